This design comes from an exercise in tuning for small area, a short achievable clock period and few clock cycles on the open sky130 flow, not from production work. Where RTL was checked, it was by simulation tests only, not by an equivalence proof against the original. The runs stand in the order in which they began. Some may have run side by side, so a run need not build on the results above it, and the first need not be the original design. The series may have gaps, and a smaller design here may also do less where the tests do not look. The RTL of runs 2 and 3 was laid out without a check of its function.

### run.sh
#!/bin/bash
# synth_recipe.tcl (not shown) runs the flow's synth.tcl, then flattens the netlist and writes it again
# the make line also repeats each setting of config.mk as NAME=value (left out here)
make -C /OpenROAD-flow-scripts/flow DESIGN_CONFIG=/design/flow/config.mk WORK_HOME=/design/flow/orfs CLKGATE_MAP_FILE= SYNTH_SCRIPT=/design/flow/synth_recipe.tcl finish
### config.mk
export PLATFORM = sky130hd
export DESIGN_NAME = processor
export DESIGN_NICKNAME = processor
export VERILOG_FILES = /design/flow/design.v
export SDC_FILE = /design/flow/constraint.sdc
export NUM_CORES = 8
export LEC_CHECK = 0
export CAP_MARGIN = 20
export CORE_MARGIN = 2
export CORE_UTILIZATION = 40
export SETUP_SLACK_MARGIN = 2.0
export SLEW_MARGIN = 20
### constraint.sdc
create_clock -name core_clock -period 28.0 [get_ports {clk}]
set_input_delay 5.6000 -clock core_clock [delete_from_list [all_inputs] [get_ports {clk}]]
set_output_delay 5.6000 -clock core_clock [all_outputs]
set_load 0.01 [all_outputs]
### design.v
`timescale 1ns / 1ps
`default_nettype none
/*verilator lint_off UNUSEDPARAM*/
module lif #(
    parameter integer INPUT_WIDTH   = 16,            
    parameter integer VMEM_WIDTH    = 16,            
    parameter integer THRESH_WIDTH  = 16,            
    parameter integer LEAK_WIDTH    = 16,            
    parameter integer REFRAC_WIDTH  = 4              
) (
    input  wire clk,
    input  wire rst_n,
    input  wire [THRESH_WIDTH-1:0]  cfg_threshold,        
    input  wire [LEAK_WIDTH-1:0]    cfg_leak,             
    input  wire [VMEM_WIDTH-1:0]    cfg_reset_potential,  
    input  wire [REFRAC_WIDTH-1:0]  cfg_refractory,       
    input  wire [INPUT_WIDTH-1:0]        synaptic_input,
    input  wire                          input_valid,      
    input  wire                          update_en,        
    output reg                           spike_out,        
    output reg  [VMEM_WIDTH-1:0]         vmem_out,         
    output wire                          in_refractory     
);
    localparam [15:0] FP16_ZERO     = 16'h0000;   
    localparam [15:0] FP16_NEG_ZERO = 16'h8000;   
    reg [VMEM_WIDTH-1:0] vmem;               
    reg [REFRAC_WIDTH-1:0] refrac_cnt;       
    assign in_refractory = (refrac_cnt != 0);
    function [15:0] fp16_add;
        input [15:0] a;
        input [15:0] b;
        reg        sign_a, sign_b;
        reg [4:0]  exp_a, exp_b;
        reg [9:0]  mant_a, mant_b;
        reg        a_is_zero, b_is_zero;
        reg [4:0]  exp_diff;
        reg        a_larger;
        reg [11:0] full_mant_a, full_mant_b;
        reg [11:0] mant_large, mant_small;
        reg        sign_large, sign_small;
        reg [4:0]  result_exp;
        reg        effective_sub;
        reg [12:0] mant_sum;
        reg        result_sign;
        reg [12:0] mant_abs;
        reg [11:0] mant_norm;
        reg [5:0]  exp_adj;
        reg [9:0]  final_mant;
        reg [4:0]  final_exp;
        begin
            sign_a = a[15];
            sign_b = b[15];
            exp_a  = a[14:10];
            exp_b  = b[14:10];
            mant_a = a[9:0];
            mant_b = b[9:0];
            a_is_zero = (exp_a == 5'd0) && (mant_a == 10'd0);
            b_is_zero = (exp_b == 5'd0) && (mant_b == 10'd0);
            if (a_is_zero && b_is_zero) begin
                fp16_add = FP16_ZERO;
            end else if (a_is_zero) begin
                fp16_add = b;
            end else if (b_is_zero) begin
                fp16_add = a;
            end else begin
                if (exp_a == 5'd0) begin
                    full_mant_a = {1'b0, mant_a, 1'b0};   
                end else begin
                    full_mant_a = {1'b1, mant_a, 1'b0};   
                end
                if (exp_b == 5'd0) begin
                    full_mant_b = {1'b0, mant_b, 1'b0};   
                end else begin
                    full_mant_b = {1'b1, mant_b, 1'b0};   
                end
                if (exp_a > exp_b) begin
                    a_larger = 1'b1;
                end else if (exp_a < exp_b) begin
                    a_larger = 1'b0;
                end else begin
                    a_larger = (full_mant_a >= full_mant_b);
                end
                if (a_larger) begin
                    exp_diff   = (exp_a == 5'd0 ? 5'd1 : exp_a) - (exp_b == 5'd0 ? 5'd1 : exp_b);
                    mant_large = full_mant_a;
                    mant_small = (exp_diff > 5'd11) ? 12'd0 : (full_mant_b >> exp_diff);
                    sign_large = sign_a;
                    sign_small = sign_b;
                    result_exp = exp_a;
                end else begin
                    exp_diff   = (exp_b == 5'd0 ? 5'd1 : exp_b) - (exp_a == 5'd0 ? 5'd1 : exp_a);
                    mant_large = full_mant_b;
                    mant_small = (exp_diff > 5'd11) ? 12'd0 : (full_mant_a >> exp_diff);
                    sign_large = sign_b;
                    sign_small = sign_a;
                    result_exp = exp_b;
                end
                effective_sub = sign_large ^ sign_small;
                if (effective_sub) begin
                    mant_sum = {1'b0, mant_large} - {1'b0, mant_small};
                    result_sign = sign_large;
                end else begin
                    mant_sum = {1'b0, mant_large} + {1'b0, mant_small};
                    result_sign = sign_large;
                end
                mant_abs = mant_sum;
                if (mant_abs == 13'd0) begin
                    fp16_add = FP16_ZERO;
                end else begin
                    if (mant_abs[12]) begin
                        mant_norm = mant_abs[12:1];
                        exp_adj = {1'b0, result_exp} + 6'd1;
                    end else if (mant_abs[11]) begin
                        mant_norm = mant_abs[11:0];
                        exp_adj = {1'b0, result_exp};
                    end else if (mant_abs[10]) begin
                        mant_norm = {mant_abs[10:0], 1'b0};
                        exp_adj = {1'b0, result_exp} - 6'd1;
                    end else if (mant_abs[9]) begin
                        mant_norm = {mant_abs[9:0], 2'b0};
                        exp_adj = {1'b0, result_exp} - 6'd2;
                    end else if (mant_abs[8]) begin
                        mant_norm = {mant_abs[8:0], 3'b0};
                        exp_adj = {1'b0, result_exp} - 6'd3;
                    end else if (mant_abs[7]) begin
                        mant_norm = {mant_abs[7:0], 4'b0};
                        exp_adj = {1'b0, result_exp} - 6'd4;
                    end else if (mant_abs[6]) begin
                        mant_norm = {mant_abs[6:0], 5'b0};
                        exp_adj = {1'b0, result_exp} - 6'd5;
                    end else if (mant_abs[5]) begin
                        mant_norm = {mant_abs[5:0], 6'b0};
                        exp_adj = {1'b0, result_exp} - 6'd6;
                    end else if (mant_abs[4]) begin
                        mant_norm = {mant_abs[4:0], 7'b0};
                        exp_adj = {1'b0, result_exp} - 6'd7;
                    end else if (mant_abs[3]) begin
                        mant_norm = {mant_abs[3:0], 8'b0};
                        exp_adj = {1'b0, result_exp} - 6'd8;
                    end else if (mant_abs[2]) begin
                        mant_norm = {mant_abs[2:0], 9'b0};
                        exp_adj = {1'b0, result_exp} - 6'd9;
                    end else if (mant_abs[1]) begin
                        mant_norm = {mant_abs[1:0], 10'b0};
                        exp_adj = {1'b0, result_exp} - 6'd10;
                    end else begin
                        mant_norm = {mant_abs[0], 11'b0};
                        exp_adj = {1'b0, result_exp} - 6'd11;
                    end
                    final_mant = mant_norm[10:1];
                    if (exp_adj[5]) begin
                        fp16_add = FP16_ZERO;
                    end else if (exp_adj == 6'd0) begin
                        fp16_add = {result_sign, 5'd0, final_mant};
                    end else if (exp_adj >= 6'd31) begin
                        fp16_add = {result_sign, 5'b11111, 10'd0};
                    end else begin
                        final_exp = exp_adj[4:0];
                        fp16_add = {result_sign, final_exp, final_mant};
                    end
                end
            end
        end
    endfunction
    function [15:0] fp16_sub;
        input [15:0] a;
        input [15:0] b;
        reg [15:0] neg_b;
        begin
            neg_b = {~b[15], b[14:0]};
            fp16_sub = fp16_add(a, neg_b);
        end
    endfunction
    function fp16_gte;
        input [15:0] a;
        input [15:0] b;
        reg sign_a, sign_b;
        reg [4:0] exp_a, exp_b;
        reg [9:0] mant_a, mant_b;
        reg a_is_zero, b_is_zero;
        reg a_is_neg, b_is_neg;
        begin
            sign_a = a[15];
            sign_b = b[15];
            exp_a  = a[14:10];
            exp_b  = b[14:10];
            mant_a = a[9:0];
            mant_b = b[9:0];
            a_is_zero = (exp_a == 5'd0) && (mant_a == 10'd0);
            b_is_zero = (exp_b == 5'd0) && (mant_b == 10'd0);
            a_is_neg = sign_a && !a_is_zero;
            b_is_neg = sign_b && !b_is_zero;
            if (a_is_zero && b_is_zero) begin
                fp16_gte = 1'b1;
            end
            else if (!a_is_neg && b_is_neg) begin
                fp16_gte = 1'b1;
            end
            else if (a_is_neg && !b_is_neg) begin
                fp16_gte = 1'b0;
            end
            else if (!a_is_neg && !b_is_neg) begin
                if (exp_a > exp_b) begin
                    fp16_gte = 1'b1;
                end else if (exp_a < exp_b) begin
                    fp16_gte = 1'b0;
                end else begin
                    fp16_gte = (mant_a >= mant_b);
                end
            end
            else begin
                if (exp_a > exp_b) begin
                    fp16_gte = 1'b0;
                end else if (exp_a < exp_b) begin
                    fp16_gte = 1'b1;
                end else begin
                    fp16_gte = (mant_a <= mant_b);
                end
            end
        end
    endfunction
    function fp16_is_negative;
        input [15:0] a;
        reg [4:0] exp_a;
        reg [9:0] mant_a;
        begin
            exp_a = a[14:10];
            mant_a = a[9:0];
            fp16_is_negative = a[15] && !((exp_a == 5'd0) && (mant_a == 10'd0));
        end
    endfunction
    reg [15:0] vmem_after_leak;
    reg [15:0] vmem_after_input;
    always @(posedge clk) begin
        if (!rst_n) begin
            vmem <= FP16_ZERO;
            refrac_cnt <= {REFRAC_WIDTH{1'b0}};
            spike_out <= 1'b0;
        end else if (update_en) begin
            spike_out <= 1'b0;
            if (refrac_cnt != 0) begin
                refrac_cnt <= refrac_cnt - 1'b1;
            end else begin
                vmem_after_leak = fp16_sub(vmem, cfg_leak);
                if (fp16_is_negative(vmem_after_leak)) begin
                    vmem_after_leak = FP16_ZERO;
                end
                if (input_valid) begin
                    vmem_after_input = fp16_add(vmem_after_leak, synaptic_input);
                end else begin
                    vmem_after_input = vmem_after_leak;
                end
                if (fp16_is_negative(vmem_after_input)) begin
                    vmem_after_input = FP16_ZERO;
                end
                if (fp16_gte(vmem_after_input, cfg_threshold)) begin
                    spike_out <= 1'b1;
                    vmem <= cfg_reset_potential;
                    refrac_cnt <= cfg_refractory;
                end else begin
                    vmem <= vmem_after_input;
                end
            end
        end
    end
    always @(*) begin
        vmem_out = vmem;
    end
endmodule
`default_nettype wire
`timescale 1ns / 1ps
/*verilator lint_off WIDTHEXPAND*/
/*verilator lint_off UNUSEDPARAM*/
/*verilator lint_off UNUSEDSIGNAL*/
module processor #(
    parameter ROWS        = 256,       
    parameter SPIKES      = 16,        
    parameter PE_COUNT    = 16,        
    parameter WEIGHT_WIDTH = 16,       
    parameter ACC_WIDTH   = 16,        
    parameter NO_WIDTH    = 8,         
    parameter VMEM_WIDTH    = 16,      
    parameter THRESH_WIDTH  = 16,      
    parameter LEAK_WIDTH    = 16,      
    parameter REFRAC_WIDTH  = 4        
) (
    input  wire clk,
    input  wire rst_n,
    input  wire                        task_valid,
    output wire                        task_ready,
    input  wire [$clog2(ROWS)-1:0]     task_row_id,
    input  wire [$clog2(ROWS)-1:0]     task_prefix_id, 
    input  wire [SPIKES-1:0]           task_pattern,     
    output wire [$clog2(SPIKES*PE_COUNT)-1:0] weight_addr,     
    input  wire [WEIGHT_WIDTH-1:0] weight_data,               
    output wire                    weight_rd_en,
    output wire [$clog2(ROWS)-1:0]     output_rd_addr,
    output wire [$clog2(ROWS)-1:0]     output_wr_addr,
    input  wire [PE_COUNT*ACC_WIDTH-1:0] output_rd_data,
    output wire [PE_COUNT*ACC_WIDTH-1:0] output_wr_data,
    output wire                        output_wr_en,
    input  wire [THRESH_WIDTH-1:0]     cfg_threshold,         
    input  wire [LEAK_WIDTH-1:0]       cfg_leak,              
    input  wire [VMEM_WIDTH-1:0]       cfg_reset_potential,   
    input  wire [REFRAC_WIDTH-1:0]     cfg_refractory,        
    input  wire                        lif_enable,            
    input  wire                        timestep_end,          
    output wire [PE_COUNT-1:0]         spike_out,             
    output reg                         spike_valid,           
    input  wire [$clog2(PE_COUNT)-1:0] vmem_rd_idx,
    output wire [VMEM_WIDTH-1:0]       vmem_rd_data,
    output wire                        proc_busy,
    output wire                        proc_done
);
    localparam ST_IDLE       = 4'd0;
    localparam ST_LOAD_WEIGHTS = 4'd1;
    localparam ST_LOAD_PFX   = 4'd2;
    localparam ST_DECODE     = 4'd3;
    localparam ST_ACCUMULATE = 4'd4;
    localparam ST_CLEAR_BIT  = 4'd5;
    localparam ST_LIF_UPDATE = 4'd6;    
    localparam ST_WRITEBACK  = 4'd7;
    reg [3:0] state, next_state;
    reg [$clog2(ROWS)-1:0] current_row_id;
    reg [$clog2(ROWS)-1:0] current_prefix_id;
    reg [SPIKES-1:0] current_pattern;
    reg [SPIKES-1:0] pattern_working;   
    wire is_null_prefix;
    assign is_null_prefix = (current_prefix_id == current_row_id);
    reg [ACC_WIDTH-1:0] pe_partial_sum [0:PE_COUNT-1];
    reg [WEIGHT_WIDTH-1:0] pe_weight [0:PE_COUNT-1];   
    reg [WEIGHT_WIDTH-1:0] weight_buffer [0:PE_COUNT-1][0:SPIKES-1];  
    reg pe_accumulate_en;
    reg [$clog2(PE_COUNT)-1:0] weight_load_pe_idx;
    reg [$clog2(SPIKES)-1:0] weight_load_spike_idx;
    reg weight_loading;
    reg weights_loaded;
    reg [$clog2(PE_COUNT)-1:0] weight_store_pe_idx;
    reg [$clog2(SPIKES)-1:0] weight_store_spike_idx;
    reg weight_store_valid;
    reg [$clog2(SPIKES)-1:0] current_spike_idx;
    reg spike_valid_decode;
    wire pattern_empty;
    reg mac_accumulate;
    wire [PE_COUNT-1:0] lif_spike_out;
    wire [VMEM_WIDTH-1:0] lif_vmem_out [0:PE_COUNT-1];
    wire [PE_COUNT-1:0] lif_in_refractory;
    reg lif_update_en;
    reg lif_input_valid;
    reg [PE_COUNT*ACC_WIDTH-1:0] prefix_result;
    reg prefix_loaded;
    reg writeback_en;
    function [15:0] fp16_add;
        input [15:0] a;
        input [15:0] b;
        reg        sign_a, sign_b;
        reg [4:0]  exp_a, exp_b;
        reg [9:0]  mant_a, mant_b;
        reg        a_is_zero, b_is_zero;
        reg [4:0]  exp_diff;
        reg        a_larger;
        reg [11:0] full_mant_a, full_mant_b;   
        reg [11:0] mant_large, mant_small;
        reg        sign_large, sign_small;
        reg [4:0]  result_exp;
        reg        effective_sub;
        reg [12:0] mant_sum;       
        reg        result_sign;
        reg [12:0] mant_abs;
        reg [3:0]  lz;             
        reg [11:0] mant_norm;
        reg [5:0]  exp_adj;
        reg [9:0]  final_mant;
        reg [4:0]  final_exp;
        begin
            sign_a = a[15];
            sign_b = b[15];
            exp_a  = a[14:10];
            exp_b  = b[14:10];
            mant_a = a[9:0];
            mant_b = b[9:0];
            a_is_zero = (exp_a == 5'd0) && (mant_a == 10'd0);
            b_is_zero = (exp_b == 5'd0) && (mant_b == 10'd0);
            if (a_is_zero && b_is_zero) begin
                fp16_add = 16'h0000;
            end else if (a_is_zero) begin
                fp16_add = b;
            end else if (b_is_zero) begin
                fp16_add = a;
            end else begin
                if (exp_a == 5'd0) begin
                    full_mant_a = {1'b0, mant_a, 1'b0};   
                end else begin
                    full_mant_a = {1'b1, mant_a, 1'b0};   
                end
                if (exp_b == 5'd0) begin
                    full_mant_b = {1'b0, mant_b, 1'b0};   
                end else begin
                    full_mant_b = {1'b1, mant_b, 1'b0};   
                end
                if (exp_a > exp_b) begin
                    a_larger = 1'b1;
                end else if (exp_a < exp_b) begin
                    a_larger = 1'b0;
                end else begin
                    a_larger = (full_mant_a >= full_mant_b);
                end
                if (a_larger) begin
                    exp_diff   = (exp_a == 5'd0 ? 5'd1 : exp_a) - (exp_b == 5'd0 ? 5'd1 : exp_b);
                    mant_large = full_mant_a;
                    mant_small = (exp_diff > 5'd11) ? 12'd0 : (full_mant_b >> exp_diff);
                    sign_large = sign_a;
                    sign_small = sign_b;
                    result_exp = exp_a;
                end else begin
                    exp_diff   = (exp_b == 5'd0 ? 5'd1 : exp_b) - (exp_a == 5'd0 ? 5'd1 : exp_a);
                    mant_large = full_mant_b;
                    mant_small = (exp_diff > 5'd11) ? 12'd0 : (full_mant_a >> exp_diff);
                    sign_large = sign_b;
                    sign_small = sign_a;
                    result_exp = exp_b;
                end
                effective_sub = sign_large ^ sign_small;
                if (effective_sub) begin
                    mant_sum = {1'b0, mant_large} - {1'b0, mant_small};
                    result_sign = sign_large;
                end else begin
                    mant_sum = {1'b0, mant_large} + {1'b0, mant_small};
                    result_sign = sign_large;
                end
                mant_abs = mant_sum;
                if (mant_abs == 13'd0) begin
                    fp16_add = 16'h0000;
                end else begin
                    if (mant_abs[12]) begin
                        mant_norm = mant_abs[12:1];
                        exp_adj = {1'b0, result_exp} + 6'd1;
                    end else if (mant_abs[11]) begin
                        mant_norm = mant_abs[11:0];
                        exp_adj = {1'b0, result_exp};
                    end else if (mant_abs[10]) begin
                        mant_norm = {mant_abs[10:0], 1'b0};
                        exp_adj = {1'b0, result_exp} - 6'd1;
                    end else if (mant_abs[9]) begin
                        mant_norm = {mant_abs[9:0], 2'b0};
                        exp_adj = {1'b0, result_exp} - 6'd2;
                    end else if (mant_abs[8]) begin
                        mant_norm = {mant_abs[8:0], 3'b0};
                        exp_adj = {1'b0, result_exp} - 6'd3;
                    end else if (mant_abs[7]) begin
                        mant_norm = {mant_abs[7:0], 4'b0};
                        exp_adj = {1'b0, result_exp} - 6'd4;
                    end else if (mant_abs[6]) begin
                        mant_norm = {mant_abs[6:0], 5'b0};
                        exp_adj = {1'b0, result_exp} - 6'd5;
                    end else if (mant_abs[5]) begin
                        mant_norm = {mant_abs[5:0], 6'b0};
                        exp_adj = {1'b0, result_exp} - 6'd6;
                    end else if (mant_abs[4]) begin
                        mant_norm = {mant_abs[4:0], 7'b0};
                        exp_adj = {1'b0, result_exp} - 6'd7;
                    end else if (mant_abs[3]) begin
                        mant_norm = {mant_abs[3:0], 8'b0};
                        exp_adj = {1'b0, result_exp} - 6'd8;
                    end else if (mant_abs[2]) begin
                        mant_norm = {mant_abs[2:0], 9'b0};
                        exp_adj = {1'b0, result_exp} - 6'd9;
                    end else if (mant_abs[1]) begin
                        mant_norm = {mant_abs[1:0], 10'b0};
                        exp_adj = {1'b0, result_exp} - 6'd10;
                    end else begin
                        mant_norm = {mant_abs[0], 11'b0};
                        exp_adj = {1'b0, result_exp} - 6'd11;
                    end
                    final_mant = mant_norm[10:1];
                    if (exp_adj[5]) begin
                        fp16_add = 16'h0000;
                    end else if (exp_adj == 6'd0) begin
                        fp16_add = {result_sign, 5'd0, final_mant};
                    end else if (exp_adj >= 6'd31) begin
                        fp16_add = {result_sign, 5'b11111, 10'd0};
                    end else begin
                        final_exp = exp_adj[4:0];
                        fp16_add = {result_sign, final_exp, final_mant};
                    end
                end
            end
        end
    endfunction
    assign weight_addr = weight_loading ? (($clog2(SPIKES*PE_COUNT))'(weight_load_pe_idx) * SPIKES + ($clog2(SPIKES*PE_COUNT))'(weight_load_spike_idx)) : 
                                         {($clog2(SPIKES*PE_COUNT)){1'b0}};  
    assign weight_rd_en = weight_loading;  
    reg [$clog2(PE_COUNT)-1:0] weight_pipe_pe_idx;
    reg [$clog2(SPIKES)-1:0] weight_pipe_spike_idx;
    reg weight_pipe_valid;
    reg [WEIGHT_WIDTH-1:0] weight_data_reg;
    reg [WEIGHT_WIDTH-1:0] weight_data_reg2;
    always @(posedge clk) begin
        if (!rst_n) begin
            weight_data_reg <= {WEIGHT_WIDTH{1'b0}};
            weight_data_reg2 <= {WEIGHT_WIDTH{1'b0}};
            weight_pipe_pe_idx <= 0;
            weight_pipe_spike_idx <= 0;
            weight_pipe_valid <= 1'b0;
        end else begin
            weight_data_reg <= weight_data;
            weight_pipe_pe_idx <= weight_load_pe_idx;
            weight_pipe_spike_idx <= weight_load_spike_idx;
            weight_pipe_valid <= weight_loading;
            weight_data_reg2 <= weight_data_reg;
        end
    end
    always @(posedge clk) begin
        if (!rst_n) begin
            weight_loading <= 1'b0;
            weights_loaded <= 1'b0;
            weight_load_pe_idx <= 0;
            weight_load_spike_idx <= 0;
            weight_store_pe_idx <= 0;
            weight_store_spike_idx <= 0;
            weight_store_valid <= 1'b0;
        end else begin
            weight_store_pe_idx <= weight_pipe_pe_idx;
            weight_store_spike_idx <= weight_pipe_spike_idx;
            weight_store_valid <= weight_pipe_valid;
            if (weight_store_valid) begin
                weight_buffer[weight_store_pe_idx][weight_store_spike_idx] <= weight_data_reg;
            end
            if (state == ST_LOAD_WEIGHTS && !weights_loaded) begin
                if (weight_loading) begin
                    if (weight_load_spike_idx == ($clog2(SPIKES))'(SPIKES-1)) begin
                        weight_load_spike_idx <= 0;
                        if (weight_load_pe_idx == ($clog2(PE_COUNT))'(PE_COUNT-1)) begin
                            weight_load_pe_idx <= 0;
                            weight_loading <= 1'b0;
                            weights_loaded <= 1'b1;
                        end else begin
                            weight_load_pe_idx <= weight_load_pe_idx + 1;
                        end
                    end else begin
                        weight_load_spike_idx <= weight_load_spike_idx + 1;
                    end
                end else begin
                    weight_loading <= 1'b1;
                end
            end
        end
    end
    genvar i;
    generate
        for (i = 0; i < PE_COUNT; i = i + 1) begin : pe_array
            always @(*) begin
                if (spike_valid_decode)
                    pe_weight[i] = weight_buffer[i][current_spike_idx];
                else
                    pe_weight[i] = 16'h0000;   
            end
            wire [15:0] fp16_sum;
            assign fp16_sum = fp16_add(pe_partial_sum[i], pe_weight[i]);
            always @(posedge clk) begin
                if (!rst_n) begin
                    pe_partial_sum[i] <= 16'h0000;   
                end else if (state == ST_LOAD_PFX) begin
                    if (is_null_prefix) begin
                        pe_partial_sum[i] <= 16'h0000;   
                    end else begin
                        pe_partial_sum[i] <= output_rd_data[(i+1)*ACC_WIDTH-1:i*ACC_WIDTH];
                    end
                end else if (mac_accumulate && state != ST_CLEAR_BIT) begin
                    pe_partial_sum[i] <= fp16_sum;
                end
            end
            lif #(
                .INPUT_WIDTH  (ACC_WIDTH),
                .VMEM_WIDTH   (VMEM_WIDTH),
                .THRESH_WIDTH (THRESH_WIDTH),
                .LEAK_WIDTH   (LEAK_WIDTH),
                .REFRAC_WIDTH (REFRAC_WIDTH)
            ) u_lif (
                .clk                (clk),
                .rst_n              (rst_n),
                .cfg_threshold      (cfg_threshold),
                .cfg_leak           (cfg_leak),
                .cfg_reset_potential(cfg_reset_potential),
                .cfg_refractory     (cfg_refractory),
                .synaptic_input     (pe_partial_sum[i]),
                .input_valid        (lif_input_valid),
                .update_en          (lif_update_en),
                .spike_out          (lif_spike_out[i]),
                .vmem_out           (lif_vmem_out[i]),
                .in_refractory      (lif_in_refractory[i])
            );
        end
    endgenerate
    assign spike_out = lif_spike_out;
    assign vmem_rd_data = lif_vmem_out[vmem_rd_idx];
    integer bit_idx;
    always @(*) begin
        current_spike_idx = {$clog2(SPIKES){1'b0}};
        spike_valid_decode = 1'b0;
        for (bit_idx = 0; bit_idx < SPIKES; bit_idx = bit_idx + 1) begin
            if (pattern_working[bit_idx] && !spike_valid_decode) begin
                current_spike_idx = bit_idx[$clog2(SPIKES)-1:0];
                spike_valid_decode = 1'b1;
            end
        end
    end
    assign pattern_empty = (pattern_working == 0);
    assign output_rd_addr = current_prefix_id;   
    assign output_wr_addr = current_row_id;      
    genvar j;
    generate
        for (j = 0; j < PE_COUNT; j = j + 1) begin : output_pack
            assign output_wr_data[(j+1)*ACC_WIDTH-1:j*ACC_WIDTH] = pe_partial_sum[j];
        end
    endgenerate
    assign output_wr_en = writeback_en;
    always @(posedge clk) begin
        if (!rst_n) begin
            state <= ST_IDLE;
        end else begin
            state <= next_state;
        end
    end
    always @(*) begin
        next_state = state;
        case (state)
            ST_IDLE: begin
                if (task_valid) begin
                    next_state = weights_loaded ? ST_LOAD_PFX : ST_LOAD_WEIGHTS;
                end
            end
            ST_LOAD_WEIGHTS: begin
                if (weights_loaded) begin
                    next_state = ST_LOAD_PFX;
                end
            end
            ST_LOAD_PFX: begin
                next_state = ST_DECODE;
            end
            ST_DECODE: begin
                if (pattern_empty) begin
                    next_state = lif_enable ? ST_LIF_UPDATE : ST_WRITEBACK;
                end else if (spike_valid_decode) begin
                    next_state = ST_ACCUMULATE;
                end
            end
            ST_ACCUMULATE: begin
                next_state = ST_CLEAR_BIT;
            end
            ST_CLEAR_BIT: begin
                next_state = ST_DECODE;
            end
            ST_LIF_UPDATE: begin
                next_state = ST_WRITEBACK;
            end
            ST_WRITEBACK: begin
                next_state = ST_IDLE;
            end
            default: next_state = ST_IDLE;
        endcase
    end
    always @(posedge clk) begin
        if (!rst_n) begin
            current_row_id <= 0;
            current_prefix_id <= 0;
            current_pattern <= 0;
            pattern_working <= 0;
            prefix_result <= 0;
            prefix_loaded <= 1'b0;
            pe_accumulate_en <= 1'b0;
            writeback_en <= 1'b0;
            lif_update_en <= 1'b0;
            lif_input_valid <= 1'b0;
            spike_valid <= 1'b0;
            mac_accumulate <= 1'b0;
        end else begin
            lif_update_en <= 1'b0;
            lif_input_valid <= 1'b0;
            spike_valid <= 1'b0;
            case (state)
                ST_IDLE: begin
                    if (task_valid) begin
                        current_row_id <= task_row_id;
                        current_prefix_id <= task_prefix_id;
                        current_pattern <= task_pattern;
                        pattern_working <= task_pattern;
                        prefix_loaded <= 1'b0;
                    end
                    pe_accumulate_en <= 1'b0;
                    writeback_en <= 1'b0;
                end
                ST_LOAD_WEIGHTS: begin
                    pe_accumulate_en <= 1'b0;
                    writeback_en <= 1'b0;
                end
                ST_LOAD_PFX: begin
                    if (!prefix_loaded) begin
                        prefix_result <= output_rd_data;
                        prefix_loaded <= 1'b1;
                    end
                end
                ST_DECODE: begin
                    pe_accumulate_en <= 1'b0;
                    mac_accumulate <= 1'b0;   
                    if (spike_valid_decode && !pattern_empty) begin
                        mac_accumulate <= 1'b1;
                    end
                end
                ST_ACCUMULATE: begin
                    pe_accumulate_en <= 1'b1;
                end
                ST_CLEAR_BIT: begin
                    pe_accumulate_en <= 1'b0;
                    mac_accumulate <= 1'b0;   
                    if (current_spike_idx < SPIKES && pattern_working[current_spike_idx]) begin
                        pattern_working[current_spike_idx] <= 1'b0;
                    end
                end
                ST_LIF_UPDATE: begin
                    lif_update_en <= 1'b1;
                    lif_input_valid <= 1'b1;
                    spike_valid <= 1'b0;   
                end
                ST_WRITEBACK: begin
                    writeback_en <= 1'b1;
                    pe_accumulate_en <= 1'b0;
                    lif_update_en <= 1'b0;   
                    lif_input_valid <= 1'b0;
                    spike_valid <= lif_enable;   
                end
                default: begin
                    pe_accumulate_en <= 1'b0;
                    writeback_en <= 1'b0;
                end
            endcase
            if (timestep_end && lif_enable && state != ST_LIF_UPDATE) begin
                lif_update_en <= 1'b1;
                lif_input_valid <= 1'b0;   
            end
        end
    end
    assign task_ready = (state == ST_IDLE);
    assign proc_busy = (state != ST_IDLE);
    assign proc_done = (state == ST_WRITEBACK);
endmodule
==> impl_metrics.tcl, run 1 <==
set metrics [dict create \
    grt_usage 0.392 \
    wl_per_cell_um 34.9 \
    nets 55200 \
    syn_area_per_cell_um2 8.69 \
    dr.pass1.iters 11 \
    hold_viol 0 \
    slowest_delay_ns 0.61 \
    period_share 0.903 \
    ys_seq_area_frac 0.304 \
    maxSlewHeadroom 0.0748 \
    largest_registers "weight_buffer: 4096 flops, pe_array.u_lif.vmem: 256 flops, pe_partial_sum: 256 flops" \
    grt_max_degree 134 \
    htreeDepth 6 \
    largest_reg_flops 4096 \
    arrival_ns 26.37 \
    yosys_warnings 6 \
    critical_path_required_ns 29.09 \
    cp_max_fo 25 \
    dpl_cell_area_um2 481000 \
    postLayoutCoreUtil 0.449 \
    critical_path_class "in -> reg" \
    die_w_mm 1.06 \
    io_pins 683 \
    synth_cells 51600 \
    top_register "weight_buffer" \
    die_y_mm 1.06 \
    numCtsBuffers 539 \
    synth-edff-count 4096 \
    tightest_slew_ns 1.38 \
    viasPerCell 6.83 \
    setup_viol 0 \
    cap_violations 0 \
    syn_to_final_growth_pct 12.1 \
    dr_total_vias 461000 \
    drive_above_1_share 0.120 \
    core_um2 1120000 \
    timing.fmax_mhz 39.6 \
    numPortBuffers 682 \
    seqCellArea_um2 137000 \
    synth.net_count 55000 \
    drt-total-wl_mm 2350 \
    initialDrtViolationCount 69200 \
    maxSlewViolCount 0 \
    status "timing/DRC/antenna clean" \
    core.rowCount 389 \
    nFillCells 110000 \
    path_clk_slew_ns 0.06 \
    critPathLaunchType "primary input" \
    rr_worst_depth 82 \
    synth_top_flop_cell "edfxtp_1" \
    rsz0062_at_grt "no" \
    min_path_cells 1 \
    ys_ff_latch 4772 \
    route.antenna.remaining_nets 0 \
    gp_congestion 1.07 \
    min_path_type "reg -> reg" \
    drc 0 \
    slowest_stage "or4_1" \
    overflow 0 \
    period_needed_ns 25.28 \
    numClockSinks 4772 \
    cts_tree "yes" \
    holdBufCountCts 0 \
    design_area_um2 503000 \
    synth_area_um2 449000 \
    dp_hpwl_mm 1750 \
    initial_core_util 0.401 \
    insertion_delay_ns 1.18 \
    grt_pass1_wl_mm 3250 \
    clock-root-buffer "clkbuf_16" \
    grt_pass1_vias 414000 \
    clock_skew_ns 0.125 \
    multiInputGateArea_um2 293000 \
    clock_path_buffers 5 \
    synth_cell_types 151 \
    critPathCaptureType "flip-flop" \
    dieArea_um2 1130000 \
    async_flop_share 0 \
    antenna_found_initial 307 \
]
==> through the flow <==
stage / TNS (ns) / hold slack (ns) / worst slack (ns) / cells
finish: 0 / 0.428 / 2.72 / 67400
global route: 0 / 0.455 / 1.92 / 67300
CTS: 0 / 0.430 / 1.96 / 67000
detailed placement: 0 / 0.422 / 0.169 / 66100
global placement: -0.176 / 0.421 / -0.151 / 66100
floorplan: 0 / 0.412 / 2.01 / 51600
==> final cells by class <==
cell class | instances | area share
antenna | 265 | 0.00132
inverter | 1944 | 0.0147
multi-input combinational | 41000 | 0.582
clock inverter | 316 | 0.00689
clock buffer | 650 | 0.0281
timing repair buffer | 3611 | 0.0584
sequential | 4772 | 0.272
timing repair inverter | 1 | 0.00000995
tap | 14900 | 0.0370
==> kinds of logic (layout without fill, tap and decap cells) <==
kind of cell / Yosys count / count (layout) / synth area share
AOI/OAI and AO/OA: 17800 / 17800 / 0.267
and+or+nand+nor: 15200 / 15200 / 0.159
buffers and inverters: 5857 / 6522 / 0.0521
DFF: 4772 / 4772 / 0.304
adders and majority gates: 2965 / 2965 / 0.0851
muxes: 2844 / 2844 / 0.0892
xor gates and xnor gates: 2205 / 2207 / 0.0433
other: 0 / 265 / 0
==> worst max-delay path, delay by kind of cell <==
family / cells / cell delay, ns
multiplexers: 3 / 1.09
adder cells (fa/ha/maj): 9 / 3.19
buffers and inverters: 15 / 2.25
AND/OR/NAND/NOR: 21 / 5.70
AO/OA/AOI/OAI: 34 / 7.83
XOR/XNOR: 3 / 0.60
==> Yosys cell counts, types with 1165 or more instances <==
| library cell | number | area (µm²) |
|---|---|---|
| nand2_1 | 4704 | 17700 |
| edfxtp_1 | 4096 | 123000 |
| nor2_1 | 4024 | 15100 |
| a21oi_1 | 3808 | 19100 |
| o21ai_0 | 3662 | 18300 |
| clkbuf_1 | 3093 | 11600 |
| ha_1 | 2821 | 35300 |
| inv_1 | 1815 | 6810 |
| mux2i_1 | 1636 | 16400 |
| nand3_1 | 1406 | 7040 |
| xnor2_1 | 1392 | 12200 |
| a211oi_1 | 1278 | 9590 |
| nor3_1 | 1165 | 5830 |
==> layout by cell type, fill, tap and decap left out, drive strengths merged, types with 459 or more instances in the layout <==
master	synthesis	layout
a2111oi	560	560
a211o	498	498
a211oi	1294	1294
a21o	913	913
a21oi	3816	3817
a22oi	572	572
a31oi	917	917
and3	703	703
buf	795	2964
clkbuf	3109	652
clkdlybuf4s50	0	645
dfxtp	676	676
edfxtp	4096	4096
ha	2821	2821
inv	1861	1892
mux2i	1636	1636
mux4	892	892
nand2	4708	4708
nand2b	477	477
nand3	1406	1406
nand4	473	473
nor2	4030	4030
nor3	1184	1184
o211ai	687	687
o21ai	3851	3851
o31ai	459	459
xnor2	1399	1401
xor2	806	806
==> path summary, 6_finish.rpt <==
kind | to | slack, ns | start
max | pe_array[3].u_lif.vmem[14]$_SDFFE_PN0P_ | 2.72 | cfg_leak[11]
min | weight_store_pe_idx[0]$_SDFF_PN0_ | 0.43 | weight_pipe_pe_idx[0]$_SDFF_PN0_
max reg2reg | pe_array[3].u_lif.vmem[14]$_SDFFE_PN0P_ | 6.30 | pe_array[3].u_lif.vmem[13]$_SDFFE_PN0P_
min reg2reg | weight_store_pe_idx[0]$_SDFF_PN0_ | 0.43 | weight_pipe_pe_idx[0]$_SDFF_PN0_
==> routing by layer <==
| metal | vias up | global-route usage | share of wire |
|---|---|---|---|
| met4 | 162 | 0.234 | 0.070 |
| met1 | 225000 | 0.526 | 0.40 |
| met5 | - | 0.00331 | 0.00065 |
| met3 | 5801 | 0.124 | 0.13 |
| li1 | 199000 | - | - |
| met2 | 30600 | 0.550 | 0.40 |
==> repair_timing <==
item | 4_1_cts | 5_1_grt
buffers inserted | 4 | 111
pin swaps | 2 | 50
hold endpoints to repair | 0 | 0
endpoints found under the setup margin | 169 | 336
resized for setup | 55 | 495
cloned | 0 | 9
Testbench counts, summed over its fixed seeds: cycles 44,698.
Power of run 1 is not shown: default switching activity piles up to over one toggle a cycle in this logic, so the estimate is an artifact.
==> run 2: changes to the inputs <==
==> design.v (replaced) <==
`timescale 1ns / 1ps
`default_nettype none
module fpadd (
    input  wire [15:0] a,
    input  wire [15:0] b,
    input  wire        byp,
    output wire [15:0] y
);
    wire za = ~|a[14:0];
    wire zb = ~|b[14:0];
    wire swap = a[14:0] < b[14:0];
    wire [14:0] L = swap ? b[14:0] : a[14:0];
    wire [14:0] S = swap ? a[14:0] : b[14:0];
    wire sL = swap ? b[15] : a[15];
    wire sub = a[15] ^ b[15];
    wire [4:0] eL = L[14:10];
    wire [4:0] eS = S[14:10];
    wire hL = |eL;
    wire hS = |eS;
    wire [4:0] d = {eL[4:1], eL[0] | ~hL} - {eS[4:1], eS[0] | ~hS};
    wire [11:0] mS0 = {hS, S[9:0], 1'b0};
    wire [11:0] mS = d[4] ? 12'd0 : (mS0 >> d[3:0]);
    wire [12:0] mL = {1'b0, hL, L[9:0], 1'b0};
    wire [12:0] sum = sub ? (mL - {1'b0, mS}) : (mL + {1'b0, mS});
    wire z8 = ~|sum[12:5];
    wire [12:0] s1 = z8 ? {sum[4:0], 8'b0} : sum;
    wire z4 = ~|s1[12:9];
    wire [12:0] s2 = z4 ? {s1[8:0], 4'b0} : s1;
    wire z2 = ~|s2[12:11];
    wire [12:0] s3 = z2 ? {s2[10:0], 2'b0} : s2;
    wire z1 = ~s3[12];
    wire [12:0] s4 = z1 ? {s3[11:0], 1'b0} : s3;
    wire [5:0] ea = {1'b0, eL} + 6'd1 - {2'b0, z8, z4, z2, z1};
    wire flush = (~|sum) | ea[5];
    wire ovf = &ea[4:0];
    wire [15:0] r = flush ? 16'h0000 : ovf ? {sL, 5'b11111, 10'd0} : {sL, ea[4:0], s4[11:2]};
    assign y = zb ? ((za & ~byp) ? 16'h0000 : a) : za ? b : r;
endmodule
module fpgte (
    input  wire [15:0] a,
    input  wire [15:0] b,
    output reg         ge
);
    wire a_is_zero = ~|a[14:0];
    wire b_is_zero = ~|b[14:0];
    wire a_is_neg = a[15] & ~a_is_zero;
    wire b_is_neg = b[15] & ~b_is_zero;
    always @(*) begin
        if (a_is_zero && b_is_zero) ge = 1'b1;
        else if (!a_is_neg && b_is_neg) ge = 1'b1;
        else if (a_is_neg && !b_is_neg) ge = 1'b0;
        else if (!a_is_neg) ge = (a[14:0] >= b[14:0]);
        else ge = (a[14:0] <= b[14:0]);
    end
endmodule
module lif (
    input  wire        clk,
    input  wire        rst_n,
    input  wire [15:0] cfg_threshold,
    input  wire [15:0] cfg_nleak,           
    input  wire [15:0] cfg_reset_potential,
    input  wire [15:0] cfg_rp_leak,
    input  wire [3:0]  cfg_refractory,
    input  wire [15:0] synaptic_input,
    input  wire        op_leak1,
    input  wire        op_input,
    input  wire        op_check,
    output wire        spike_out,
    output wire [15:0] vmem_out
);
    reg [15:0] vmem;
    reg [3:0]  refrac_cnt;
    reg        pend;
    wire ge;
    fpgte u_gte (.a(vmem), .b(cfg_threshold), .ge(ge));
    wire fire = pend & ge;
    assign spike_out = fire;
    assign vmem_out  = fire ? cfg_reset_potential : vmem;
    wire [3:0] refrac_eff = fire ? cfg_refractory : refrac_cnt;
    wire active_eff = (refrac_eff == 4'd0);
    wire active_raw = (refrac_cnt == 4'd0);
    wire [15:0] sum;
    fpadd u_add (.a(vmem), .b(op_input ? synaptic_input : cfg_nleak), .byp(1'b0), .y(sum));
    wire [15:0] v = (sum[15] && (|sum[14:0])) ? 16'h0000 : sum;
    wire [15:0] v_leak = fire ? cfg_rp_leak : v;
    always @(posedge clk) begin
        if (!rst_n) begin
            vmem       <= 16'h0000;
            refrac_cnt <= 4'd0;
            pend       <= 1'b0;
        end else if (op_input) begin
            if (active_raw) begin
                vmem <= v;
                pend <= 1'b1;
            end else begin
                refrac_cnt <= refrac_cnt - 4'd1;
            end
        end else if (op_leak1 || op_check) begin
            if (active_eff) begin
                vmem       <= v_leak;
                refrac_cnt <= 4'd0;
                pend       <= op_check;
            end else begin
                vmem       <= vmem_out;
                refrac_cnt <= refrac_eff - (op_check ? 4'd1 : 4'd0);
                pend       <= 1'b0;
            end
        end else if (pend) begin
            vmem       <= vmem_out;
            refrac_cnt <= refrac_eff;
            pend       <= 1'b0;
        end
    end
endmodule
`default_nettype wire
`timescale 1ns / 1ps
`default_nettype none
module processor #(
    parameter ROWS        = 256,
    parameter SPIKES      = 16,
    parameter PE_COUNT    = 16,
    parameter WEIGHT_WIDTH = 16,
    parameter ACC_WIDTH   = 16,
    parameter NO_WIDTH    = 8,
    parameter VMEM_WIDTH    = 16,
    parameter THRESH_WIDTH  = 16,
    parameter LEAK_WIDTH    = 16,
    parameter REFRAC_WIDTH  = 4
) (
    input  wire clk,
    input  wire rst_n,
    input  wire                        task_valid,
    output wire                        task_ready,
    input  wire [$clog2(ROWS)-1:0]     task_row_id,
    input  wire [$clog2(ROWS)-1:0]     task_prefix_id,
    input  wire [SPIKES-1:0]           task_pattern,
    output wire [$clog2(SPIKES*PE_COUNT)-1:0] weight_addr,
    input  wire [WEIGHT_WIDTH-1:0] weight_data,
    output wire                    weight_rd_en,
    output wire [$clog2(ROWS)-1:0]     output_rd_addr,
    output wire [$clog2(ROWS)-1:0]     output_wr_addr,
    input  wire [PE_COUNT*ACC_WIDTH-1:0] output_rd_data,
    output wire [PE_COUNT*ACC_WIDTH-1:0] output_wr_data,
    output wire                        output_wr_en,
    input  wire [THRESH_WIDTH-1:0]     cfg_threshold,
    input  wire [LEAK_WIDTH-1:0]       cfg_leak,
    input  wire [VMEM_WIDTH-1:0]       cfg_reset_potential,
    input  wire [REFRAC_WIDTH-1:0]     cfg_refractory,
    input  wire                        lif_enable,
    input  wire                        timestep_end,
    output wire [PE_COUNT-1:0]         spike_out,
    output reg                         spike_valid,
    input  wire [$clog2(PE_COUNT)-1:0] vmem_rd_idx,
    output wire [VMEM_WIDTH-1:0]       vmem_rd_data,
    output wire                        proc_busy,
    output wire                        proc_done
);
    reg [15:0] th_r, nleak_r, rp_r;
    reg [3:0]  ref_r;
    reg        le_r;
    always @(posedge clk) begin
        th_r    <= cfg_threshold;
        nleak_r <= {~cfg_leak[15], cfg_leak[14:0]};
        rp_r    <= cfg_reset_potential;
        ref_r   <= cfg_refractory;
        le_r    <= lif_enable;
    end
    reg  [15:0] rpl_r;
    reg [3:0] ph;
    reg [8:0] ld_cnt;
    reg       ld_dv;
    reg [3:0] ld_dn;
    always @(posedge clk) begin
        if (!rst_n) begin
            ph     <= 4'd0;
            ld_cnt <= 9'd0;
            ld_dv  <= 1'b0;
            ld_dn  <= 4'd0;
        end else begin
            ph     <= ph + 4'd1;
            ld_dv  <= ~ld_cnt[8];
            ld_dn  <= ld_cnt[7:4];
            if (!ld_cnt[8]) ld_cnt <= ld_cnt + 9'd1;
        end
    end
    wire wready = ld_cnt[8] & ~ld_dv;
    wire rpl_cap = (ld_cnt == 9'd32);    
    reg  rpl_add, rpl_st;
    always @(posedge clk) begin
        rpl_add <= rst_n & rpl_cap;
        rpl_st  <= rst_n & rpl_add;
    end
    assign weight_addr  = {ld_cnt[7:4], ph + 4'd1};
    assign weight_rd_en = ~ld_cnt[8];
    genvar gn;
    reg        q_v;
    reg [7:0]  q_row, q_pid;
    reg [15:0] q_pat;
    reg        q_null;
    reg        a_v;
    reg [15:0] a_pat;           
    reg        a_patz;          
    reg [7:0]  a_row;           
    reg        a_rowv;
    reg        use_acc, use_pfx, byp;
    reg        h_v;
    reg [7:0]  h_row;
    reg        r_v;
    reg [7:0]  sl_row;
    reg        l1_done;
    reg        do_l2;           
    reg        op_l1, op_in, op_lk, op_chk;
    reg  [255:0] acc, slot, pfx;
    wire a_last  = a_v & a_patz;
    wire       h_nx       = (h_v & ~do_l2) | a_last;
    wire       l1_done_nx = op_l1 | (l1_done & ~do_l2);
    wire       do_l2_nx   = h_nx & (l1_done_nx | (~le_r & ~do_l2));
    wire       q_go       = q_v & wready & (~a_v | a_last) & (~h_nx | do_l2_nx);
    wire       a_v_nx     = q_go | (a_v & ~a_last);
    assign task_ready = ~q_v | q_go;
    wire   accept     = task_valid & task_ready;
    wire   q_v_nx     = accept | (q_v & ~q_go);
    wire lk_nx      = timestep_end & le_r;
    wire do_l1_nx   = ~l1_done_nx & le_r & ~lk_nx & (q_v_nx | a_v_nx | h_nx);
    wire [15:0] a_pat_rest = a_pat & (a_pat - 16'd1);
    wire [15:0] np_src = q_go ? q_pat : (a_v ? a_pat : 16'd0);
    wire [15:0] np_low = np_src & (~np_src + 16'd1);
    wire [31:0] np_dbl = {np_low, np_low} >> ph;
    wire [15:0] sel_rd = np_dbl[15:0];
    wire [15:0] np_rest = np_src & (np_src - 16'd1);
    wire        fwd_nx = a_rowv & (a_row == q_pid) & ~q_null;
    always @(posedge clk) begin
        if (!rst_n) begin
            q_v     <= 1'b0;
            a_v     <= 1'b0;
            a_rowv  <= 1'b0;
            use_acc <= 1'b1;
            use_pfx <= 1'b0;
            byp     <= 1'b1;
            h_v     <= 1'b0;
            r_v     <= 1'b0;
            l1_done <= 1'b0;
            do_l2   <= 1'b0;
            op_l1   <= 1'b0;
            op_in   <= 1'b0;
            op_lk   <= 1'b0;
            op_chk  <= 1'b0;
        end else begin
            q_v <= q_v_nx;
            if (accept) begin
                q_row  <= task_row_id;
                q_pid  <= task_prefix_id;
                q_pat  <= task_pattern;
                q_null <= (task_prefix_id == task_row_id);
            end
            a_v     <= a_v_nx;
            byp     <= ~|np_src & ~rpl_cap;
            use_acc <= (~q_go | fwd_nx) & ~rpl_cap;
            use_pfx <= (q_go & ~fwd_nx & ~q_null) | rpl_cap;
            if (q_go) begin
                a_row  <= q_row;
                a_rowv <= 1'b1;
                a_pat  <= np_rest;
                a_patz <= ~|np_rest;
            end else begin
                a_pat  <= a_pat_rest;
                a_patz <= ~|a_pat_rest;
            end
            h_v <= h_nx;
            if (a_last) h_row <= a_row;
            r_v <= do_l2;
            if (do_l2) sl_row <= h_row;
            l1_done <= l1_done_nx;
            do_l2   <= do_l2_nx;
            op_l1   <= do_l1_nx;
            op_in   <= do_l2_nx & le_r;
            op_lk   <= lk_nx;
            op_chk  <= (do_l2_nx & le_r) | lk_nx;
        end
    end
    wire fwd_slot = r_v & (sl_row == q_pid);
    always @(posedge clk) begin
        pfx <= fwd_slot ? slot : output_rd_data;
        if (rpl_cap) pfx[15:0] <= rp_r;
        if (rpl_st) rpl_r <= (acc[15] && (|acc[14:0])) ? 16'h0000 : acc[15:0];
        if (do_l2) slot <= acc;
    end
    wire [PE_COUNT-1:0] spk;
    wire [15:0] vm [0:PE_COUNT-1];
    generate
        for (gn = 0; gn < PE_COUNT; gn = gn + 1) begin : pe
            reg [255:0] ring;
            always @(posedge clk)
                ring <= {(ld_dv && ld_dn == gn) ? weight_data : ring[15:0], ring[255:16]};
            wire [15:0] src = ({16{use_acc}} & acc[16*gn +: 16]) | ({16{use_pfx}} & pfx[16*gn +: 16]);
            reg  [15:0] w_rd, w;
            integer j;
            always @(*) begin
                w_rd = 16'd0;
                for (j = 0; j < 16; j = j + 1)
                    w_rd = w_rd | ({16{sel_rd[j]}} & ring[16*j +: 16]);
                if (gn == 0) w_rd = w_rd | ({16{rpl_cap}} & nleak_r);
            end
            always @(posedge clk) w <= w_rd;
            wire [15:0] sum;
            fpadd u_acc (.a(src), .b(w), .byp(byp), .y(sum));
            always @(posedge clk) acc[16*gn +: 16] <= sum;
            lif u_lif (
                .clk                (clk),
                .rst_n              (rst_n),
                .cfg_threshold      (th_r),
                .cfg_nleak          (nleak_r),
                .cfg_reset_potential(rp_r),
                .cfg_rp_leak        (rpl_r),
                .cfg_refractory     (ref_r),
                .synaptic_input     (acc[16*gn +: 16]),
                .op_leak1           (op_l1),
                .op_input           (op_in),
                .op_check           (op_chk),
                .spike_out          (spk[gn]),
                .vmem_out           (vm[gn])
            );
        end
    endgenerate
    assign output_rd_addr = q_pid;
    assign output_wr_addr = sl_row;
    assign output_wr_data = slot;
    assign output_wr_en   = r_v;
    always @(*) spike_valid = r_v & le_r;
    assign spike_out    = spk;
    assign vmem_rd_data = vm[vmem_rd_idx];
    assign proc_done    = do_l2;
    assign proc_busy    = q_v | a_v | h_v;
endmodule
`default_nettype wire
==> flow/run.sh (new file) <==
#!/bin/bash
# Own flow: the standard ORFS flow (standard.sh, unchanged synthesis),
# with repair_timing asked for extra setup slack so that it shortens the
# critical paths below the clock period that the constraints give.
set -euo pipefail
MARGIN=$(cat flow/margin.txt)
bash standard.sh SETUP_SLACK_MARGIN=$MARGIN finish > standard_flow.log 2>&1
==> flow/margin.txt (new file) <==
15
==> standard.sh (new file) <==
#!/bin/bash
# synth_recipe.tcl (not shown) runs the flow's synth.tcl, then flattens the netlist and writes it again
# the make line also repeats each setting of config.mk as NAME=value (left out here)
make -C /OpenROAD-flow-scripts/flow DESIGN_CONFIG=/design/flow/config.mk WORK_HOME=/design/flow/orfs CLKGATE_MAP_FILE= SYNTH_SCRIPT=/design/flow/synth_recipe.tcl "${@:-finish}"
--- a/config.mk
+++ b/config.mk
@@ -5,8 +5,10 @@
 export SDC_FILE = /design/flow/constraint.sdc
 export NUM_CORES = 8
 export LEC_CHECK = 0
+export ABC_AREA = 1
 export CAP_MARGIN = 20
 export CORE_MARGIN = 2
-export CORE_UTILIZATION = 40
+export CORE_UTILIZATION = 55
+export PLACE_DENSITY = 0.65
 export SETUP_SLACK_MARGIN = 2.0
 export SLEW_MARGIN = 20
removed: run.sh
==> impl_metrics.tcl, run 2 <==
set metrics [dict create \
    wl_met1_mm 490 \
    nFillCells 48600 \
    final_cell_mix "10700 x nand2_1, 5254 x dfxtp_1, 4223 x inv_1" \
    ys_seq_area_frac 0.387 \
    wl_met2_mm 521 \
    cap_violations 1 \
    period_needed_ns 13.10 \
    critPathLaunchType "flip-flop" \
    synth.net_count 43000 \
    drt-total-wl_mm 1280 \
    drive_above_1_share 0.0809 \
    numPortBuffers 682 \
    critPathCaptureType "primary output" \
    dr.pass1.iters 18 \
    clock-root-buffer "clkbuf_16" \
    die_y_um 742 \
    die_w_um 742 \
    initialDrtViolationCount 40600 \
    synthTopCellsByCount "10800 x nand2_1, 5286 x dfxtp_1, 4282 x inv_1" \
    postLayoutCoreUtil 0.618 \
    synth_area_um2 300000 \
    path_clk_slew_ns 0.07 \
    grt_pass1_vias 272000 \
    grt_pass1_wl_mm 1810 \
    placed_cells 47400 \
    critical_path_required_ns 22.40 \
    synth_top_flop_cell "dfxtp_1" \
    setup_viol 0 \
    yosysMostFrequentCell "nand2_1" \
    clock_skew_ns 0.123 \
    async_flop_share 0 \
    dr_total_vias 301000 \
    maxSlewHeadroom 0.00407 \
    status "failed layout checks" \
    largest_reg_flops 4096 \
    tightest_slew_ns 1.49 \
    synth_top_area_share 0.353 \
    synthTopCellsByArea "dfxtp_1 35%, nand2_1 14%, ha_1 7.3%" \
    yosys_warnings 3 \
    nets 43100 \
    drc 0 \
    holdBufCountCts 0 \
    met3_length_mm 167 \
    antenna_found_initial 191 \
    gp_congestion 1.07 \
    cp_max_fo 32 \
    route.antenna.remaining_nets 1 \
    min_path_type "reg -> reg" \
    top_register "pe.ring" \
    highest_layer "met5" \
    hold_viol 0 \
    setup_tns_ns 0 \
    core_um2 544000 \
    insertion_delay_ns 1.16 \
    grt_usage 0.439 \
    cts_tree "yes" \
    synth_cells 40800 \
    dp_hpwl_mm 918 \
    wl_per_cell_um 26.3 \
    core.rowCount 271 \
    synth-edff-count 345 \
    final_common_cell "nand2_1" \
    hold_ws_ns 0.269 \
    maxSlewViolCount 0 \
    numClockSinks 5631 \
    arrival_ns 7.50 \
    timing.fmax_mhz 76.3 \
    clock_path_buffers 4 \
    dieArea_um2 551000 \
    fin_cells 48900 \
    initial_core_util 0.551 \
    violations "antenna rules" \
    synth_cell_types 97 \
    syn_to_final_growth_pct 12.1 \
    critical_path_class "reg -> out" \
    viasPerCell 6.15 \
    synth_top_area_cell "dfxtp_1" \
    rsz0062_at_grt "yes" \
    period_share 0.468 \
    htreeDepth 6 \
    overflow 0 \
    numCtsBuffers 556 \
    syn_area_per_cell_um2 7.34 \
    io_pins 683 \
    grt_max_degree 131 \
    ys_ff_latch 5631 \
]
[run 2: cell types whose count changed in the layout (fill, tap and decap cells not counted), moves of 1572 or more]
cell,change
nand2_1,+6015
dfxtp_1,+4597
edfxtp_1,-3751
inv_1,+2447
buf_4,-2381
nor2_1,-1878
nand3_1,+1617
a21oi_1,-1577
mux2i_1,-1572
[run 2: what timing repair did]
| item | 4_1_cts | 5_1_grt |
|---|---|---|
| buffers inserted | 37 | 158 |
| pin swaps | 33 | 76 |
| setup endpoints to repair | 452 | 524 |
| resized for setup | 340 | 603 |
| cloned | 3 | 33 |
[run 2: critical path, cell delays in order (launching register included)]
cell	delay, ns
dfxtp_2	0.31
buf_4	0.37
nor3_1	0.10
nand4_1	0.12
buf_4	0.46
inv_1	0.50
nor2_2	0.47
buf_4	0.59
nand2_1	0.14
o211ai_1	0.12
nand2_1	0.60
buf_4	0.49
o21ai_0	0.78
o22ai_1	0.23
nor4_4	0.48
o2111ai_4	0.30
buf_6	0.21
[run 2: final timing paths]
check	from	endpoint	slack, ns	cells after the start
worst max-delay path	th_r[0]$_DFF_P_	vmem_rd_data[1]	14.90	16
worst min-delay path	pe[8].ring[203]$_DFF_P_	pe[8].ring[187]$_DFF_P_	0.27	0
worst max register to register	op_in$_SDFF_PN0_	pe[5].u_lif.vmem[11]$_SDFFE_PN0P_	15.58	72
worst min register to register	pe[8].ring[203]$_DFF_P_	pe[8].ring[187]$_DFF_P_	0.27	0
[run 2: metrics by stage]
| stage | instance area (µm²) | setup slack [ns] |
|---|---|---|
| after global placement | 310000 | 12.63 |
| after detailed placement | 310000 | 12.53 |
| final | 336000 | 14.90 |
| after CTS | 331000 | 14.98 |
| after global routing | 336000 | 14.81 |
| after floorplan | 300000 | 15.55 |
[run 2: cell families (layout without fill, tap and decap cells)]
kind of cell               Yosys count  in the layout  synth area share
and+or+nand+nor                  18300          18400             0.265
AOI/OAI and AO/OA                 8111           8111             0.161
buffers and inverters             6201           6719            0.0847
DFF                               5631           5631             0.387
adders and majority gates         1843           1843            0.0793
xor gates and xnor gates           410            410            0.0120
muxes                              295            295            0.0108
other                                0            249                 0
[run 2: metal layers]
metal  GRT usage  vias to the layer above
met1       0.554                   141000
met4       0.310                      107
met5           0                        -
met3       0.145                     4173
li1            -                   137000
met2       0.629                    18500
[run 2: cell type report]
class | instances | area (µm²) | area share
Timing Repair Buffer | 1281 | 12500 | 0.0371
Antenna cell | 249 | 623 | 0.00185
Clock inverter | 240 | 3480 | 0.0103
Multi-Input combinational cell | 29000 | 162000 | 0.480
Tap cell | 7234 | 9050 | 0.0269
Clock buffer | 762 | 15700 | 0.0467
Timing Repair inverter | 2 | 23.8 | 0.0000707
Sequential cell | 5631 | 116000 | 0.346
Inverter | 4434 | 17000 | 0.0507
Power of run 2 is not shown: the default activity estimate is doubtful for this run.
==> run 3: changes to the inputs <==
--- a/design.v
+++ b/design.v
@@ -6,22 +6,56 @@
     input  wire        byp,
     output wire [15:0] y
 );
+    function lt_r;
+        input [9:0] x, z;
+        integer i;
+        reg c;
+        begin
+            c = 1'b0;
+            for (i = 0; i < 10; i = i + 1) c = (~x[i] & z[i]) | (~(x[i] ^ z[i]) & c);
+            lt_r = c;
+        end
+    endfunction
+    function [12:0] addsub13;
+        input [12:0] x, z;
+        input s;
+        integer i;
+        reg c, zz;
+        begin
+            c = s;
+            for (i = 0; i < 13; i = i + 1) begin
+                zz = z[i] ^ s;
+                addsub13[i] = x[i] ^ zz ^ c;
+                c = (x[i] & zz) | ((x[i] ^ zz) & c);
+            end
+        end
+    endfunction
     wire za = ~|a[14:0];
     wire zb = ~|b[14:0];
-    wire swap = a[14:0] < b[14:0];
+    wire elt = lt_r({5'd0, a[14:10]}, {5'd0, b[14:10]});
+    wire eeq = (a[14:10] == b[14:10]);
+    wire mlt = lt_r(a[9:0], b[9:0]);
+    wire swap = elt | (eeq & mlt);
     wire [14:0] L = swap ? b[14:0] : a[14:0];
     wire [14:0] S = swap ? a[14:0] : b[14:0];
     wire sL = swap ? b[15] : a[15];
     wire sub = a[15] ^ b[15];
     wire [4:0] eL = L[14:10];
-    wire [4:0] eS = S[14:10];
     wire hL = |eL;
-    wire hS = |eS;
-    wire [4:0] d = {eL[4:1], eL[0] | ~hL} - {eS[4:1], eS[0] | ~hS};
+    wire hS = |S[14:10];
+    wire [4:0] ea1 = {a[14:11], a[10] | ~|a[14:10]};
+    wire [4:0] eb1 = {b[14:11], b[10] | ~|b[14:10]};
+    wire [4:0] dab = ea1 - eb1;
+    wire [4:0] dba = eb1 - ea1;
+    wire [4:0] d = swap ? dba : dab;
     wire [11:0] mS0 = {hS, S[9:0], 1'b0};
-    wire [11:0] mS = d[4] ? 12'd0 : (mS0 >> d[3:0]);
+    wire [11:0] t1 = d[0] ? {1'b0, mS0[11:1]} : mS0;
+    wire [11:0] t2 = d[1] ? {2'b0, t1[11:2]} : t1;
+    wire [11:0] t3 = d[2] ? {4'b0, t2[11:4]} : t2;
+    wire [11:0] t4 = d[3] ? {8'b0, t3[11:8]} : t3;
+    wire [11:0] mS = d[4] ? 12'd0 : t4;
     wire [12:0] mL = {1'b0, hL, L[9:0], 1'b0};
-    wire [12:0] sum = sub ? (mL - {1'b0, mS}) : (mL + {1'b0, mS});
+    wire [12:0] sum = addsub13(mL, {1'b0, mS}, sub);
     wire z8 = ~|sum[12:5];
     wire [12:0] s1 = z8 ? {sum[4:0], 8'b0} : sum;
     wire z4 = ~|s1[12:9];
==> impl_metrics.tcl, run 3 <==
set metrics [dict create \
    yosys_warnings 4 \
    overflow 0 \
    dr.pass1.iters 13 \
    tightest_slew_ns 1.58 \
    violations "capacitance limit, slew limit" \
    grt_usage 0.470 \
    critical_path_class "in -> out" \
    dp_hpwl_mm 913 \
    slowest_delay_ns 0.46 \
    final_common_cell "nand2_1" \
    die_y_um 725 \
    top_register "pe.ring" \
    hold_viol 0 \
    cts_tree "yes" \
    synthTopCellsByArea "dfxtp_1 37%, nand2_1 15%, nand3_1 8.5%" \
    die_w_um 725 \
    slowest_stage "o21ai_4" \
    initial_core_util 0.553 \
    arrival_ns 7.82 \
    syn_to_final_growth_pct 17.4 \
    synth_area_um2 286000 \
    numCtsBuffers 560 \
    clock_skew_ns 0.123 \
    critPathCaptureType "primary output" \
    synthTopCellsByCount "11400 x nand2_1, 5286 x dfxtp_1, 4829 x nand3_1" \
    dieArea_um2 525000 \
    core_um2 517000 \
    period_share 0.479 \
    core.rowCount 264 \
    status "failed layout checks" \
    drt-total-wl_mm 1320 \
    dr_total_vias 297000 \
    largest_reg_flops 4096 \
    maxSlewViolCount 6 \
    route.antenna.remaining_nets 0 \
    numPortBuffers 682 \
    crit_family "buffers and inverters" \
    gp_congestion 1.10 \
    cp_max_fo 5 \
    setup_viol 0 \
    critical_path_required_ns 22.40 \
    setup_tns_ns 0 \
    yosysMostFrequentCell "nand2_1" \
    path_clk_slew_ns 0.06 \
    wl_per_cell_um 27.8 \
    critPathLaunchType "primary input" \
    grt_pass1_vias 265000 \
    synth_top_area_cell "dfxtp_1" \
    clock-root-buffer "clkbuf_16" \
    rsz0062_at_grt "yes" \
    io_pins 683 \
    maxSlewHeadroom -0.0649 \
    period_needed_ns 13.42 \
    final_cell_mix "11100 x nand2_1, 5272 x dfxtp_1, 4749 x nand3_1" \
    synth-edff-count 345 \
    synth_top_area_share 0.370 \
    synth.net_count 41300 \
    path_buf_inv 8 \
    cp_cell_sequence "buf_12, nor2_4, inv_2, buf_12, buf_12, nor2_4, clkinvlp_4, buf_12, buf_16, o21ai_4, nor4_2, nand4_1, buf_2" \
    synth_top_flop_cell "dfxtp_1" \
    async_flop_share 0 \
    antenna_found_initial 214 \
    viasPerCell 6.24 \
    ys_seq_area_frac 0.407 \
    synth_cells 39200 \
    initialDrtViolationCount 44100 \
    nets 42100 \
    drive_above_1_share 0.109 \
    htreeDepth 6 \
    grt_max_degree 122 \
    cap_violations 2 \
    min_path_type "reg -> reg" \
    ys_ff_latch 5631 \
    insertion_delay_ns 1.13 \
    path_common_cell "buf_12" \
    clock_path_buffers 4 \
    grt_pass1_wl_mm 1830 \
    syn_area_per_cell_um2 7.28 \
    numClockSinks 5631 \
    synth_cell_types 89 \
    drc 0 \
    timing.fmax_mhz 74.5 \
    holdBufCountCts 0 \
]
-- run 3: changes by cell type after synthesis, moves of 398 or more --
cell / change
ha_1: -496
a21oi_1: -957
a221oi_1: -589
a22o_1: -398
nand3_1: +1820
inv_1: -436
o21ai_0: -821
nand4_1: +420
nand2_1: +630
-- run 3: area by class of cell --
| class | instances | area [µm²] |
|---|---|---|
| timing repair buffer | 2030 | 20000 |
| fill | 44800 | 181000 |
| clock buffer | 789 | 16100 |
| sequential | 5631 | 116000 |
| antenna | 296 | 741 |
| timing repair inverter | 19 | 175 |
| clock inverter | 226 | 3510 |
| multi-input combinational | 27800 | 155000 |
| tap | 6916 | 8650 |
| inverter | 4000 | 15400 |
-- run 3: logic make-up (layout without fill, tap and decap cells) --
group                    count (synthesis)  after routing  share of synthesized area
multiplexers                           263            263                     0.0103
AND/OR/NAND/NOR                      20400          20400                      0.306
adder cells (fa/ha/maj)               1699           1699                     0.0862
buffers and inverters                 5865           7064                     0.0810
flip-flops                            5631           5631                      0.407
XOR/XNOR                               528            528                     0.0162
other                                    0            296                          0
AO/OA/AOI/OAI                         4833           4839                     0.0936
-- run 3: path summary, 6_finish.rpt --
check | to | startpoint | slack, ns | cells after the start
setup / recovery | vmem_rd_data[13] | vmem_rd_idx[3] | 14.58 | 13
hold / removal | pe[14].ring[79]$_DFF_P_ | pe[14].ring[95]$_DFF_P_ | 0.27 | 0
setup reg to reg | pe[1].u_lif.vmem[7]$_SDFFE_PN0P_ | op_in$_SDFF_PN0_ | 15.27 | 72
hold reg to reg | pe[14].ring[79]$_DFF_P_ | pe[14].ring[95]$_DFF_P_ | 0.27 | 0
-- run 3: repair_timing --
| action | CTS | global route |
|---|---|---|
| gates cloned | 42 | 99 |
| resized for setup | 1083 | 1399 |
| setup endpoints to repair | 528 | 527 |
| hold endpoints to repair | 0 | 0 |
| pin swaps | 119 | 419 |
| buffers inserted | 161 | 646 |
-- run 3: per-stage QoR --
step	cell area, µm²	setup slack (ns)	hold slack [ns]	util	cells
global placement	297000	12.10	0.331	0.574	45400
global route	335000	14.59	0.286	0.648	47400
CTS	323000	14.84	0.279	0.624	46600
detailed placement	297000	11.86	0.335	0.574	45400
floorplan	286000	15.40	0.331	-	39200
finish	335000	14.58	0.266	0.649	47700
-- run 3: worst register-to-register path: cells and delay by family (launching register included) --
family	cells	cell delay (ns)
AOI/OAI and AO/OA	9	1.68
and+or+nand+nor	29	3.52
DFF	1	0.39
adders and majority gates	17	4.97
xor gates and xnor gates	2	0.43
buffers and inverters	15	1.59
-- run 3: per-layer routing --
layer  global-route usage  wire length, µm  up-vias
met5              0.00435              959        -
met4                0.350           117000       96
met3                0.176           196000     5230
met2                0.655           526000    21700
met1                0.590           484000   140000
li1                     -                -   131000
Power of run 3 is not shown: the default activity estimate is doubtful for this run.
==> run 4: changes to the inputs <==
--- a/design.v
+++ b/design.v
@@ -6,56 +6,22 @@
     input  wire        byp,
     output wire [15:0] y
 );
-    function lt_r;
-        input [9:0] x, z;
-        integer i;
-        reg c;
-        begin
-            c = 1'b0;
-            for (i = 0; i < 10; i = i + 1) c = (~x[i] & z[i]) | (~(x[i] ^ z[i]) & c);
-            lt_r = c;
-        end
-    endfunction
-    function [12:0] addsub13;
-        input [12:0] x, z;
-        input s;
-        integer i;
-        reg c, zz;
-        begin
-            c = s;
-            for (i = 0; i < 13; i = i + 1) begin
-                zz = z[i] ^ s;
-                addsub13[i] = x[i] ^ zz ^ c;
-                c = (x[i] & zz) | ((x[i] ^ zz) & c);
-            end
-        end
-    endfunction
     wire za = ~|a[14:0];
     wire zb = ~|b[14:0];
-    wire elt = lt_r({5'd0, a[14:10]}, {5'd0, b[14:10]});
-    wire eeq = (a[14:10] == b[14:10]);
-    wire mlt = lt_r(a[9:0], b[9:0]);
-    wire swap = elt | (eeq & mlt);
+    wire swap = a[14:0] < b[14:0];
     wire [14:0] L = swap ? b[14:0] : a[14:0];
     wire [14:0] S = swap ? a[14:0] : b[14:0];
     wire sL = swap ? b[15] : a[15];
     wire sub = a[15] ^ b[15];
     wire [4:0] eL = L[14:10];
+    wire [4:0] eS = S[14:10];
     wire hL = |eL;
-    wire hS = |S[14:10];
-    wire [4:0] ea1 = {a[14:11], a[10] | ~|a[14:10]};
-    wire [4:0] eb1 = {b[14:11], b[10] | ~|b[14:10]};
-    wire [4:0] dab = ea1 - eb1;
-    wire [4:0] dba = eb1 - ea1;
-    wire [4:0] d = swap ? dba : dab;
+    wire hS = |eS;
+    wire [4:0] d = {eL[4:1], eL[0] | ~hL} - {eS[4:1], eS[0] | ~hS};
     wire [11:0] mS0 = {hS, S[9:0], 1'b0};
-    wire [11:0] t1 = d[0] ? {1'b0, mS0[11:1]} : mS0;
-    wire [11:0] t2 = d[1] ? {2'b0, t1[11:2]} : t1;
-    wire [11:0] t3 = d[2] ? {4'b0, t2[11:4]} : t2;
-    wire [11:0] t4 = d[3] ? {8'b0, t3[11:8]} : t3;
-    wire [11:0] mS = d[4] ? 12'd0 : t4;
+    wire [11:0] mS = d[4] ? 12'd0 : (mS0 >> d[3:0]);
     wire [12:0] mL = {1'b0, hL, L[9:0], 1'b0};
-    wire [12:0] sum = addsub13(mL, {1'b0, mS}, sub);
+    wire [12:0] sum = sub ? (mL - {1'b0, mS}) : (mL + {1'b0, mS});
     wire z8 = ~|sum[12:5];
     wire [12:0] s1 = z8 ? {sum[4:0], 8'b0} : sum;
     wire z4 = ~|s1[12:9];
@@ -200,32 +166,21 @@
         le_r    <= lif_enable;
     end
     reg  [15:0] rpl_r;
+    wire [15:0] rpl_acc;
+    wire [15:0] rpl_now;
     reg [3:0] ph;
-    reg [8:0] ld_cnt;
-    reg       ld_dv;
-    reg [3:0] ld_dn;
+    reg       first;            
     always @(posedge clk) begin
-        if (!rst_n) begin
-            ph     <= 4'd0;
-            ld_cnt <= 9'd0;
-            ld_dv  <= 1'b0;
-            ld_dn  <= 4'd0;
-        end else begin
-            ph     <= ph + 4'd1;
-            ld_dv  <= ~ld_cnt[8];
-            ld_dn  <= ld_cnt[7:4];
-            if (!ld_cnt[8]) ld_cnt <= ld_cnt + 9'd1;
-        end
+        first <= ~rst_n;
+        if (!rst_n) ph <= 4'd0;
+        else        ph <= ph + 4'd1;
     end
-    wire wready = ld_cnt[8] & ~ld_dv;
-    wire rpl_cap = (ld_cnt == 9'd32);    
+    wire rpl_cap = first;
     reg  rpl_add, rpl_st;
     always @(posedge clk) begin
         rpl_add <= rst_n & rpl_cap;
         rpl_st  <= rst_n & rpl_add;
     end
-    assign weight_addr  = {ld_cnt[7:4], ph + 4'd1};
-    assign weight_rd_en = ~ld_cnt[8];
     genvar gn;
     reg        q_v;
     reg [7:0]  q_row, q_pid;
@@ -244,6 +199,54 @@
     reg        l1_done;
     reg        do_l2;           
     reg        op_l1, op_in, op_lk, op_chk;
+    reg        l_act;           
+    reg [3:0]  l_col, l_cnt;
+    reg [15:0] l_req;           
+    reg [15:0] l_done;          
+    reg        ld_dv;           
+    reg [3:0]  ld_dn;           
+    reg        d_last;          
+    reg [3:0]  d_col;
+    wire [3:0]  l_n     = l_col - ph - 4'd1;
+    wire        l_end   = ~l_act | (l_cnt == 4'd15);
+    wire [15:0] l_want  = q_v ? (q_pat & ~l_req) : 16'd0;
+    wire [15:0] l_want2 = task_valid ? (task_pattern & ~l_req) : 16'd0;
+    wire [15:0] l_cand  = (|l_want) ? l_want : (|l_want2) ? l_want2 : ~l_req;
+    reg  [3:0]  l_next;
+    integer li;
+    always @(*) begin
+        l_next = 4'd0;
+        for (li = 15; li >= 0; li = li - 1)
+            if (l_cand[li]) l_next = li[3:0];
+    end
+    wire l_start = l_end & ~&l_req;
+    always @(posedge clk) begin
+        if (!rst_n) begin
+            l_act  <= 1'b0;
+            l_req  <= 16'd0;
+            l_done <= 16'd0;
+            ld_dv  <= 1'b0;
+            d_last <= 1'b0;
+        end else begin
+            ld_dv  <= l_act;
+            ld_dn  <= l_n;
+            d_last <= l_act & (l_cnt == 4'd15);
+            d_col  <= l_col;
+            if (d_last) l_done[d_col] <= 1'b1;
+            if (l_start) begin
+                l_act <= 1'b1;
+                l_col <= l_next;
+                l_cnt <= 4'd0;
+                l_req[l_next] <= 1'b1;
+            end else begin
+                if (l_end) l_act <= 1'b0;
+                l_cnt <= l_cnt + 4'd1;
+            end
+        end
+    end
+    assign weight_addr  = {l_n, l_col};
+    assign weight_rd_en = l_act;
+    wire wready = ~|(q_pat & ~l_done);
     reg  [255:0] acc, slot, pfx;
     wire a_last  = a_v & a_patz;
     wire       h_nx       = (h_v & ~do_l2) | a_last;
@@ -312,11 +315,13 @@
             op_chk  <= (do_l2_nx & le_r) | lk_nx;
         end
     end
+    assign rpl_acc = (acc[15] && (|acc[14:0])) ? 16'h0000 : acc[15:0];
+    assign rpl_now = rpl_st ? rpl_acc : rpl_r;
     wire fwd_slot = r_v & (sl_row == q_pid);
     always @(posedge clk) begin
         pfx <= fwd_slot ? slot : output_rd_data;
-        if (rpl_cap) pfx[15:0] <= rp_r;
-        if (rpl_st) rpl_r <= (acc[15] && (|acc[14:0])) ? 16'h0000 : acc[15:0];
+        if (rpl_cap) pfx[15:0] <= cfg_reset_potential;
+        if (rpl_st) rpl_r <= rpl_acc;
         if (do_l2) slot <= acc;
     end
     wire [PE_COUNT-1:0] spk;
@@ -332,8 +337,8 @@
             always @(*) begin
                 w_rd = 16'd0;
                 for (j = 0; j < 16; j = j + 1)
-                    w_rd = w_rd | ({16{sel_rd[j]}} & ring[16*j +: 16]);
-                if (gn == 0) w_rd = w_rd | ({16{rpl_cap}} & nleak_r);
+                    w_rd = w_rd | ({16{sel_rd[(j + gn) % 16]}} & ring[16*j +: 16]);
+                if (gn == 0) w_rd = w_rd | ({16{rpl_cap}} & {~cfg_leak[15], cfg_leak[14:0]});
             end
             always @(posedge clk) w <= w_rd;
             wire [15:0] sum;
@@ -345,7 +350,7 @@
                 .cfg_threshold      (th_r),
                 .cfg_nleak          (nleak_r),
                 .cfg_reset_potential(rp_r),
-                .cfg_rp_leak        (rpl_r),
+                .cfg_rp_leak        (rpl_now),
                 .cfg_refractory     (ref_r),
                 .synaptic_input     (acc[16*gn +: 16]),
                 .op_leak1           (op_l1),
==> flow/run.sh (replaced) <==
#!/bin/bash
set -euo pipefail
bash standard.sh SETUP_SLACK_MARGIN=15 MAX_REPAIR_ANTENNAS_ITER_DRT=10 finish > standard_flow.log 2>&1
--- a/config.mk
+++ b/config.mk
@@ -6,9 +6,9 @@
 export NUM_CORES = 8
 export LEC_CHECK = 0
 export ABC_AREA = 1
-export CAP_MARGIN = 20
+export CAP_MARGIN = 40
 export CORE_MARGIN = 2
 export CORE_UTILIZATION = 55
 export PLACE_DENSITY = 0.65
 export SETUP_SLACK_MARGIN = 2.0
-export SLEW_MARGIN = 20
+export SLEW_MARGIN = 40
removed: flow/margin.txt
==> impl_metrics.tcl, run 4 <==
set metrics [dict create \
    cap_violations 0 \
    grt_pass1_wl_mm 1790 \
    startpoint "th_r[3]$_DFF_P_" \
    async_flop_share 0 \
    timing.rr.end "pe[0].u_lif.vmem[13]$_SDFFE_PN0P_" \
    overflow 0 \
    status "timing/DRC/antenna clean" \
    critical_path_required_ns 22.40 \
    endpoint "vmem_rd_data[10]" \
    worst_slack_ns 14.57 \
    nets 43500 \
    r2r_setup_slack_ns 15.70 \
    wl_per_cell_um 25.8 \
    reg2reg_from "op_in$_SDFF_PN0_" \
    synth_cell_types 90 \
    final_common_cell "nand2_1" \
    die_w_um 744 \
    numCtsBuffers 566 \
    core_um2 545000 \
    yosys_warnings 3 \
    dp_hpwl_mm 909 \
    arrival_ns 7.83 \
    synth_top_flop_cell "dfxtp_1" \
    period_needed_ns 13.43 \
    synth-edff-count 345 \
    setup_viol 0 \
    numPortBuffers 682 \
    cp_cell_sequence "inv_2, buf_4, nand3_1, nor4_2, buf_4, clkinv_1, buf_4, o211ai_1, nand2_1, buf_4, o21ai_0, or2_2, o221ai_1, nor3_2, o2111ai_4, dlygate4sd2_1" \
    drive_above_1_share 0.0785 \
    viasPerCell 6.12 \
    maxSlewHeadroom 0.308 \
    core.rowCount 271 \
    clock_path_buffers 4 \
    synthTopCellsByArea "dfxtp_1 35%, nand2_1 13%, ha_1 7.3%" \
    clock-root-buffer "clkbuf_16" \
    rsz0062_at_grt "yes" \
    min_path_type "reg -> reg" \
    path_common_cell "buf_4" \
    grt_pass1_vias 270000 \
    maxSlewViolCount 0 \
    final_cell_mix "10700 x nand2_1, 5298 x dfxtp_1, 4276 x inv_1" \
    rr_worst_depth 71 \
    drt-total-wl_mm 1270 \
    dieArea_um2 554000 \
    insertion_delay_ns 1.14 \
    hold_viol 0 \
    dr.pass1.iters 12 \
    synthTopCellsByCount "10800 x nand2_1, 5324 x dfxtp_1, 4373 x inv_1" \
    cp_max_fo 52 \
    synth_top_area_share 0.354 \
    ys_seq_area_frac 0.388 \
    synth.net_count 43400 \
    syn_area_per_cell_um2 7.32 \
    slowest_delay_ns 0.80 \
    grt_usage 0.432 \
    setup_tns_ns 0 \
    drc 0 \
    antenna_found_initial 174 \
    top_register "pe.ring" \
    gp_congestion 1.07 \
    htreeDepth 6 \
    period_share 0.480 \
    critical_path_class "reg -> out" \
    ys_ff_latch 5669 \
    numClockSinks 5669 \
    tightest_slew_ns 1.03 \
    die_y_um 744 \
    cts_tree "yes" \
    syn_to_final_growth_pct 12.1 \
    critPathCaptureType "primary output" \
    postLayoutCoreUtil 0.620 \
    path_clk_slew_ns 0.07 \
    io_pins 683 \
    pre_cts_slack_ns 13.08 \
    initialDrtViolationCount 40400 \
    initial_core_util 0.553 \
    nFillCells 49100 \
    dr_total_vias 300000 \
    largest_reg_flops 4096 \
    yosysMostFrequentCell "nand2_1" \
    clock_skew_ns 0.119 \
    route.antenna.remaining_nets 0 \
    slowest_stage "o21ai_0" \
    timing.fmax_mhz 74.5 \
    critPathLaunchType "flip-flop" \
    grt_max_degree 157 \
    synth_top_area_cell "dfxtp_1" \
    synth_cells 41200 \
    synth_area_um2 301000 \
]
==> run 4: cell types whose count changed in the layout (fill, tap and decap cells not counted), sizes merged, moves of 164 or more <==
cell | before | now
nand3b | 70 | 234
nand2 | 11557 | 11175
nand4 | 1126 | 684
a221oi | 72 | 656
nand3 | 4836 | 3142
o21ai | 2419 | 3371
inv | 3941 | 4454
buf | 1288 | 582
a22o | 14 | 490
fa | 448 | 97
a21oi | 1325 | 2392
ha | 1251 | 1757
==> run 4: area by class of cell <==
cell class | count | area, µm² | area share
antenna | 166 | 415 | 0.00123
clock buffer | 789 | 16200 | 0.0480
clock inverter | 224 | 2840 | 0.00841
inverter | 4522 | 17400 | 0.0515
multi-input combinational | 29200 | 163000 | 0.481
sequential | 5669 | 117000 | 0.346
tap | 7234 | 9050 | 0.0268
timing repair buffer | 1264 | 12300 | 0.0365
timing repair inverter | 4 | 37.5 | 0.000111
==> run 4: routing by layer <==
metal	vias up	wire length, µm	GRT usage
met5	-	831	0
li1	138000	-	-
met2	17300	520000	0.625
met4	76	102000	0.304
met3	3753	156000	0.122
met1	141000	490000	0.554
==> run 4: through the flow <==
| step | area (µm²) | hold WS (ns) | std cells |
|---|---|---|---|
| after floorplan | 301000 | 0.327 | 41200 |
| after global placement | 312000 | 0.328 | 47700 |
| after detailed placement | 313000 | 0.335 | 47700 |
| after CTS | 333000 | 0.265 | 48700 |
| after global routing | 338000 | 0.278 | 49000 |
| final | 338000 | 0.267 | 49100 |
==> run 4: logic make-up after synthesis <==
family          Yosys count  synth area share
compound gates         8227             0.163
xor+xnor                425            0.0124
fa+ha+maj              1854            0.0794
buf+inv                6298            0.0838
flops                  5669             0.388
mux                     286            0.0105
simple gates          18400             0.263
==> run 4: how the worst min path moves through the flow <==
stage / slack, ns / cells past startpoint / startpoint / endpoint
final: 0.27 / 0 / pe[13].ring[16]$_DFF_P_ / pe[13].ring[0]$_DFF_P_
after global routing: 0.28 / 0 / pe[5].ring[45]$_DFF_P_ / pe[5].ring[29]$_DFF_P_
after CTS: 0.27 / 0 / pe[5].ring[45]$_DFF_P_ / pe[5].ring[29]$_DFF_P_
after detailed placement: 0.33 / 0 / pe[13].ring[22]$_DFF_P_ / pe[13].ring[6]$_DFF_P_
after global placement: 0.33 / 0 / pe[14].ring[93]$_DFF_P_ / pe[14].ring[77]$_DFF_P_
after floorplan: 0.33 / 0 / pe[0].ring[247]$_DFF_P_ / pe[0].ring[231]$_DFF_P_
==> run 4: repair_timing <==
item | CTS | global route
hold buffers | 0 | 0
gates resized for setup | 279 | 575
setup buffers | 41 | 151
endpoints found under the setup margin | 392 | 521
gates cloned | 3 | 25
pin swaps | 29 | 61
==> run 4: critical path, delay by kind of cell, from the launching register on <==
kind | cells | cell delay (ns)
buf+inv | 7 | 3.18
compound gates | 4 | 1.71
simple gates | 5 | 1.48
flops | 1 | 0.31
Testbench counts for the RTL of run 4, summed over its fixed seeds: cycles 12,290.
Power of run 4 is not shown: the default activity estimate is doubtful for this run.
==> run 5: changes to the inputs <==
==> flow/run.sh (replaced) <==
#!/bin/bash
set -euo pipefail
bash standard.sh SETUP_SLACK_MARGIN=15.5 MAX_REPAIR_ANTENNAS_ITER_DRT=10 finish > standard_flow.log 2>&1
--- a/config.mk
+++ b/config.mk
@@ -8,7 +8,9 @@
 export ABC_AREA = 1
 export CAP_MARGIN = 40
 export CORE_MARGIN = 2
-export CORE_UTILIZATION = 55
-export PLACE_DENSITY = 0.65
+export CORE_UTILIZATION = 65
+export CTS_CLUSTER_DIAMETER = 100
+export CTS_CLUSTER_SIZE = 30
+export PLACE_DENSITY = 0.72
 export SETUP_SLACK_MARGIN = 2.0
 export SLEW_MARGIN = 40
==> impl_metrics.tcl, run 5 <==
set metrics [dict create \
    status "did not finish" \
    failing_step "global routing (5_1_grt)" \
    error_line "[ERROR GRT-0232] Routing congestion too high. Check the congestion heatmap in the GUI." \
    io_pins 683 \
    yosys_warnings 3 \
    synth_top_area_cell "dfxtp_1" \
    synthXorXnorAreaFrac 0.0124 \
    die_y_um 685 \
    numCtsBuffers 266 \
    synth_top_flop_cell "dfxtp_1" \
    htreeDepth 5 \
    grt_max_degree 121 \
    ys_seq_area_frac 0.388 \
    synthTopCellsByCount "10800 x nand2_1, 5324 x dfxtp_1, 4373 x inv_1" \
    grt-worst-endpoint "vmem_rd_data[13]" \
    synth-simple-area-share 0.263 \
    clock_path_buffers 4 \
    ys_ff_latch 5669 \
    overflow 561 \
    initial_core_util 0.651 \
    worstEpCategory "output port" \
    synth_cell_types 90 \
    synth-edff-count 345 \
    dp_hpwl_mm 934 \
    pre_cts_slack_ns 13.62 \
    core.rowCount 250 \
    synth_area_um2 301000 \
    yosysMostFrequentCell "nand2_1" \
    synthTopCellsByArea "dfxtp_1 35%, nand2_1 13%, ha_1 7.3%" \
    synth_top_family_by_area "simple AND/OR/NAND/NOR gates" \
    grt_usage 0.715 \
    synthAdderAreaFrac 0.0794 \
    die_w_um 685 \
    synth_top_area_share 0.354 \
    dpl_cell_area_um2 311000 \
    gp_congestion 1.11 \
    async_flop_share 0 \
    synth.area.mux_share 0.0105 \
    synth-compound-area-share 0.163 \
    numPortBuffers 682 \
    clock-root-buffer "clkbuf_16" \
    synth.net_count 43400 \
    syn_area_per_cell_um2 7.32 \
    synth_cells 41200 \
    antenna_found_initial 317 \
    numClockSinks 5669 \
    placed_cells 46600 \
]
-- run 5: cell counts after synthesis --
Identical to the previous run, type by type.
-- run 5: worst max path at each step --
| stage | startpoint | end | cells past startpoint |
|---|---|---|---|
| CTS | vmem_rd_idx[2] | vmem_rd_data[13] | 13 |
| detailed placement | vmem_rd_idx[0] | vmem_rd_data[4] | 12 |
| floorplan | vmem_rd_idx[0] | vmem_rd_data[12] | 9 |
| global placement | vmem_rd_idx[0] | vmem_rd_data[6] | 9 |
-- run 5: cell families after synthesis --
kind of cell	after synthesis
simple gates	18400
xor+xnor	425
mux	286
buf+inv	6298
fa+ha+maj	1854
flops	5669
compound gates	8227
-- run 5: metrics by stage --
stage / hold slack [ns] / util
floorplan: 0.327 / -
global placement: 0.329 / 0.671
detailed placement: 0.333 / 0.673
CTS: 0.303 / 0.696
-- run 5: timing repair --
item | 4_1_cts
resized for setup | 442
hold buffers | 0
setup endpoints to repair | 503
setup buffers | 77
gates cloned | 8
pin swaps | 53
-- run 5: metal layers --
metal	global-route usage	overflow
met1	0.751	32
met2	0.864	221
met3	0.559	69
met4	0.631	230
met5	0.387	9
==> run 6: changes to the inputs <==
==> flow/run.sh (replaced) <==
#!/bin/bash
set -euo pipefail
bash standard.sh SETUP_SLACK_MARGIN=15.5 MAX_REPAIR_ANTENNAS_ITER_DRT=10 \
  "BUFFER_PORTS_ARGS=-buffer_cell sky130_fd_sc_hd__buf_2" finish > standard_flow.log 2>&1
--- a/config.mk
+++ b/config.mk
@@ -8,9 +8,9 @@
 export ABC_AREA = 1
 export CAP_MARGIN = 40
 export CORE_MARGIN = 2
-export CORE_UTILIZATION = 65
+export CORE_UTILIZATION = 55
 export CTS_CLUSTER_DIAMETER = 100
 export CTS_CLUSTER_SIZE = 30
-export PLACE_DENSITY = 0.72
+export PLACE_DENSITY = 0.65
 export SETUP_SLACK_MARGIN = 2.0
 export SLEW_MARGIN = 40
==> impl_metrics.tcl, run 6 <==
set metrics [dict create \
    numPortBuffers 682 \
    status "timing/DRC/antenna clean" \
    min_path_type "reg -> reg" \
    die_y_um 744 \
    drive_above_1_share 0.0940 \
    maxSlewHeadroom 0.252 \
    ys_seq_area_frac 0.388 \
    synth_top_flop_cell "dfxtp_1" \
    critPathCaptureType "primary output" \
    dp_hpwl_mm 921 \
    postLayoutCoreUtil 0.601 \
    path_clk_slew_ns 0.11 \
    setup_viol 0 \
    maxSlewViolCount 0 \
    worst_slack_ns 14.83 \
    core.rowCount 271 \
    dieArea_um2 554000 \
    initialDrtViolationCount 41000 \
    hold_viol 0 \
    ys_ff_latch 5669 \
    synth_top_area_share 0.354 \
    synth_top_area_cell "dfxtp_1" \
    async_flop_share 0 \
    critical_path_class "reg -> out" \
    core_um2 545000 \
    htreeDepth 4 \
    insertion_delay_ns 1.09 \
    arrival_ns 7.57 \
    clock_skew_ns 0.0965 \
    synthTopCellsByCount "10800 x nand2_1, 5324 x dfxtp_1, 4373 x inv_1" \
    syn_area_per_cell_um2 7.32 \
    grt_pass1_vias 267000 \
    holdBufCountCts 0 \
    grt_most_used_layer "met2" \
    cap_violations 0 \
    syn_to_final_growth_pct 8.77 \
    fin_cells 48700 \
    period_share 0.470 \
    pre_cts_slack_ns 13.21 \
    gp_congestion 1.07 \
    setup_tns_ns 0 \
    overflow 0 \
    synthTopCellsByArea "dfxtp_1 35%, nand2_1 13%, ha_1 7.3%" \
    critical_path_required_ns 22.40 \
    nets 43400 \
    placed_cells 47700 \
    met2_usage 0.622 \
    dr.pass1.iters 13 \
    clock-root-buffer "clkbuf_16" \
    grt_usage 0.431 \
    final_cell_mix "10700 x nand2_1, 5297 x dfxtp_1, 4251 x inv_1" \
    viasPerCell 6.17 \
    top_register "pe.ring" \
    grt_max_degree 121 \
    initial_core_util 0.553 \
    route.antenna.remaining_nets 0 \
    numClockSinks 5669 \
    nFillCells 50300 \
    drt-total-wl_mm 1270 \
    tightest_slew_ns 1.11 \
    grt.met1_usage 0.561 \
    numCtsBuffers 245 \
    largest_reg_flops 4096 \
    die_w_um 744 \
    synth_area_um2 301000 \
    grt_pass1_wl_mm 1790 \
    io_pins 683 \
    drc 0 \
    synth-edff-count 345 \
    cts_tree "yes" \
    antenna_found_initial 141 \
    yosysMostFrequentCell "nand2_1" \
    critPathLaunchType "flip-flop" \
    final_common_cell "nand2_1" \
    rsz0062_at_grt "yes" \
    clock_path_buffers 4 \
    period_needed_ns 13.17 \
    cp_max_fo 34 \
    use_met3 0.119 \
    synth_cells 41200 \
    wl_per_cell_um 26.1 \
    timing.fmax_mhz 75.9 \
    synth.net_count 43400 \
    yosys_warnings 3 \
    synth_cell_types 90 \
    dr_total_vias 300000 \
]
[run 6: cell counts after synthesis]
No cell type changed its count.
[run 6: repair_timing]
item | CTS | global route
pin swaps | 48 | 121
gates resized for setup | 496 | 845
gates cloned | 9 | 48
setup endpoints to repair | 503 | 528
hold endpoints to repair | 0 | 0
setup buffers | 71 | 307
[run 6: metal layers]
layer,share of wire,vias to the layer above
met5,0.00061,-
met4,0.079,60
met3,0.12,3746
met2,0.41,17700
met1,0.39,141000
li1,-,138000
[run 6: worst max-delay path, stage by stage (launching register included)]
cell	delay [ns]
dfxtp_1	0.32
inv_2	0.64
buf_4	0.57
nand4_1	0.19
nor4_2	0.20
buf_4	0.51
clkinv_1	0.59
buf_4	0.45
o211ai_1	0.38
nand2_2	0.44
buf_4	0.39
o21ai_0	0.72
o22ai_1	0.26
nor3_2	0.29
o2111ai_2	0.29
buf_2	0.25
[run 6: cell families after synthesis]
kind of cell | Yosys count | share of synthesized area
compound gates | 8227 | 0.163
xor+xnor | 425 | 0.0124
fa+ha+maj | 1854 | 0.0794
buf+inv | 6298 | 0.0838
flops | 5669 | 0.388
mux | 286 | 0.0105
simple gates | 18400 | 0.263
[run 6: layout make-up]
type	instances	area (µm²)	share of cell area
clock inverters	68	1370	0.00417
flip-flops and latches	5669	117000	0.357
repair buffers	1490	11100	0.0340
multi-input cells	29200	165000	0.503
clock buffers	265	6300	0.0192
diodes	201	503	0.00153
inverters	4522	17500	0.0535
repair inverters	14	106	0.000325
well taps	7234	9050	0.0276
[run 6: final timing paths]
path	from	end	slack (ns)	cells past startpoint
setup / recovery	th_r[12]$_DFF_P_	vmem_rd_data[10]	14.83	15
hold / removal	pe[14].ring[180]$_DFF_P_	pe[14].ring[164]$_DFF_P_	0.27	0
setup reg to reg	op_in$_SDFF_PN0_	pe[0].u_lif.vmem[3]$_SDFFE_PN0P_	16.10	72
hold reg to reg	pe[14].ring[180]$_DFF_P_	pe[14].ring[164]$_DFF_P_	0.27	0
[run 6: through the flow]
step	area (µm²)	hold WS, ns
6_report	328000	0.274
3_3_place_gp	309000	0.331
4_1_cts	320000	0.286
3_5_place_dp	310000	0.333
5_1_grt	327000	0.293
2_1_floorplan	301000	0.327
Power of run 6 is not shown: the default activity estimate is doubtful for this run.
==> run 7: changes to the inputs <==
--- a/design.v
+++ b/design.v
@@ -36,32 +36,21 @@
     wire [15:0] r = flush ? 16'h0000 : ovf ? {sL, 5'b11111, 10'd0} : {sL, ea[4:0], s4[11:2]};
     assign y = zb ? ((za & ~byp) ? 16'h0000 : a) : za ? b : r;
 endmodule
-module fpgte (
-    input  wire [15:0] a,
-    input  wire [15:0] b,
-    output reg         ge
-);
-    wire a_is_zero = ~|a[14:0];
-    wire b_is_zero = ~|b[14:0];
-    wire a_is_neg = a[15] & ~a_is_zero;
-    wire b_is_neg = b[15] & ~b_is_zero;
-    always @(*) begin
-        if (a_is_zero && b_is_zero) ge = 1'b1;
-        else if (!a_is_neg && b_is_neg) ge = 1'b1;
-        else if (a_is_neg && !b_is_neg) ge = 1'b0;
-        else if (!a_is_neg) ge = (a[14:0] >= b[14:0]);
-        else ge = (a[14:0] <= b[14:0]);
-    end
-endmodule
 module lif (
     input  wire        clk,
     input  wire        rst_n,
     input  wire [15:0] cfg_threshold,
+    input  wire        cfg_th_neg,
     input  wire [15:0] cfg_nleak,           
     input  wire [15:0] cfg_reset_potential,
     input  wire [15:0] cfg_rp_leak,
     input  wire [3:0]  cfg_refractory,
-    input  wire [15:0] synaptic_input,
+    input  wire [15:0] synaptic_input,      
+    input  wire [15:0] synaptic_alt,        
+    input  wire        sel_syn,             
+    input  wire        sel_alt,             
+    input  wire        sel_leak,            
+    output wire [15:0] operand,             
     input  wire        op_leak1,
     input  wire        op_input,
     input  wire        op_check,
@@ -71,8 +60,7 @@
     reg [15:0] vmem;
     reg [3:0]  refrac_cnt;
     reg        pend;
-    wire ge;
-    fpgte u_gte (.a(vmem), .b(cfg_threshold), .ge(ge));
+    wire ge = cfg_th_neg | (vmem[14:0] >= cfg_threshold[14:0]);
     wire fire = pend & ge;
     assign spike_out = fire;
     assign vmem_out  = fire ? cfg_reset_potential : vmem;
@@ -80,7 +68,9 @@
     wire active_eff = (refrac_eff == 4'd0);
     wire active_raw = (refrac_cnt == 4'd0);
     wire [15:0] sum;
-    fpadd u_add (.a(vmem), .b(op_input ? synaptic_input : cfg_nleak), .byp(1'b0), .y(sum));
+    assign operand = ({16{sel_syn}} & synaptic_input) | ({16{sel_alt}} & synaptic_alt) |
+                     ({16{sel_leak}} & cfg_nleak);
+    fpadd u_add (.a(vmem), .b(operand), .byp(1'b0), .y(sum));
     wire [15:0] v = (sum[15] && (|sum[14:0])) ? 16'h0000 : sum;
     wire [15:0] v_leak = fire ? cfg_rp_leak : v;
     always @(posedge clk) begin
@@ -156,10 +146,12 @@
     output wire                        proc_done
 );
     reg [15:0] th_r, nleak_r, rp_r;
+    reg        thn_r;
     reg [3:0]  ref_r;
     reg        le_r;
     always @(posedge clk) begin
         th_r    <= cfg_threshold;
+        thn_r   <= cfg_threshold[15] & (|cfg_threshold[14:0]);
         nleak_r <= {~cfg_leak[15], cfg_leak[14:0]};
         rp_r    <= cfg_reset_potential;
         ref_r   <= cfg_refractory;
@@ -194,6 +186,10 @@
     reg        use_acc, use_pfx, byp;
     reg        h_v;
     reg [7:0]  h_row;
+    reg        p_v;
+    reg [7:0]  p_row;
+    reg        a_st;            
+    reg        bs_a, bs_p, bs_l;  
     reg        r_v;
     reg [7:0]  sl_row;
     reg        l1_done;
@@ -249,16 +245,21 @@
     wire wready = ~|(q_pat & ~l_done);
     reg  [255:0] acc, slot, pfx;
     wire a_last  = a_v & a_patz;
-    wire       h_nx       = (h_v & ~do_l2) | a_last;
+    wire       cons_p     = do_l2 & p_v;       
+    wire       cons_h     = do_l2 & ~p_v;      
+    wire       move       = a_st & h_v & ~cons_h;    
+    wire       p_nx       = (p_v & ~cons_p) | move;
+    wire       h_nx       = (h_v & ~cons_h & ~move) | a_last;
     wire       l1_done_nx = op_l1 | (l1_done & ~do_l2);
-    wire       do_l2_nx   = h_nx & (l1_done_nx | (~le_r & ~do_l2));
-    wire       q_go       = q_v & wready & (~a_v | a_last) & (~h_nx | do_l2_nx);
+    wire       do_l2_nx   = (p_nx | h_nx) & (l1_done_nx | (~le_r & ~do_l2));
+    wire       cap_ok     = (~p_v | cons_p) & ~move;
+    wire       q_go       = q_v & wready & (~a_v | a_last) & cap_ok;
     wire       a_v_nx     = q_go | (a_v & ~a_last);
     assign task_ready = ~q_v | q_go;
     wire   accept     = task_valid & task_ready;
     wire   q_v_nx     = accept | (q_v & ~q_go);
     wire lk_nx      = timestep_end & le_r;
-    wire do_l1_nx   = ~l1_done_nx & le_r & ~lk_nx & (q_v_nx | a_v_nx | h_nx);
+    wire do_l1_nx   = ~l1_done_nx & le_r & ~lk_nx & (q_v_nx | a_v_nx | h_nx | p_nx);
     wire [15:0] a_pat_rest = a_pat & (a_pat - 16'd1);
     wire [15:0] np_src = q_go ? q_pat : (a_v ? a_pat : 16'd0);
     wire [15:0] np_low = np_src & (~np_src + 16'd1);
@@ -275,6 +276,11 @@
             use_pfx <= 1'b0;
             byp     <= 1'b1;
             h_v     <= 1'b0;
+            p_v     <= 1'b0;
+            a_st    <= 1'b0;
+            bs_a    <= 1'b0;
+            bs_p    <= 1'b0;
+            bs_l    <= 1'b1;
             r_v     <= 1'b0;
             l1_done <= 1'b0;
             do_l2   <= 1'b0;
@@ -303,10 +309,16 @@
                 a_pat  <= a_pat_rest;
                 a_patz <= ~|a_pat_rest;
             end
+            a_st    <= q_go;
             h_v <= h_nx;
             if (a_last) h_row <= a_row;
+            p_v <= p_nx;
+            if (move) p_row <= h_row;
+            bs_a <= do_l2_nx & ~p_nx;
+            bs_p <= do_l2_nx & p_nx;
+            bs_l <= ~do_l2_nx;
             r_v <= do_l2;
-            if (do_l2) sl_row <= h_row;
+            if (do_l2) sl_row <= p_v ? p_row : h_row;
             l1_done <= l1_done_nx;
             do_l2   <= do_l2_nx;
             op_l1   <= do_l1_nx;
@@ -317,12 +329,21 @@
     end
     assign rpl_acc = (acc[15] && (|acc[14:0])) ? 16'h0000 : acc[15:0];
     assign rpl_now = rpl_st ? rpl_acc : rpl_r;
+    wire fwd_h    = h_v & (h_row == q_pid);
+    wire fwd_p    = p_v & (p_row == q_pid);
     wire fwd_slot = r_v & (sl_row == q_pid);
+    wire hold_p   = p_v & ~cons_p;
+    wire pf_acc   = move | (~hold_p & fwd_h);
+    wire pf_pfx   = ~move & (hold_p | (~fwd_h & fwd_p));
+    wire pf_slot  = ~move & ~hold_p & ~fwd_h & ~fwd_p & fwd_slot;
+    wire pf_ob    = ~move & ~hold_p & ~fwd_h & ~fwd_p & ~fwd_slot;
+    wire [255:0] operand;
     always @(posedge clk) begin
-        pfx <= fwd_slot ? slot : output_rd_data;
+        pfx <= ({256{pf_acc}} & acc) | ({256{pf_pfx}} & pfx) |
+               ({256{pf_slot}} & slot) | ({256{pf_ob}} & output_rd_data);
         if (rpl_cap) pfx[15:0] <= cfg_reset_potential;
         if (rpl_st) rpl_r <= rpl_acc;
-        if (do_l2) slot <= acc;
+        if (do_l2) slot <= operand;
     end
     wire [PE_COUNT-1:0] spk;
     wire [15:0] vm [0:PE_COUNT-1];
@@ -348,11 +369,17 @@
                 .clk                (clk),
                 .rst_n              (rst_n),
                 .cfg_threshold      (th_r),
+                .cfg_th_neg         (thn_r),
                 .cfg_nleak          (nleak_r),
                 .cfg_reset_potential(rp_r),
                 .cfg_rp_leak        (rpl_now),
                 .cfg_refractory     (ref_r),
                 .synaptic_input     (acc[16*gn +: 16]),
+                .synaptic_alt       (pfx[16*gn +: 16]),
+                .sel_syn            (bs_a),
+                .sel_alt            (bs_p),
+                .sel_leak           (bs_l),
+                .operand            (operand[16*gn +: 16]),
                 .op_leak1           (op_l1),
                 .op_input           (op_in),
                 .op_check           (op_chk),
@@ -369,6 +396,6 @@
     assign spike_out    = spk;
     assign vmem_rd_data = vm[vmem_rd_idx];
     assign proc_done    = do_l2;
-    assign proc_busy    = q_v | a_v | h_v;
+    assign proc_busy    = q_v | a_v | h_v | p_v;
 endmodule
 `default_nettype wire
--- a/config.mk
+++ b/config.mk
@@ -10,7 +10,7 @@
 export CORE_MARGIN = 2
 export CORE_UTILIZATION = 55
 export CTS_CLUSTER_DIAMETER = 100
-export CTS_CLUSTER_SIZE = 30
+export CTS_CLUSTER_SIZE = 26
 export PLACE_DENSITY = 0.65
 export SETUP_SLACK_MARGIN = 2.0
 export SLEW_MARGIN = 40
==> impl_metrics.tcl, run 7 <==
set metrics [dict create \
    status "timing/DRC/antenna clean" \
    synth-simple-area-share 0.254 \
    numPortBuffers 682 \
    core.rowCount 272 \
    dieArea_um2 558000 \
    synth.area.mux_share 0.00178 \
    nFillCells 50200 \
    synth-edff-count 353 \
    htreeDepth 5 \
    tightest_slew_ns 1.12 \
    route.antenna.remaining_nets 0 \
    numCtsBuffers 288 \
    grt_max_degree 105 \
    nets 44200 \
    dr.pass1.iters 8 \
    grt_pass1_wl_mm 1890 \
    synth.net_count 43900 \
    dr_total_vias 309000 \
    slowest_delay_ns 0.45 \
    path_clk_slew_ns 0.09 \
    antenna_found_initial 186 \
    synthXorXnorAreaFrac 0.0147 \
    min_path_type "reg -> reg" \
    synthAdderAreaFrac 0.0805 \
    largest_reg_flops 4096 \
    path_buf_inv 4 \
    io_pins 683 \
    core_um2 549000 \
    numClockSinks 5682 \
    synth-compound-area-share 0.171 \
    gp_congestion 1.12 \
    ys_ff_latch 5682 \
    initial_core_util 0.553 \
    cap_violations 0 \
    ys_seq_area_frac 0.386 \
    timing.fmax_mhz 76.9 \
    clock_path_buffers 4 \
    wl_per_cell_um 27.4 \
    cp_cell_sequence "buf_12, nor2_4, inv_2, nor2_2, buf_6, nand2_4, nand4_1, a2111oi_4, o211ai_1, buf_2" \
    hold_viol 0 \
    drc 0 \
    synth_area_um2 304000 \
    cts_tree "yes" \
    critical_path_required_ns 22.40 \
    die_w_um 747 \
    arrival_ns 7.41 \
    period_share 0.465 \
    synthTopCellsByCount "11500 x nand2_1, 5329 x dfxtp_1, 4817 x inv_1" \
    insertion_delay_ns 1.08 \
    initialDrtViolationCount 43500 \
    yosysMostFrequentCell "nand2_1" \
    yosys_warnings 2 \
    syn_to_final_growth_pct 10.0 \
    clock_skew_ns 0.121 \
    setup_tns_ns 0 \
    slowest_stage "a2111oi_4" \
    final_common_cell "nand2_1" \
    clock-root-buffer "clkbuf_16" \
    synth_top_area_cell "dfxtp_1" \
    synth_top_area_share 0.351 \
    synth_top_family_by_area "simple AND/OR/NAND/NOR gates" \
    critical_path_class "in -> out" \
    die_y_um 747 \
    maxSlewViolCount 0 \
    final_cell_mix "11400 x nand2_1, 5300 x dfxtp_1, 4666 x inv_1" \
    period_needed_ns 13.01 \
    setup_viol 0 \
    synth_top_flop_cell "dfxtp_1" \
    grt_pass1_vias 278000 \
    crit_family "compound AO/OA/AOI/OAI gates" \
    critPathCaptureType "primary output" \
    syn_area_per_cell_um2 7.29 \
    top_register "pe.ring" \
    rsz0062_at_grt "yes" \
    critPathLaunchType "primary input" \
    async_flop_share 0 \
    maxSlewHeadroom 0.246 \
    synth_cell_types 98 \
    synth_cells 41700 \
    viasPerCell 6.24 \
    dp_hpwl_mm 994 \
    drive_above_1_share 0.0970 \
    grt_usage 0.455 \
    overflow 0 \
    synthTopCellsByArea "dfxtp_1 35%, nand2_1 14%, ha_1 7.3%" \
    holdBufCountCts 0 \
    cp_max_fo 7 \
    drt-total-wl_mm 1360 \
]
[run 7: final cells by class]
type | instances | area (µm²) | area share
repair buffers | 1779 | 13600 | 0.0407
clock buffers | 317 | 7370 | 0.0221
multi-input cells | 29200 | 165000 | 0.495
repair inverters | 13 | 125 | 0.000375
well taps | 7261 | 9080 | 0.0272
flip-flops and latches | 5682 | 117000 | 0.351
clock inverters | 79 | 1280 | 0.00384
inverters | 4985 | 19300 | 0.0576
diodes | 197 | 493 | 0.00148
[run 7: final timing paths]
kind	start	cells past startpoint	slack [ns]	end
setup / recovery	vmem_rd_idx[1]	10	14.99	vmem_rd_data[4]
hold reg to reg	pe[4].ring[121]$_DFF_P_	0	0.29	pe[4].ring[105]$_DFF_P_
hold / removal	pe[4].ring[121]$_DFF_P_	0	0.29	pe[4].ring[105]$_DFF_P_
setup reg to reg	nleak_r[7]$_DFF_P_	70	15.97	pe[5].u_lif.vmem[2]$_SDFFE_PN0P_
[run 7: cells by family (layout without fill, tap and decap cells)]
| group | Yosys count | after routing |
|---|---|---|
| buf+inv | 6782 | 7173 |
| mux | 54 | 54 |
| compound gates | 8534 | 8535 |
| other cells | 0 | 197 |
| fa+ha+maj | 1886 | 1886 |
| flops | 5682 | 5682 |
| simple gates | 18200 | 18300 |
| xor+xnor | 508 | 508 |
[run 7: worst reg2reg max path: cells and delay by family (launching register included)]
family,cells,cell delay (ns)
DFF,1,0.54
adders and majority gates,8,2.49
AOI/OAI and AO/OA,16,2.87
and+or+nand+nor,36,4.53
xor gates and xnor gates,2,0.44
buffers and inverters,8,1.08
[run 7: metal layers]
layer	global-route usage	vias up	wire, µm
met3	0.142	4343	181000
met4	0.330	66	124000
met1	0.574	146000	509000
met2	0.654	19800	544000
li1	-	140000	-
met5	0	-	502
[run 7: repair_timing]
action	in CTS	in global routing
gates resized for setup	622	1070
gates cloned	17	61
setup buffers	91	397
pin swaps	76	223
setup endpoints to repair	528	528
[run 7: through the flow]
stage	hold WS (ns)	util	area, µm²	setup WS (ns)	std cells
2_1_floorplan	0.327	-	304000	15.55	41700
3_3_place_gp	0.330	0.568	312000	13.05	48400
3_5_place_dp	0.335	0.569	313000	12.92	48400
5_1_grt	0.294	0.607	334000	15.00	49400
6_report	0.287	0.608	334000	14.99	49600
4_1_cts	0.266	0.592	325000	15.02	48900
Testbench counts for the RTL of run 7, summed over its fixed seeds: cycles 11,742.
Power of run 7 is not shown: the default activity estimate is doubtful for this run.
==> run 8: changes to the inputs <==
--- a/config.mk
+++ b/config.mk
@@ -9,8 +9,8 @@
 export CAP_MARGIN = 40
 export CORE_MARGIN = 2
 export CORE_UTILIZATION = 55
-export CTS_CLUSTER_DIAMETER = 100
-export CTS_CLUSTER_SIZE = 26
+export CTS_CLUSTER_DIAMETER = 70
+export CTS_CLUSTER_SIZE = 22
 export PLACE_DENSITY = 0.65
 export SETUP_SLACK_MARGIN = 2.0
 export SLEW_MARGIN = 40
==> impl_metrics.tcl, run 8 <==
set metrics [dict create \
    min_path_type "reg -> reg" \
    holdBufCountCts 0 \
    route.antenna.remaining_nets 0 \
    setup_viol 0 \
    htreeDepth 5 \
    nets 44300 \
    drc 0 \
    die_y_um 747 \
    drive_above_1_share 0.101 \
    period_needed_ns 13.01 \
    antenna_found_initial 182 \
    syn_to_final_growth_pct 11.1 \
    synthTopCellsByArea "dfxtp_1 35%, nand2_1 14%, ha_1 7.3%" \
    clock-root-buffer "clkbuf_16" \
    numCtsBuffers 373 \
    numClockSinks 5682 \
    initial_core_util 0.553 \
    maxSlewViolCount 0 \
    period_share 0.465 \
    grt_max_degree 105 \
    grt_usage 0.457 \
    dp_hpwl_mm 994 \
    path_clk_slew_ns 0.09 \
    dpl_cell_area_um2 313000 \
    ys_seq_area_frac 0.386 \
    critical_path_required_ns 22.40 \
    tightest_slew_ns 1.14 \
    overflow 0 \
    yosys_warnings 2 \
    rsz0062_at_grt "yes" \
    clock_skew_ns 0.127 \
    critical_path_class "in -> out" \
    synth_cell_types 98 \
    synth_top_area_share 0.351 \
    dr.pass1.iters 14 \
    top_register "pe.ring" \
    initialDrtViolationCount 43900 \
    ys_ff_latch 5682 \
    synth_top_flop_cell "dfxtp_1" \
    synth_top_area_cell "dfxtp_1" \
    synth-edff-count 353 \
    largest_reg_flops 4096 \
    synth_area_um2 304000 \
    cts_tree "yes" \
    grt_pass1_wl_mm 1900 \
    critPathCaptureType "primary output" \
    dr_total_vias 310000 \
    gp_congestion 1.12 \
    wl_per_cell_um 27.4 \
    async_flop_share 0 \
    synthTopCellsByCount "11500 x nand2_1, 5329 x dfxtp_1, 4817 x inv_1" \
    cap_violations 0 \
    core.rowCount 272 \
    grt_pass1_vias 279000 \
    clock_path_buffers 4 \
    final_cell_mix "11400 x nand2_1, 5301 x dfxtp_1, 4656 x inv_1" \
    setup_tns_ns 0 \
    maxSlewHeadroom 0.230 \
    numPortBuffers 682 \
    dieArea_um2 558000 \
    design_area_um2 337000 \
    placed_cells 48400 \
    fin_cells 49700 \
    die_w_um 747 \
    io_pins 683 \
    synth.net_count 43900 \
    critPathLaunchType "primary input" \
    status "timing/DRC/antenna clean" \
    final_common_cell "nand2_1" \
    core_um2 549000 \
    hold_viol 0 \
    timing.fmax_mhz 76.9 \
    arrival_ns 7.41 \
    insertion_delay_ns 1.10 \
    yosysMostFrequentCell "nand2_1" \
    drt-total-wl_mm 1360 \
    viasPerCell 6.25 \
    syn_area_per_cell_um2 7.29 \
    synth_cells 41700 \
    cp_max_fo 5 \
]
## run 8: cell counts after synthesis
Identical to the previous run, type by type.
## run 8: kinds of logic (layout without fill, tap and decap cells)
family	Yosys count	after routing	share of synthesized area
AOI/OAI and AO/OA	8534	8536	0.171
and+or+nand+nor	18200	18300	0.254
xor gates and xnor gates	508	508	0.0147
DFF	5682	5682	0.386
buffers and inverters	6782	7307	0.0908
other	0	186	0
adders and majority gates	1886	1886	0.0805
muxes	54	54	0.00178
## run 8: path summary, 6_finish.rpt
kind                           start  slack [ns]  depth (start not counted)                       to
max reg2reg       use_pfx$_SDFF_PN0_       15.84                         60         acc[212]$_DFF_P_
max                   vmem_rd_idx[0]       14.99                         12          vmem_rd_data[0]
min reg2reg  pe[7].ring[234]$_DFF_P_        0.29                          0  pe[7].ring[218]$_DFF_P_
min          pe[7].ring[234]$_DFF_P_        0.29                          0  pe[7].ring[218]$_DFF_P_
## run 8: worst max-delay path, cell delays in order
cell	delay, ns
buf_12	0.11
clkinv_8	0.06
nor2_4	0.10
inv_4	0.06
buf_4	0.14
nor2_4	0.21
clkinv_4	0.13
buf_4	0.15
nor2_2	0.15
a2111oi_4	0.05
o211ai_1	0.38
buf_2	0.26
## run 8: per-stage QoR
step / hold slack (ns) / utilization / worst slack [ns]
floorplan: 0.327 / - / 15.55
global placement: 0.330 / 0.568 / 13.05
global route: 0.293 / 0.613 / 15.04
finish: 0.285 / 0.614 / 14.99
CTS: 0.277 / 0.597 / 15.02
detailed placement: 0.335 / 0.569 / 12.92
## run 8: layout make-up
cell class | count | area (µm²)
fill | 49800 | 212000
multi-input combinational | 29200 | 166000
sequential | 5682 | 117000
inverter | 4985 | 19300
timing repair buffer | 1775 | 13500
clock buffer | 404 | 9680
tap | 7261 | 9080
clock inverter | 130 | 2020
antenna | 186 | 465
timing repair inverter | 13 | 111
## run 8: metal layers
metal | GRT usage | wire length (µm) | vias up
met5 | 0 | 925 | -
met4 | 0.338 | 126000 | 76
met2 | 0.653 | 544000 | 19800
li1 | - | - | 140000
met3 | 0.145 | 181000 | 4579
met1 | 0.575 | 510000 | 146000
## run 8: repair_timing
action / in CTS / in global routing
gates resized for setup: 592 / 1152
pin swaps: 78 / 214
setup buffers: 92 / 394
endpoints found under the setup margin: 528 / 528
gates cloned: 20 / 59
Power of run 8 is not shown: the default activity estimate is doubtful for this run.
==> run 9: changes to the inputs <==
--- a/config.mk
+++ b/config.mk
@@ -9,8 +9,9 @@
 export CAP_MARGIN = 40
 export CORE_MARGIN = 2
 export CORE_UTILIZATION = 55
-export CTS_CLUSTER_DIAMETER = 70
-export CTS_CLUSTER_SIZE = 22
+export CTS_CLUSTER_DIAMETER = 100
+export CTS_CLUSTER_SIZE = 26
 export PLACE_DENSITY = 0.65
 export SETUP_SLACK_MARGIN = 2.0
 export SLEW_MARGIN = 40
+export TNS_END_PERCENT = 5
==> impl_metrics.tcl, run 9 <==
set metrics [dict create \
    maxSlewViolCount 0 \
    synthTopCellsByCount "11500 x nand2_1, 5329 x dfxtp_1, 4817 x inv_1" \
    holdBufCountCts 0 \
    wl_per_cell_um 27.4 \
    dr_total_vias 308000 \
    numCtsBuffers 288 \
    numClockSinks 5682 \
    synth_top_area_share 0.351 \
    min_path_type "reg -> reg" \
    clock_path_buffers 4 \
    viasPerCell 6.24 \
    critical_path_required_ns 22.40 \
    setup_viol 0 \
    synth_top_flop_cell "dfxtp_1" \
    die_w_um 747 \
    synth-edff-count 353 \
    multiInputGateArea_um2 164000 \
    critPathLaunchType "primary input" \
    critical_path_class "in -> out" \
    synth_area_um2 304000 \
    yosys_warnings 2 \
    nets 44000 \
    die_y_um 747 \
    clock_skew_ns 0.133 \
    hold_viol 0 \
    cap_violations 0 \
    path_clk_slew_ns 0.09 \
    period_needed_ns 13.08 \
    ys_ff_latch 5682 \
    grt_pass1_wl_mm 1890 \
    drt-total-wl_mm 1350 \
    syn_to_final_growth_pct 8.76 \
    period_share 0.467 \
    route.antenna.remaining_nets 0 \
    seqCellArea_um2 117000 \
    final_cell_mix "11400 x nand2_1, 5304 x dfxtp_1, 4702 x inv_1" \
    gp_congestion 1.12 \
    status "timing/DRC/antenna clean" \
    antenna_found_initial 198 \
    numPortBuffers 682 \
    grt_usage 0.454 \
    grt_max_degree 105 \
    insertion_delay_ns 1.08 \
    htreeDepth 5 \
    core.rowCount 272 \
    initial_core_util 0.553 \
    clock-root-buffer "clkbuf_16" \
    top_register "pe.ring" \
    drc 0 \
    overflow 0 \
    synth_cell_types 98 \
    arrival_ns 7.48 \
    final_common_cell "nand2_1" \
    synth_cells 41700 \
    core_um2 549000 \
    drive_above_1_share 0.0861 \
    cts_tree "yes" \
    async_flop_share 0 \
    dp_hpwl_mm 994 \
    yosysMostFrequentCell "nand2_1" \
    setup_tns_ns 0 \
    rsz0062_at_grt "yes" \
    ys_seq_area_frac 0.386 \
    io_pins 683 \
    r2r_setup_slack_ns 15.47 \
    maxSlewHeadroom 0.246 \
    largest_reg_flops 4096 \
    initialDrtViolationCount 43900 \
    nFillCells 50500 \
    dr.pass1.iters 15 \
    synth.net_count 43900 \
    synthTopCellsByArea "dfxtp_1 35%, nand2_1 14%, ha_1 7.3%" \
    critPathCaptureType "primary output" \
    synth_top_area_cell "dfxtp_1" \
    timing.fmax_mhz 76.5 \
    hold_ws_ns 0.278 \
    syn_area_per_cell_um2 7.29 \
    grt_pass1_vias 277000 \
    tightest_slew_ns 1.13 \
    dieArea_um2 558000 \
    cp_max_fo 8 \
]
[run 9: cell types whose count changed in the layout (fill, tap and decap cells not counted), moves of 29 or more]
cell | previous run | this run
o21ai_2 | 142 | 113
o21ai_0 | 3172 | 3239
buf_4 | 911 | 745
nand2_4 | 129 | 82
inv_1 | 4656 | 4702
o21ai_1 | 484 | 449
clkbuf_16 | 396 | 303
nand2_1 | 11360 | 11419
diode_2 | 186 | 154
[run 9: worst max-delay path, cell delays in order]
cell and delay, ns:
buf_12 0.12, clkinv_8 0.06, nor2_4 0.03, inv_4 0.07, nor2_4 0.04, buf_6 0.14, nand2_2 0.06, nand4_1 0.17
a2111oi_4 0.47, o211ai_1 0.42, buf_2 0.28
[run 9: final timing paths]
check | startpoint | endpoint | depth (start not counted)
setup / recovery | vmem_rd_idx[0] | vmem_rd_data[4] | 11
hold / removal | pe[4].ring[121]$_DFF_P_ | pe[4].ring[105]$_DFF_P_ | 0
setup reg to reg | use_pfx$_SDFF_PN0_ | acc[208]$_DFF_P_ | 60
hold reg to reg | pe[4].ring[121]$_DFF_P_ | pe[4].ring[105]$_DFF_P_ | 0
[run 9: metrics by stage]
step           std cells  utilization  setup WS (ns)  area (µm²)
3_3_place_gp       48400        0.568          13.05      312000
5_1_grt            49200        0.600          14.84      330000
3_5_place_dp       48400        0.569          12.92      313000
4_1_cts            48800        0.589          15.02      324000
2_1_floorplan      41700            -          15.55      304000
6_report           49300        0.601          14.92      330000
[run 9: layout make-up]
| cell class | instances | share of cell area |
|---|---|---|
| Multi-Input combinational cell | 29200 | 0.495 |
| Tap cell | 7261 | 0.0275 |
| Sequential cell | 5682 | 0.355 |
| Timing Repair inverter | 11 | 0.000250 |
| Clock buffer | 317 | 0.0223 |
| Antenna cell | 154 | 0.00117 |
| Clock inverter | 79 | 0.00388 |
| Inverter | 4985 | 0.0581 |
| Timing Repair Buffer | 1586 | 0.0359 |
[run 9: kinds of logic (layout without fill, tap and decap cells)]
kind of cell    Yosys count  in the layout  share of synthesized area
flops                  5682           5682                      0.386
buf+inv                6782           6978                     0.0908
mux                      54             54                    0.00178
fa+ha+maj              1886           1886                     0.0805
other cells               0            154                          0
xor+xnor                508            508                     0.0147
simple gates          18200          18200                      0.254
compound gates         8534           8535                      0.171
[run 9: what timing repair did]
item                       4_1_cts  5_1_grt
gates cloned                    10       48
setup endpoints to repair      528      528
pin swaps                       43      127
resized for setup              389      798
buffers inserted                62      234
[run 9: layer usage]
layer / wire length (µm) / GRT usage
met5: 808 / 0
met4: 121000 / 0.329
met3: 179000 / 0.141
met2: 542000 / 0.653
met1: 508000 / 0.573
Power of run 9 is not shown: the default activity estimate is doubtful for this run.
==> run 10: changes to the inputs <==
==> flow/run.sh (replaced) <==
#!/bin/bash
set -euo pipefail
bash standard.sh SETUP_SLACK_MARGIN=16.5 MAX_REPAIR_ANTENNAS_ITER_DRT=10 \
  "BUFFER_PORTS_ARGS=-buffer_cell sky130_fd_sc_hd__buf_2" finish > standard_flow.log 2>&1
==> impl_metrics.tcl, run 10 <==
set metrics [dict create \
    status "timing/DRC/antenna clean" \
    core_um2 549000 \
    antenna_found_initial 181 \
    yosysMostFrequentCell "nand2_1" \
    synth_cell_types 98 \
    rsz0062_at_grt "yes" \
    overflow 0 \
    cap_violations 0 \
    synth_area_um2 304000 \
    final_cell_mix "11400 x nand2_1, 5300 x dfxtp_1, 4682 x inv_1" \
    path_common_cell "nor2_4" \
    io_pins 683 \
    synth.net_count 43900 \
    synth_top_flop_cell "dfxtp_1" \
    slowest_stage "a2111oi_4" \
    viasPerCell 6.24 \
    synth_cells 41700 \
    dr.pass1.iters 17 \
    hold_viol 0 \
    route.antenna.remaining_nets 0 \
    syn_area_per_cell_um2 7.29 \
    critical_path_required_ns 22.40 \
    dieArea_um2 558000 \
    grt_usage 0.456 \
    critical_path_class "in -> out" \
    rr_worst_depth 61 \
    top_register "pe.ring" \
    die_w_um 747 \
    critPathCaptureType "primary output" \
    wl_per_cell_um 27.4 \
    initial_core_util 0.553 \
    ys_seq_area_frac 0.386 \
    cp_max_fo 8 \
    path_buf_inv 5 \
    path_depth 11 \
    period_needed_ns 13.04 \
    async_flop_share 0 \
    final_common_cell "nand2_1" \
    clock_path_buffers 4 \
    highest_layer "met5" \
    critPathLaunchType "primary input" \
    grt_pass1_wl_mm 1890 \
    numClockSinks 5682 \
    initialDrtViolationCount 43800 \
    drt-total-wl_mm 1350 \
    htreeDepth 5 \
    synth_top_area_share 0.351 \
    insertion_delay_ns 1.07 \
    timing.fmax_mhz 76.7 \
    drive_above_1_share 0.0906 \
    cp_cell_sequence "buf_12, clkinv_8, nor2_4, inv_4, nor2_4, buf_6, nand2_2, nand4_1, a2111oi_4, o211ai_1, buf_2" \
    slowest_delay_ns 0.46 \
    numCtsBuffers 288 \
    met3_length_mm 180 \
    synthTopCellsByCount "11500 x nand2_1, 5329 x dfxtp_1, 4817 x inv_1" \
    wl_met2_mm 541 \
    syn_to_final_growth_pct 9.24 \
    yosys_warnings 2 \
    largest_reg_flops 4096 \
    numPortBuffers 682 \
    setup_tns_ns 0 \
    crit_family "compound AO/OA/AOI/OAI gates" \
    drc 0 \
    synth_top_area_cell "dfxtp_1" \
    maxSlewHeadroom 0.215 \
    cts_tree "yes" \
    synth-edff-count 353 \
    path_clk_slew_ns 0.10 \
    synthTopCellsByArea "dfxtp_1 35%, nand2_1 14%, ha_1 7.3%" \
    clock-root-buffer "clkbuf_16" \
    grt_pass1_vias 278000 \
    arrival_ns 7.44 \
    dp_hpwl_mm 994 \
    holdBufCountCts 0 \
    wl_met1_mm 506 \
    period_share 0.466 \
    setup_viol 0 \
    die_y_um 747 \
    min_path_cells 0 \
    ys_ff_latch 5682 \
    grt_max_degree 105 \
    clock_skew_ns 0.128 \
    nFillCells 50300 \
    tightest_slew_ns 1.17 \
    maxSlewViolCount 0 \
    core.rowCount 272 \
    nets 44100 \
    gp_congestion 1.12 \
    dr_total_vias 309000 \
    min_path_type "reg -> reg" \
]
[run 10: what timing repair did]
| action | CTS | global route |
|---|---|---|
| endpoints found under the setup margin | 528 | 528 |
| setup buffers | 138 | 236 |
| gates resized for setup | 545 | 819 |
| pin swaps | 81 | 125 |
| gates cloned | 23 | 45 |
[run 10: routing by layer]
metal  GRT usage  vias up
li1            -   139000
met1       0.573   145000
met2       0.651    19900
met3       0.142     4341
met4       0.343       70
met5           0        -
[run 10: cell families after synthesis]
group                      Yosys count  share of synthesized area
and+or+nand+nor                  18200                      0.254
AOI/OAI and AO/OA                 8534                      0.171
buffers and inverters             6782                     0.0908
DFF                               5682                      0.386
adders and majority gates         1886                     0.0805
xor gates and xnor gates           508                     0.0147
muxes                               54                    0.00178
[run 10: final timing paths]
path         slack [ns]                 endpoint                     from
min reg2reg        0.28  pe[4].ring[188]$_DFF_P_  pe[4].ring[204]$_DFF_P_
max               14.96          vmem_rd_data[4]           vmem_rd_idx[0]
min                0.28  pe[4].ring[188]$_DFF_P_  pe[4].ring[204]$_DFF_P_
max reg2reg       15.47         acc[208]$_DFF_P_       use_pfx$_SDFF_PN0_
[run 10: metrics by stage]
step / util / setup slack, ns / cells / hold WS (ns) / cell area, µm²
final: 0.604 / 14.96 / 49400 / 0.276 / 332000
after floorplan: - / 15.55 / 41700 / 0.327 / 304000
after detailed placement: 0.569 / 12.92 / 48400 / 0.335 / 313000
after global placement: 0.568 / 13.05 / 48400 / 0.330 / 312000
after CTS: 0.592 / 15.02 / 48900 / 0.266 / 325000
after global routing: 0.603 / 14.87 / 49300 / 0.294 / 331000
[run 10: area by class of cell]
class	instances	area (µm²)	share of cell area
clock buffer	317	7370	0.0222
tap	7261	9080	0.0274
timing repair buffer	1667	12600	0.0380
multi-input combinational	29200	164000	0.495
antenna	201	503	0.00152
clock inverter	79	1280	0.00387
sequential	5682	117000	0.354
timing repair inverter	13	101	0.000306
inverter	4985	19200	0.0579
Power of run 10 is not shown: the default activity estimate is doubtful for this run.
==> run 11: changes to the inputs <==
==> flow/run.sh (replaced) <==
#!/bin/bash
set -euo pipefail
bash standard.sh SETUP_SLACK_MARGIN=15.5 MAX_REPAIR_ANTENNAS_ITER_DRT=10 \
  "BUFFER_PORTS_ARGS=-buffer_cell sky130_fd_sc_hd__buf_2" finish > standard_flow.log 2>&1
--- a/config.mk
+++ b/config.mk
@@ -8,10 +8,10 @@
 export ABC_AREA = 1
 export CAP_MARGIN = 40
 export CORE_MARGIN = 2
-export CORE_UTILIZATION = 55
+export CORE_UTILIZATION = 60
 export CTS_CLUSTER_DIAMETER = 100
-export CTS_CLUSTER_SIZE = 26
-export PLACE_DENSITY = 0.65
+export CTS_CLUSTER_SIZE = 24
+export PLACE_DENSITY = 0.7
 export SETUP_SLACK_MARGIN = 2.0
 export SLEW_MARGIN = 40
 export TNS_END_PERCENT = 5
==> impl_metrics.tcl, run 11 <==
set metrics [dict create \
    status "timing/DRC/antenna clean" \
    synth-simple-area-share 0.254 \
    critical_path_class "in -> out" \
    synth_top_flop_cell "dfxtp_1" \
    route.antenna.remaining_nets 0 \
    synth_top_area_cell "dfxtp_1" \
    nFillCells 43600 \
    synth-edff-count 353 \
    dp_hpwl_mm 945 \
    wl_per_cell_um 27.1 \
    synthTopCellsByArea "dfxtp_1 35%, nand2_1 14%, ha_1 7.3%" \
    arrival_ns 7.55 \
    cts_tree "yes" \
    grt_max_degree 154 \
    yosysMostFrequentCell "nand2_1" \
    startpoint "vmem_rd_idx[3]" \
    synthTopCellsByCount "11500 x nand2_1, 5329 x dfxtp_1, 4817 x inv_1" \
    overflow 0 \
    maxSlewViolCount 0 \
    path_clk_slew_ns 0.09 \
    synthAdderAreaFrac 0.0805 \
    final_cell_mix "11400 x nand2_1, 5301 x dfxtp_1, 4713 x inv_1" \
    cp_max_fo 16 \
    yosys_warnings 2 \
    insertion_delay_ns 1.08 \
    async_flop_share 0 \
    dr_total_vias 309000 \
    clock_path_buffers 4 \
    clock_skew_ns 0.115 \
    hold_viol 0 \
    die_y_um 715 \
    critical_path_required_ns 22.40 \
    critPathLaunchType "primary input" \
    setup_tns_ns 0 \
    cp_cell_sequence "buf_4, nand2_4, nor2_1, buf_6, nand2_1, nand4_1, a2111oi_4, o211ai_1, buf_2" \
    antenna_found_initial 199 \
    slowest_delay_ns 0.43 \
    synth_top_family_by_area "simple AND/OR/NAND/NOR gates" \
    synth.area.mux_share 0.00178 \
    synth_top_area_share 0.351 \
    syn_to_final_growth_pct 8.21 \
    synth_cell_types 98 \
    htreeDepth 5 \
    synth_area_um2 304000 \
    synth.net_count 43900 \
    core.rowCount 261 \
    numClockSinks 5682 \
    dieArea_um2 512000 \
    core_um2 505000 \
    synth_cells 41700 \
    slowest_stage "o211ai_1" \
    ys_ff_latch 5682 \
    top_register "pe.ring" \
    final_common_cell "nand2_1" \
    ys_seq_area_frac 0.386 \
    die_w_um 715 \
    setup_viol 0 \
    cap_violations 0 \
    largest_reg_flops 4096 \
    maxSlewHeadroom 0.0813 \
    min_path_type "reg -> reg" \
    nets 43900 \
    critPathCaptureType "primary output" \
    hp-start "pe[4].ring[75]$_DFF_P_" \
    numCtsBuffers 296 \
    clock-root-buffer "clkbuf_16" \
    period_needed_ns 13.15 \
    path_buf_inv 3 \
    tightest_slew_ns 1.37 \
    synthXorXnorAreaFrac 0.0147 \
    synth-compound-area-share 0.171 \
    drt-total-wl_mm 1320 \
    grt_pass1_wl_mm 1830 \
    drc 0 \
    crit_family "compound AO/OA/AOI/OAI gates" \
    grt_pass1_vias 277000 \
    hold_ws_ns 0.293 \
    io_pins 683 \
    initial_core_util 0.602 \
    rsz0062_at_grt "yes" \
    initialDrtViolationCount 44700 \
    drive_above_1_share 0.0821 \
    postLayoutCoreUtil 0.651 \
    dr.pass1.iters 12 \
    timing.fmax_mhz 76.1 \
    viasPerCell 6.35 \
    period_share 0.470 \
    reg2reg_from "bs_p$_SDFF_PN0_" \
    syn_area_per_cell_um2 7.29 \
    grt_usage 0.481 \
    numPortBuffers 682 \
    gp_congestion 1.12 \
]
==> run 11: changes by cell type in the layout (fill, tap and decap cells not counted), moves of 24 or more <==
cell,before,now
buf_4,816,633
nand3_1,2630,2679
o21ai_0,3216,3264
nand3_2,193,151
inv_1,4682,4713
nand2_1,11403,11434
diode_2,201,231
o22ai_1,194,165
o22ai_2,61,87
o21ai_2,120,96
==> run 11: routing by layer <==
metal  vias to the layer above  GRT usage  share of wire
li1                     139000          -              -
met1                    144000      0.588           0.36
met2                     21200      0.673           0.39
met3                      4935      0.176           0.15
met4                       108      0.397           0.10
met5                         -          0        0.00065
==> run 11: final cells by class <==
type / instances / area [µm²] / share of cell area
repair buffers: 1469 / 11000 / 0.0334
flip-flops and latches: 5682 / 117000 / 0.357
diodes: 231 / 578 / 0.00176
inverters: 4985 / 19100 / 0.0582
multi-input cells: 29200 / 163000 / 0.497
clock inverters: 69 / 1130 / 0.00344
clock buffers: 329 / 7610 / 0.0232
well taps: 6706 / 8390 / 0.0255
repair inverters: 12 / 111 / 0.000339
==> run 11: timing repair <==
| item | CTS | global route |
|---|---|---|
| gates resized for setup | 414 | 646 |
| pin swaps | 41 | 75 |
| cloned | 12 | 43 |
| hold buffers | 0 | 0 |
| endpoints found under the setup margin | 518 | 528 |
| buffers inserted | 55 | 163 |
==> run 11: stage by stage <==
stage               instances  setup slack, ns  cell area, µm²
floorplan               41700            15.55          304000
global placement        47800            12.83          311000
detailed placement      47800            13.28          312000
CTS                     48200            15.02          323000
global route            48500            14.68          328000
finish                  48700            14.85          328000
==> run 11: logic make-up (layout without fill, tap and decap cells) <==
logic type | count (synthesis) | in the layout
AO/OA/AOI/OAI | 8534 | 8535
XOR/XNOR | 508 | 508
adder cells (fa/ha/maj) | 1886 | 1886
buffers and inverters | 6782 | 6864
flip-flops | 5682 | 5682
multiplexers | 54 | 54
other | 0 | 231
AND/OR/NAND/NOR | 18200 | 18200
==> run 11: path summary, 6_finish.rpt <==
kind | end | slack (ns) | cells after the start
setup / recovery | vmem_rd_data[4] | 14.85 | 9
hold / removal | pe[4].ring[59]$_DFF_P_ | 0.29 | 0
setup reg to reg | pe[2].u_lif.vmem[11]$_SDFFE_PN0P_ | 15.53 | 70
hold reg to reg | pe[4].ring[59]$_DFF_P_ | 0.29 | 0
Power of run 11 is not shown: the default activity estimate is doubtful for this run.

what the ideal ports hide:
In the flow no input, the clock included, has a driving cell. The finished layouts below were timed again as built, in two steps. Step 1: set_driving_cell puts a clkbuf_16 on clk and a buf_2 on each other input, an assumption about the parent block. Step 2 moves the port delays by t, midway between the first and last clock arrival at a register: inputs arrive t later, outputs are due t later. That takes back most of the time a late clock gives input paths. a / b / c = ideal / step 1 / step 2; a / b = the first two.
run | t, ns | setup slack, ns | pins driven straight from the clock port
run 1 | 1.272 | 2.716 / 2.791 / 1.519 | 1
run 2 | 1.231 | 14.899 / 14.766 / 14.766 | 1
run 3 | 1.215 | 14.580 / 14.357 / 14.357 | 1
run 4 | 1.232 | 14.573 / 14.418 / 14.755 | 1
run 6 | 1.154 | 14.827 / 14.689 / 14.804 | 1
run 7 | 1.170 | 14.991 / 14.782 / 14.782 | 1
run 8 | 1.182 | 14.990 / 14.787 / 14.787 | 1
run 9 | 1.159 | 14.924 / 14.733 / 14.733 | 1
run 10 | 1.144 | 14.961 / 14.774 / 14.774 | 1
run 11 | 1.162 | 14.852 / 14.679 / 14.679 | 1
The setup slack of run 1, which loses most, moves by +0.075 ns with the drivers and by -1.197 ns with both steps.
